What follows belongs to an exercise in optimizing a design on an open flow for small area, a short achievable clock period and few clock cycles; a production flow would make more cautious choices. In this exercise RTL edits were held to simulation tests only and were not proved equivalent to the original. Runs are listed by start time; runs that overlapped did not see each other's results, and the first one shown may already differ from the original design. The series may have gaps, and a smaller design here may also do less where the tests do not look. Power figures rest on the tool's default switching activity, not on a simulated workload.

$ cat design/flow/config.mk
export PLATFORM = sky130hd
export DESIGN_NAME = CPU
export DESIGN_NICKNAME = CPU
export VERILOG_FILES = /design/flow/design.v
export SDC_FILE = /design/flow/constraint.sdc
export NUM_CORES = 4
export LEC_CHECK = 0
export CAP_MARGIN = 20
export CORE_MARGIN = 2
export CORE_UTILIZATION = 40
export SLEW_MARGIN = 20
$ cat design/flow/constraint.sdc
create_clock -name core_clock -period 21.0 [get_ports {clk}]
set_input_delay 4.2000 -clock core_clock [delete_from_list [all_inputs] [get_ports {clk}]]
set_output_delay 4.2000 -clock core_clock [all_outputs]
set_load 0.01 [all_outputs]
$ cat design/flow/design.v
`timescale 1ns / 1ps
module Mux21_5bit(out, in0, in1, sel);
input [4:0] in0, in1;
input sel;
output reg [4:0] out;
always @(in0 or in1 or sel) begin
	if (sel == 1'b0)
		out = in0;
	else
		out = in1;
end
endmodule
`timescale 1ns / 1ps
module Mux_3_1(out, in00, in01, in10, sel);
input [31:0] in00, in01, in10;
input [1:0] sel;
output reg [31:0] out;
always @(in00 or in01 or in10 or sel) begin
	if (sel == 2'b00)
		out = in00;
	else if (sel == 2'b01)
		out = in01;
	else
		out = in10;
end
endmodule
`timescale 1ns / 1ps
module multiplexer21(a,b,select,out);
input [31:0]a,b;
input  select;
output reg [31:0]out;
always@(*) begin
	if(select) out=a;
	else out =b;
end
endmodule
`timescale 1ns / 1ps
module add4(inp, out);
input [31:0]inp;
output reg [31:0] out;
always@(inp)
	out=inp+4;
endmodule
`timescale 1ns / 1ps
module sign_extend(out, in);
input [15:0] in;
output reg [31:0] out;
always @(in) begin
	out[31:0] = { {16{in[15]}}, in[15:0] };
end
endmodule
`timescale 1ns / 1ps
module shifter(sh_result, op, a, sh_amt);
input signed [31:0] a;
input [2:0] op;
input [4:0] sh_amt;
output reg signed [31:0] sh_result;
always @ (op or a or sh_amt) begin
	sh_result = a;
	if (op == 3'b011) begin
		sh_result = a << sh_amt;
	end else if (op == 3'b100) begin
		sh_result = a >> sh_amt;
	end else if (op == 3'b101) begin
		sh_result = a >>> sh_amt;
	end
end
endmodule
`timescale 1ns / 1ps
module One_Bit_ALU(result, c_out_add, c_out_comp, a, b, sh_result, c_in_add, c_in_comp, op);
input a;
input b;
input sh_result;
input c_in_add;
input c_in_comp;
input [2:0] op;
output reg result;
output reg c_out_add;
output reg c_out_comp;
always @ (a or b or sh_result or c_in_add or c_in_comp or op) begin
	c_out_add = a&b | (a^b) & c_in_add;
	c_out_comp = ~b & c_in_comp;
	if (op == 3'b000) begin
		result = a & b;
	end else if (op == 3'b001) begin
		result = a ^ b;
	end else if (op == 3'b010) begin
		result = a;
	end else if (op == 3'b011) begin
		result = sh_result;
	end else if (op == 3'b100) begin
		result = sh_result;
	end else if (op == 3'b101) begin
		result = sh_result;	
	end else if (op == 3'b110) begin
		result = a ^ b ^ c_in_add;
	end else begin
		result = ~b ^ c_in_comp;
	end
end
endmodule
`timescale 1ns / 1ps
module ALU(result, neg_out, zero_out, carry_out, a, b, sh_amt, op, shift_src, clk, rst);
input [31:0] a;
input [31:0] b;
input [4:0] sh_amt;
input [2:0] op;
input shift_src, clk, rst;
output [31:0] result;
output wire zero_out;
output wire neg_out;
output reg carry_out;
reg zero, neg;
wire carry;
wire [31:0] sh_result, c_add, c_comp;
wire [4:0] sh_in;
Mux21_5bit ShiftSrc(
	.in0(sh_amt),
	.in1(b[4:0]),
	.sel(shift_src),
	.out(sh_in)
);
shifter Shifter (
		.sh_result(sh_result), 
		.op(op), 
		.a(a), 
		.sh_amt(sh_in)
	);
One_Bit_ALU alu0 (result[0], c_add[0], c_comp[0], a[0], b[0], sh_result[0], 1'b0, 1'b1, op),
			alu1  (result[1], c_add[1], c_comp[1], a[1], b[1], sh_result[1], c_add[0], c_comp[0], op),
			alu2  (result[2], c_add[2], c_comp[2], a[2], b[2], sh_result[2], c_add[1], c_comp[1], op),
			alu3  (result[3], c_add[3], c_comp[3], a[3], b[3], sh_result[3], c_add[2], c_comp[2], op),
			alu4  (result[4], c_add[4], c_comp[4], a[4], b[4], sh_result[4], c_add[3], c_comp[3], op),
			alu5  (result[5], c_add[5], c_comp[5], a[5], b[5], sh_result[5], c_add[4], c_comp[4], op),
			alu6  (result[6], c_add[6], c_comp[6], a[6], b[6], sh_result[6], c_add[5], c_comp[5], op),
			alu7  (result[7], c_add[7], c_comp[7], a[7], b[7], sh_result[7], c_add[6], c_comp[6], op),
			alu8  (result[8], c_add[8], c_comp[8], a[8], b[8], sh_result[8], c_add[7], c_comp[7], op),
			alu9  (result[9], c_add[9], c_comp[9], a[9], b[9], sh_result[9], c_add[8], c_comp[8], op),
			alu10 (result[10], c_add[10], c_comp[10], a[10], b[10], sh_result[10], c_add[9], c_comp[9], op),
			alu11 (result[11], c_add[11], c_comp[11], a[11], b[11], sh_result[11], c_add[10], c_comp[10], op),
			alu12 (result[12], c_add[12], c_comp[12], a[12], b[12], sh_result[12], c_add[11], c_comp[11], op),
			alu13 (result[13], c_add[13], c_comp[13], a[13], b[13], sh_result[13], c_add[12], c_comp[12], op),
			alu14 (result[14], c_add[14], c_comp[14], a[14], b[14], sh_result[14], c_add[13], c_comp[13], op),
			alu15 (result[15], c_add[15], c_comp[15], a[15], b[15], sh_result[15], c_add[14], c_comp[14], op),
			alu16 (result[16], c_add[16], c_comp[16], a[16], b[16], sh_result[16], c_add[15], c_comp[15], op),
			alu17 (result[17], c_add[17], c_comp[17], a[17], b[17], sh_result[17], c_add[16], c_comp[16], op),
			alu18 (result[18], c_add[18], c_comp[18], a[18], b[18], sh_result[18], c_add[17], c_comp[17], op),
			alu19 (result[19], c_add[19], c_comp[19], a[19], b[19], sh_result[19], c_add[18], c_comp[18], op),
			alu20 (result[20], c_add[20], c_comp[20], a[20], b[20], sh_result[20], c_add[19], c_comp[19], op),
			alu21 (result[21], c_add[21], c_comp[21], a[21], b[21], sh_result[21], c_add[20], c_comp[20], op),
			alu22 (result[22], c_add[22], c_comp[22], a[22], b[22], sh_result[22], c_add[21], c_comp[21], op),
			alu23 (result[23], c_add[23], c_comp[23], a[23], b[23], sh_result[23], c_add[22], c_comp[22], op),
			alu24 (result[24], c_add[24], c_comp[24], a[24], b[24], sh_result[24], c_add[23], c_comp[23], op),
			alu25 (result[25], c_add[25], c_comp[25], a[25], b[25], sh_result[25], c_add[24], c_comp[24], op),
			alu26 (result[26], c_add[26], c_comp[26], a[26], b[26], sh_result[26], c_add[25], c_comp[25], op),
			alu27 (result[27], c_add[27], c_comp[27], a[27], b[27], sh_result[27], c_add[26], c_comp[26], op),
			alu28 (result[28], c_add[28], c_comp[28], a[28], b[28], sh_result[28], c_add[27], c_comp[27], op),
			alu29 (result[29], c_add[29], c_comp[29], a[29], b[29], sh_result[29], c_add[28], c_comp[28], op),
			alu30 (result[30], c_add[30], c_comp[30], a[30], b[30], sh_result[30], c_add[29], c_comp[29], op),
			alu31 (result[31], carry    , c_comp[31], a[31], b[31], sh_result[31], c_add[30], c_comp[30], op);
always @(a or result) begin
	if (result[31] == 1)
		neg = 1;
	else
		neg = 0;
	if (result == 0)
		zero = 1;
	else
		zero = 0;
end
assign zero_out = zero;
assign neg_out = neg;
always @(posedge clk) begin
	if (rst)
		carry_out <= 1'b0;
	else if (op == 3'b110)
		carry_out <= carry;
end
endmodule
`timescale 1ns / 1ps
module ALU_Control(op, shift_src, ALUOp, func_code);
input [2:0] ALUOp;
input [7:0] func_code;
output reg [2:0] op;
output reg shift_src;
always @ (ALUOp or func_code) begin
    op = 3'b010;
    shift_src = 1'b0;
	if (ALUOp == 3'b000) begin 
        if (func_code == 8'b00000001)
            op = 3'b110;
        else if (func_code == 8'b00000010)
            op = 3'b111;
        else if (func_code == 8'b00000100) begin
            op = 3'b011;
            shift_src = 1'b1;
        end
        else if (func_code == 8'b00001000) begin
            op = 3'b100;
            shift_src = 1'b1;
        end
        else if (func_code == 8'b00010000) begin
            op = 3'b101;
            shift_src = 1'b1;
        end
        else if (func_code == 8'b01000000)
            op = 3'b000;
        else if (func_code == 8'b10000000)
            op = 3'b001;
    end
    else if (ALUOp == 3'b001)
        op = 3'b010;
    else if (ALUOp == 3'b010) begin
        op = 3'b011;
        shift_src = 1'b0;
    end
    else if (ALUOp == 3'b011) begin
        op = 3'b100;
        shift_src = 1'b0;
    end
    else if (ALUOp == 3'b100) begin
        op = 3'b101;
        shift_src = 1'b0;
    end
    else if (ALUOp == 3'b101)
        op = 3'b110;
    else if (ALUOp == 3'b110)
        op = 3'b111;
end
endmodule
`timescale 1ns / 1ps
module control_unit(CondBr,
RegBr,
UncondBr,
MemRead,
MemWrite,
WriteReg,
ALUSrc,
WriteSrc,
RegDst,
UncondControl,
CondControl,
ALUOp,
opCode,
functCode
);
input [5:0] opCode;
input [7:0] functCode;
output reg CondBr, RegBr,UncondBr, MemRead, MemWrite, WriteReg, ALUSrc, RegDst;
output reg [1:0] WriteSrc, UncondControl, CondControl;
output reg [2:0] ALUOp;
always@(opCode or functCode) begin
	if(opCode==6'b000110 || opCode==6'b000111 || opCode==6'b001000)
	CondBr=1'b1;
	else CondBr=1'b0;
	if(opCode==6'b100101 || opCode==6'b100110 || opCode==6'b100111 || opCode==6'b101000)
	UncondBr=1'b1;
	else UncondBr=1'b0;
	if(opCode==6'b000000 && functCode==8'b00100000)
	RegBr=1'b1;
	else RegBr=1'b0;
	if(opCode==6'b100001)
	MemWrite=1'b1;
	else MemWrite=1'b0;
	if(opCode==6'b100000 || opCode==6'b100001)
	MemRead=1'b1;
	else MemRead=1'b0;
	if(opCode==6'b000000)
	begin 
		if(functCode==8'b00100000 || functCode==8'b00000000)
		WriteReg=1'b0;
		else WriteReg=1'b1;
	end
	else if(opCode==6'b100000)
	WriteReg=1'b1;
	else if(opCode==6'b000001)
	WriteReg=1'b1;
	else if(opCode==6'b000010)
	WriteReg=1'b1;
	else if(opCode==6'b000011)
	WriteReg=1'b1;
	else if(opCode==6'b100110)
	WriteReg=1'b1;
	else if(opCode==6'b000100)
	WriteReg=1'b1;
	else if(opCode==6'b000101)
	WriteReg=1'b1;
	else WriteReg=1'b0;
	if(opCode==6'b000000)
	ALUSrc=1'b1;
	else ALUSrc=1'b0;
	if(opCode==6'b100110)
	RegDst=1'b0;
	else RegDst=1'b1;
	if(opCode==6'b000000)
	begin
		WriteSrc=2'b10;
	end
	else if(opCode==6'b100110)
	WriteSrc=2'b00;
	else if(opCode==6'b100000)
	WriteSrc=2'b01;
	else WriteSrc=2'b10;
	if(opCode==6'b100101 || opCode==6'b100110)
	UncondControl=2'b01;
	else if(opCode==6'b100111)
	UncondControl=2'b11;
	else UncondControl=2'b10;
	if(opCode==6'b000110)
	CondControl=2'b10;
	else if(opCode==6'b000111)
	CondControl=2'b11;
	else CondControl=2'b01;
	if(opCode==6'b000000)
	ALUOp=3'b000;
	else if(opCode==6'b100000 || opCode==6'b100001)
	ALUOp=3'b101;
	else if(opCode==6'b000001)
	ALUOp=3'b101;
	else if(opCode==6'b000010)
	ALUOp=3'b110;
	else if(opCode==6'b000011)
	ALUOp=3'b010;
	else if(opCode==6'b000100)
	ALUOp=3'b011;
	else if(opCode==6'b000101)
	ALUOp=3'b100;
	else ALUOp=3'b001;
end
endmodule
`timescale 1ns / 1ps
module branch_mechanism( zero, carry, negative, immediate, pseudo_add, 
			register, pc, uncondBr, condBr, regBr, out, condControl, uncondControl);  
input zero, carry, negative, uncondBr, condBr, regBr;
input [31:0] immediate, register, pc;
input [25:0] pseudo_add;
input [1:0] uncondControl, condControl;
output [31:0] out;
wire [31:0] condOut, uncondOut;
wire condFinal, condPrefinal, uncondFinal, uncondPrefinal  ;
reg [31:0] condAdd, uncondAdd;
multiplexer21 condMux(.a(condAdd),.b(pc),.select(condFinal),.out(condOut));
multiplexer21 uncondMux(.a(uncondAdd),.b(condOut),.select(uncondFinal),.out(uncondOut));
multiplexer21 regMux(.a(register),.b(uncondOut),.select(regBr),.out(out));
always@(pc or immediate)								 
begin
	condAdd=immediate;
	condAdd=condAdd<<2;
	condAdd=pc+condAdd;
end
always@(pseudo_add or pc) begin							 
	uncondAdd=pseudo_add;
	uncondAdd=uncondAdd<<2;
	uncondAdd[31]=pc[31];	uncondAdd[30]=pc[30];		 
	uncondAdd[29]=pc[29];	uncondAdd[28]=pc[28];
end
and condAnd(condFinal, condPrefinal, condBr);
or condOr(condPrefinal, bltz, bnz, bz);
and bltzAnd(bltz, negative, !condControl[0], condControl[1]);
and bzAnd(bz, zero, condControl[0], condControl[1]);
and bnzAnd(bnz, !zero, condControl[0], !condControl[1]);
and uncondAnd(uncondFinal, uncondPrefinal, uncondBr);
or uncondOr(uncondPrefinal, bcy, bncy, blb);
and bncyAnd(bncy,!carry, !uncondControl[0], uncondControl[1]);
and bcyAnd(bcy, carry, uncondControl[0], uncondControl[1]);
and blbAnd(blb, uncondControl[0], !uncondControl[1]);
endmodule
`timescale 1ns / 1ps
module register_file(read_reg1, read_reg2, write_reg, write_data, read_data1, read_data2, write, clk, rst);
input [4:0] read_reg1, read_reg2, write_reg;
input [31:0] write_data;
input write, clk, rst;
output reg [31:0]read_data1, read_data2;
reg [31:0] registers[31:0];
always@(posedge clk) begin
if(rst) 
	begin
		registers[0]<=32'b0;
		registers[1]<=32'b0;
		registers[2]<=32'b0;
		registers[3]<=32'b0;
		registers[3]<=32'b0;
		registers[4]<=32'b0;
		registers[5]<=32'b0;
		registers[6]<=32'b0;
		registers[7]<=32'b0;
		registers[8]<=32'b0;
		registers[9]<=32'b0;
		registers[10]<=32'b0;
		registers[11]<=32'b0;
		registers[12]<=32'b0;
		registers[13]<=32'b0;
		registers[14]<=32'b0;
		registers[15]<=32'b0;
		registers[16]<=32'b0;
		registers[17]<=32'b0;
		registers[18]<=32'b0;
		registers[19]<=32'b0;
		registers[20]<=32'b0;
		registers[21]<=32'b0;
		registers[22]<=32'b0;
		registers[23]<=32'b0;
		registers[24]<=32'b0;
		registers[25]<=32'b0;
		registers[26]<=32'b0;
		registers[27]<=32'b0;
		registers[28]<=32'b0;
		registers[29]<=32'b0;
		registers[30]<=32'b0;
		registers[31]<=32'b0;
	end
	if(!rst && write)
	registers[write_reg]<=write_data;
end
always@(*)
begin
	read_data1=registers[read_reg1];
	read_data2=registers[read_reg2];
end
endmodule
`timescale 1ns / 1ps
module pc(inp, out, clk, rst);
input [31:0]inp;
input clk, rst;
output reg [31:0] out;
always@(posedge clk) begin
	if(rst) 
		out<=0;
	else
		out<=inp;
end
endmodule
`timescale 1ns / 1ps
module CPU(clk, rst, imem_addr, imem_rdata, dmem_addr, dmem_wdata, dmem_we, dmem_rdata);
input clk, rst;
output [31:0] imem_addr;
input [31:0] imem_rdata;
output [9:0] dmem_addr;
output [31:0] dmem_wdata;
output dmem_we;
input [31:0] dmem_rdata;
wire CondBr, RegBr, UncondBr,  ALUSrc, RegDst,ShiftSrc;
wire WriteReg, ALU_Neg, ALU_Zero, ALU_Carry, MemRead, MemWrite;
wire [1:0] WriteSrc, UncondControl, CondControl;
wire [2:0] ALUOp, ALU_C_Out;
wire [4:0] WriteReg_In;
wire [31:0] inst, ALU_In_A, ALU_In_B, ALU_Result, PC_In;
wire [31:0] SignExtend_Out, PC_Out, Add4_Out, WriteData_In, ReadData_1, ReadData_2, DataMemory_Out;
control_unit Control_Unit(CondBr,
                            RegBr,
                            UncondBr,
                            MemRead,
                            MemWrite,
                            WriteReg,
                            ALUSrc,
                            WriteSrc,
                            RegDst,
                            UncondControl,
                            CondControl,
                            ALUOp,
                            inst[31:26],
                            inst[15:8]);
ALU_Control ALUControl (
	.op(ALU_C_Out), 
	.ALUOp(ALUOp), 
	.func_code(inst[15:8]),
	.shift_src(ShiftSrc)
);
ALU AL_Unit (
	.result(ALU_Result), 
	.neg_out(ALU_Neg), 
	.zero_out(ALU_Zero), 
	.carry_out(ALU_Carry), 
	.a(ALU_In_A), 
	.b(ALU_In_B), 
	.sh_amt(inst[20:16]), 
	.op(ALU_C_Out),
	.shift_src(ShiftSrc),
	.clk(clk),
	.rst(rst)
);
multiplexer21 ALUSrcMux1 (
	.a(ReadData_1),
	.b(ReadData_2),
	.select(!MemRead),
	.out(ALU_In_A)
);
multiplexer21 ALUSrcMux2 (
	.a(ReadData_2),
	.b(SignExtend_Out),
	.select(ALUSrc),
	.out(ALU_In_B)
);
Mux21_5bit WriteRegMux (
	.in1(inst[25:21]),
	.in0(5'b11111),
	.sel(RegDst),
	.out(WriteReg_In)
);
Mux_3_1 WriteDataMux (
	.out(WriteData_In), 
	.in00(Add4_Out),
	.in01(DataMemory_Out),
	.in10(ALU_Result), 
	.sel(WriteSrc)
);
register_file RegisterFile (
	.read_reg1(inst[25:21]), 
	.read_reg2(inst[20:16]), 
	.write_reg(WriteReg_In), 
	.write_data(WriteData_In), 
	.read_data1(ReadData_1), 
	.read_data2(ReadData_2), 
	.write(WriteReg), 
	.clk(clk),
	.rst(rst)
);
sign_extend Sign_Extend (
	.out(SignExtend_Out), 
	.in(inst[15:0])
);
branch_mechanism Branch_Unit (
	.zero(ALU_Zero), 
	.carry(ALU_Carry), 
	.negative(ALU_Neg), 
	.immediate(SignExtend_Out), 
	.pseudo_add(inst[25:0]), 
	.register(ReadData_1), 
	.pc(Add4_Out),
	.uncondBr(UncondBr), 
	.condBr(CondBr), 
	.regBr(RegBr), 
	.out(PC_In), 
	.condControl(CondControl), 
	.uncondControl(UncondControl)		
);
pc PC (
	.inp(PC_In), 
	.out(PC_Out), 
	.clk(clk), 
	.rst(rst)
);
add4 Add4(.inp(PC_Out), .out(Add4_Out));
assign imem_addr = PC_Out;
assign inst = imem_rdata;
assign dmem_addr = ALU_Result[9:0];
assign dmem_wdata = ReadData_1;
assign dmem_we = MemWrite;
assign DataMemory_Out = dmem_rdata;
endmodule
$ cat design/flow/run.sh
#!/bin/bash
# synth_recipe.tcl (not shown) runs the flow's synth.tcl, then flattens the netlist and writes it again
# the make line also repeats each setting of config.mk as NAME=value (left out here)
make -C /OpenROAD-flow-scripts/flow DESIGN_CONFIG=/design/flow/config.mk WORK_HOME=/design/flow/orfs CLKGATE_MAP_FILE= SYNTH_SCRIPT=/design/flow/synth_recipe.tcl finish
==> impl_results.md, run 1 <==
* Status: finished clean
* Hold slack at 568 ps
* Avg Inst Size Synth at 10.7 um2
* Die X at 406 um
* Post-synth EDFFs at 1024
* Initial antenna violation count at 19
* Synth-to-Final Area Change at 14.9%
* DRC at 0
* Setup Crit Path Kind: input pin to register
* Hold/Removal Path Class: register to register
* Warnings, synthesis at 19
* Remaining antenna violation count at 0
* Starting Density at 0.403
* Vias per cell at 6.63
* Setup WS pre-CTS at -867 ps
* Crit path max-delay cell type: clkdlybuf4s50_1
* Proportion of power drawn by flip-flops and latches at 0.420
* Site row count at 147
* Ranking of synthesized cells by area: edfxtp_1 47%, mux2i_1 15%, nor2_1 7.2%
* Core Util, Final at 0.463
* Gate Count Post-Synth at 6048
* Post-synthesis sequential area ratio at 0.485
* Clk sink count at roughly 1100
* Clk root buf: clkbuf_16
* CTS tree: done
* Final hold vios at 0
* RSZ-0062 raised after global routing: no
* Max-slew headroom at 0.114
* Tcrit/Tclk final at 0.984
* Routed via count at about 56000
* Worst-path fanout max at 21
* Die height at roughly 400 um
* Clk latency of the worst-skew pair at roughly 810 ps
* Overall Global Routing Usage at 0.380
* Post-route setup slack at 333 ps
* Setup TNS at 0 ps
* Longest Clk Path Bufs at 3
* Layout cells sized above 1 at 0.144
* Cts bufs inserted at 114
* Area leader, netlist: edfxtp_1
* Clock-pin slew on the worst setup and hold paths at 60 ps
* Port bufs at 140
* Critical path required time at 21560 ps
* DRC marker count from the first detailed-route iteration at 7924
* Clock skew at 105 ps
* Pin count of the biggest net entering global routing at 94
* Final setup viols at 0
* Crit end category: register
* Vias in the first global route at 53375
* Sw frac at 0.328
* DP Wirelength at roughly 220000 um
* Switching power at roughly 1.9 mW
* Cell variety after synth at 96
* Top FF cell, synth: edfxtp_1
* Final Wtd Congestion at ~1.1
* Die ar. at between 150000 and 200000 um2
* FF+latch count, synth at 1057
* Placed Cells at 8227
* Routed WL per cell at 37.8 um
* Worst vdd rail ir drop at 74.4 uV
* Top cell type's share of synthesized area at 0.475
* Crit path DAT at 21230 ps
* Clock power share at 0.346
* Final wirelength at between 300000 and 400000 um
* Core area at 161000 um2
* Max Freq at 48.4 MHz
* FFs w/ async S/R, synth at 0
* Number of H-tree levels at 3
* First-pass GRT wire length at 436000 um
* Tmin final at 20670 ps
* Non-filler instance count after layout at 8449
* IO Pins at 141
* Worst path max stage delay at 500 ps
* Remaining Overflow, GRT at 0
* Drt pass-1 iters at 9
* PwrDens at around 78 nW/um2
* Setup crit start kind: input pin
* Final nets at 6377
* Worst-margin pin slew at roughly 1300 ps
* Max_cap viols at 0
* Synthesized cell area at 64700 um2
* P_int at 3.88 mW
* Comb pwr share at 0.233
* # hold bufs at CTS at 0
* Leak Pwr at 28.5 nW
* CP dominant cell by count: fa_1
* Slew Viols, Final at 0
## layout make-up
cell class              count  area [um2]
flip-flops and latches   1057       31400
inverters                  83         312
clock buffers             140        2970
multi-input cells        4344       31300
well taps                2160        2700
fillers                 14929       86200
clock inverters            73         691
repair buffers            587        4990
diodes                      5        12.5
## critical path: cells and delay by family
| family | cells | cell delay [ps] |
|---|---|---|
| buffers and inverters | 6 | 1230 |
| and+or+nand+nor | 6 | 870 |
| muxes | 2 | 420 |
| AOI/OAI and AO/OA | 8 | 1670 |
| adders and majority gates | 32 | 12770 |
## final timing paths
| path | start | cells after the start | to | slack, ps |
|---|---|---|---|---|
| worst max-delay path | imem_rdata[24] | 54 | PC.out[5]$_SDFF_PP0_ | 330 |
| worst min-delay path | AL_Unit.carry_out$_SDFFE_PP0P_ | 2 | AL_Unit.carry_out$_SDFFE_PP0P_ | 570 |
| worst max register to register | RegisterFile.registers[15][0]$_SDFFCE_PN0P_ | 53 | PC.out[5]$_SDFF_PP0_ | 3530 |
| worst min register to register | AL_Unit.carry_out$_SDFFE_PP0P_ | 2 | AL_Unit.carry_out$_SDFFE_PP0P_ | 570 |
## logic make-up (layout without fill, tap and decap cells)
group,after synthesis,after routing,synth area share
AO/OA/AOI/OAI,1086,1086,0.115
XOR/XNOR,60,60,0.00812
adder cells (fa/ha/maj),124,124,0.0277
buffers and inverters,647,883,0.0427
flip-flops,1057,1057,0.485
multiplexers,1078,1078,0.188
other,0,5,0
AND/OR/NAND/NOR,1996,1996,0.133
## metrics by stage
stage / cell area (um2) / power (mW)
CTS: 74200 / 5.72
detailed placement: 70600 / 3.75
floorplan: 64700 / 3.11
global route: 74400 / 5.89
global placement: 70500 / 3.75
finish: 74400 / 5.77
## registers in the layout (all words and copies together) (netlist names)
register and flops:
AL_Unit.carry_out 1, PC.out 32, RegisterFile.registers 1024
## repair_timing
item                                    CTS  global route
buffers inserted                          0             1
gates resized for setup                   1            14
pin swaps                                 0             3
endpoints found under the setup margin   30            62
gates cloned                              0             0
## layout by cell type (no fill, tap or decap), types with 33 or more instances in the layout
master           synthesis  routed
nor3_1                  72      68
nand3_1                223     223
clkdlybuf4s50_1          0     134
nor4_1                  55      43
nand2_2                  0      66
ha_1                    92      92
o22ai_1                206     203
dfxtp_1                 33      33
edfxtp_1              1024    1024
buf_4                   18     433
nand4_1                 42      42
nor2_1                1241    1232
a22oi_1                319     319
nand2_1                224     158
o21ai_0                107     103
inv_1                   83      82
o221ai_1                43      43
o211ai_1                35      35
mux2i_1                967     963
xnor2_1                 42      42
clkbuf_16                0     114
a21oi_1                134     118
mux4_2                 108     108
## Yosys cell counts, types with 24 or more instances
cell type,number
ha_1,92
o22ai_1,206
clkbuf_1,361
nor3_1,72
o21ai_0,107
nor2_1,1241
dfxtp_1,33
nand4_1,42
fa_1,32
buf_2,134
a22oi_1,319
edfxtp_1,1024
nor4_1,55
buf_1,38
nand3_1,223
mux4_2,108
a221oi_1,26
nand2_1,224
o21ai_1,24
a21oi_1,134
xnor2_1,42
inv_1,83
o221ai_1,43
a31oi_1,28
o211ai_1,35
mux2i_1,967
## routing by layer
layer  wire, um  GRT usage  vias up  part of all wire
met1     121000      0.493    28253              0.38
met2     138000      0.569     3849              0.43
met4      25200      0.254       20             0.079
met3      35100     0.0843      809              0.11
li1           -          -    23075                 -
met5        124          0        -           0.00039
## power by group through the flow
stage	registers (mW)	clock network [mW]	logic, mW
floorplan	2.45	0	0.660
global placement	2.46	0	1.29
detailed placement	2.47	0	1.29
CTS	2.42	2.01	1.29
global route	2.43	2.08	1.37
finish	2.42	2.00	1.35
Testbench counts, summed over its fixed seeds: cycles 40,198.
==> run 2: changes to the inputs <==
==> design/flow/design.v (replaced) <==
module register_file(clk, rst, ra1, ra2, rd1, rd2, we, wa, wd);
input clk, rst;
input [4:0] ra1, ra2, wa;
input we;
input [31:0] wd;
output [31:0] rd1, rd2;
wire [31:0] wdr = wd & {32{~rst}};
wire [1023:0] flat;
genvar g;
generate
for (g = 0; g < 32; g = g + 1) begin : R
	reg [31:0] q;
	wire en = rst | (we & (wa == g));
	always @(posedge clk)
		if (en) q <= wdr;
	assign flat[g*32 +: 32] = q;
end
endgenerate
wire [31:0] oh1 = 32'd1 << ra1;
wire [31:0] oh2 = 32'd1 << ra2;
reg [31:0] o1, o2;
integer i;
always @(*) begin
	o1 = 32'd0;
	o2 = 32'd0;
	for (i = 0; i < 32; i = i + 1) begin
		o1 = o1 | (flat[i*32 +: 32] & {32{oh1[i]}});
		o2 = o2 | (flat[i*32 +: 32] & {32{oh2[i]}});
	end
end
assign rd1 = o1;
assign rd2 = o2;
endmodule
module CPU(clk, rst, imem_addr, imem_rdata, dmem_addr, dmem_wdata, dmem_we, dmem_rdata);
input clk, rst;
output [31:0] imem_addr;
input [31:0] imem_rdata;
output [9:0] dmem_addr;
output [31:0] dmem_wdata;
output dmem_we;
input [31:0] dmem_rdata;
reg [29:0] pc;           
reg        xv;           
reg [31:0] ir;           
reg [29:0] xpc1;         
reg        carry;
reg        wwe;          
reg        wload;        
reg [4:0]  wdst;
reg [31:0] wres;
reg [9:0]  maddr;
reg [31:0] mwdata;
reg        mwe;
wire [5:0]  fop = imem_rdata[31:26];
wire        f_j = (fop == 6'h25) | (fop == 6'h26);
wire [29:0] pc1 = pc + 30'd1;
wire [29:0] f_jt = {pc1[29:26], imem_rdata[25:0]};
wire [5:0] op = ir[31:26];
wire [4:0] r1 = ir[25:21];
wire [4:0] r2 = ir[20:16];
wire [7:0] fn = ir[15:8];
wire [31:0] imm = {{16{ir[15]}}, ir[15:0]};
wire isR    = (op == 6'h00);
wire fADD   = isR & (fn == 8'h01);
wire fCOMP  = isR & (fn == 8'h02);
wire fSHLLV = isR & (fn == 8'h04);
wire fSHRLV = isR & (fn == 8'h08);
wire fSHRAV = isR & (fn == 8'h10);
wire fBR    = isR & (fn == 8'h20);
wire fAND   = isR & (fn == 8'h40);
wire fXOR   = isR & (fn == 8'h80);
wire oADDI  = (op == 6'h01);
wire oCOMPI = (op == 6'h02);
wire oSHLL  = (op == 6'h03);
wire oSHRL  = (op == 6'h04);
wire oSHRA  = (op == 6'h05);
wire oBLTZ  = (op == 6'h06);
wire oBZ    = (op == 6'h07);
wire oBNZ   = (op == 6'h08);
wire oLW    = (op == 6'h20);
wire oSW    = (op == 6'h21);
wire oBL    = (op == 6'h26);
wire oBCY   = (op == 6'h27);
wire oBCNY  = (op == 6'h28);
wire mem    = oLW | oSW;
wire comp   = fCOMP | oCOMPI;
wire addc   = fADD | oADDI | mem;                  
wire shl    = fSHLLV | oSHLL;
wire shr    = fSHRLV | oSHRL | fSHRAV | oSHRA;
wire sha    = fSHRAV | oSHRA;
wire shv    = fSHLLV | fSHRLV | fSHRAV;
wire use1   = fADD | shv | fAND | fXOR | fBR | oADDI | oSHLL | oSHRL | oSHRA |
              oBLTZ | oBZ | oBNZ | oSW;
wire use2   = fADD | fCOMP | shv | fAND | fXOR | mem;
wire wr     = fADD | fCOMP | shv | fAND | fXOR | oADDI | oCOMPI | oSHLL | oSHRL | oSHRA |
              oLW | oBL;
wire [31:0] rf1, rf2;
register_file RF(.clk(clk), .rst(rst), .ra1(r1), .ra2(r2), .rd1(rf1), .rd2(rf2),
                 .we(wwe), .wa(wdst), .wd(wload ? dmem_rdata : wres));
wire f1 = wwe & (wdst == r1);
wire f2 = wwe & (wdst == r2);
wire [31:0] A = f1 ? wres : rf1;
wire [31:0] B = f2 ? wres : rf2;
wire stall = xv & wload & ((f1 & use1) | (f2 & use2));
wire go = xv & ~stall;
wire [31:0] ax  = mem ? B : (comp ? 32'd0 : A);
wire [31:0] ay0 = isR ? B : imm;
wire [31:0] ay  = comp ? ~ay0 : ay0;
wire [32:0] sum = {1'b0, ax} + {1'b0, ay} + {32'd0, comp};
wire [4:0]  sa = shv ? B[4:0] : r2;
wire [31:0] arev;
genvar k;
generate for (k = 0; k < 32; k = k + 1) begin : REV
	assign arev[k] = A[31-k];
end endgenerate
wire [31:0] shin = shl ? arev : A;
wire [63:0] shx  = {{32{sha & A[31]}}, shin} >> sa;
wire [31:0] shr_o = shx[31:0];
wire [31:0] shrev;
generate for (k = 0; k < 32; k = k + 1) begin : REV2
	assign shrev[k] = shr_o[31-k];
end endgenerate
wire [31:0] res = (addc | comp) ? sum[31:0] :
                  shl ? shrev :
                  shr ? shr_o :
                  fAND ? (A & B) :
                  fXOR ? (A ^ B) :
                  {xpc1, 2'b00};                         
wire azero = (A == 32'd0);
wire take = go & (fBR | (oBLTZ & A[31]) | (oBZ & azero) | (oBNZ & ~azero) |
                  (oBCY & carry) | (oBCNY & ~carry));
wire [29:0] tgt = fBR ? A[31:2] :
                  (oBLTZ | oBZ | oBNZ) ? (xpc1 + imm[29:0]) :
                  {xpc1[29:26], ir[25:0]};
always @(posedge clk) begin
	if (rst) begin
		pc <= 30'd0;
		xv <= 1'b0;
		carry <= 1'b0;
		wwe <= 1'b0;
		mwe <= 1'b0;
	end else begin
		if (take) begin
			pc <= tgt;
			xv <= 1'b0;
		end else if (!stall) begin
			pc <= f_j ? f_jt : pc1;
			xv <= 1'b1;
		end
		if (go & addc)
			carry <= sum[32];
		wwe <= go & wr;
		mwe <= go & oSW;
	end
	if (!stall) begin
		ir <= imem_rdata;
		xpc1 <= pc1;
	end
	wload <= oLW;
	wdst <= oBL ? 5'd31 : r1;
	wres <= res;
	maddr <= sum[9:0];
	mwdata <= A;
end
assign imem_addr = {pc, 2'b00};
assign dmem_addr = maddr;
assign dmem_wdata = mwdata;
assign dmem_we = mwe;
endmodule
==> impl_results.md, run 2 <==
* Critical path required time at 21630 ps
* Initial antenna violation count at 37
* Die X at 398 um
* Avg Inst Size Synth at roughly 11 um2
* Ranking of synthesized cells by area: edfxtp_1 53%, and3_1 6.3%, a22oi_1 5.8%
* Max FFs per register at 1024
* Site row count at 144
* Clock-pin slew on the worst setup and hold paths at 60 ps
* Worst-path fanout max at 79
* Area leader, netlist: edfxtp_1
* CTS tree: done
* Commonest non-fill, non-tap cell in the layout: edfxtp_1
* Worst R2R End: carry$_SDFFE_PP0P_
* FFs w/ async S/R, synth at 0
* Die ar. at 158000 um2
* Multi-input gate area at 25900 um2
* Post-synth EDFFs at 1086
* Clk latency of the worst-skew pair at 830 ps
* Hold slack at 528 ps
* # Post-CTS Setup Buffers at 0
* PwrDens at 88.3 nW/um2
* Vias per cell at 7.60
* Longest Clk Path Bufs at 3
* Worst path max stage delay at 930 ps
* RSZ-0062 raised after global routing: no
* Cts bufs inserted at 136
* Post-CTS Resized at 0
* FF+latch area at 34900 um2
* FF+latch count, synth at 1200
* Remaining antenna violation count at 0
* Die height at 398 um
* Most common cell in the netlist: edfxtp_1
* Core area at 154000 um2
* Setup TNS at 0 ps
* Remaining Overflow, GRT at 0
* Hold endpoint: pc[25]$_SDFFE_PP0P_
* First-pass GRT wire length at 448000 um
* Cell variety after synth at 103
* Crit end category: register
* Setup WS pre-CTS at 13290 ps
* Fillcell total at 13958
* Status: finished clean
* Pin count of the biggest net entering global routing at 82
* Worst path bufs/invs at 4
* Max-slew headroom at 0.105
* DP Wirelength at 202000 um
* Worst Reg-to-Reg Cells at 23
* Clk root buf: clkbuf_16
* Setup Crit Path Kind: register to register
* Warnings, synthesis at 2
* HP Start: pc[25]$_SDFFE_PP0P_
* Final Wtd Congestion at 1.04
* Worst-margin pin slew at about 1300 ps
* Commonest cells in the netlist: 1086 x edfxtp_1, 629 x and3_1, 483 x a22oi_1
* Crit path max-delay cell type: nor2_4
* Flop2flop setup slack at 12740 ps
* Tcrit/Tclk final at 0.393
* Drt pass-1 iters at 13
* DRC marker count from the first detailed-route iteration at between 10000 and 15000
* Synthesized cell area at 62000 um2
* Leak Pwr at around 28 nW
* Setup crit start kind: register
* Final wirelength at 335000 um
* Routed via count at 58440
* Tmin final at 8260 ps
* CP cell instances: buf_4 > nor2_4 > buf_4 > buf_4 > and3_1 > a2111oi_0 > and4_1 > a31oi_2 > a22o_1 > ha_1 > a21oi_1 > inv_1 > a211oi_1 > o21bai_1 > o311ai_0 > a21oi_1 > nor4_1 > o31ai_1 > o21ai_0 > nand2b_1 > o311a_1 > o21bai_1 > a21oi_1
* Worst vdd rail ir drop at between 90 and 100 uV
* Layout cells sized above 1 at 0.118
* Hold/Removal Path Class: register to register
* Gate Count Post-Synth at 5429
* Vias in the first global route at 53501
* Starting Density at 0.403
* Routed WL per cell at approximately 44 um
* CP top delay family: compound AO/OA/AOI/OAI gates
* Final setup viols at 0
* Slew Viols, Final at 0
* Biggest register: RF.R.q
* IO Pins at 141
* Synth-to-Final Area Change at 14.9%
* Top cell type's share of synthesized area at 0.526
* Max Freq at 121 MHz
* Clock skew at 49.0 ps
* DRC at 0
* Crit path DAT at 8880 ps
* Clk sink count at 1200
* Final nets at 5675
* Final hold vios at 0
* Post-route setup slack at roughly 13000 ps
* Port bufs at around 140
* Max_cap viols at 0
* Post-synthesis sequential area ratio at 0.563
* # hold bufs at CTS at 0
* FF-to-FF Start: ir[24]$_DFFE_PN_
* WHS Path Cells at 2
* Overall Global Routing Usage at 0.409
* Number of H-tree levels at 4
* Top FF cell, synth: edfxtp_1
* Commonest cells after routing, fill and taps aside: 1086 x edfxtp_1, 628 x and3_1, 483 x a22oi_1
run 2: where the power goes:
group | switching [mW] | internal [mW]
registers | 0.146 | 2.80
logic | 0.680 | 0.266
clock network | 1.05 | 1.35
total | 1.88 | 4.41
run 2: layout make-up:
| cell class | instances | share of cell area |
|---|---|---|
| clock inverter | 83 | 0.0111 |
| multi-input combinational | 3750 | 0.364 |
| inverter | 37 | 0.00197 |
| antenna | 32 | 0.00112 |
| sequential | 1200 | 0.490 |
| tap | 2044 | 0.0359 |
| timing repair buffer | 389 | 0.0460 |
| clock buffer | 158 | 0.0505 |
run 2: logic make-up after synthesis:
kind of cell,after synthesis,synth area share
compound gates,1472,0.176
xor+xnor,123,0.0174
fa+ha+maj,95,0.0194
buf+inv,480,0.0327
flops,1200,0.563
mux,144,0.0240
other cells,1,0.0000605
simple gates,1914,0.168
run 2: worst max path at each step:
stage                                    endpoint  slack, ps  depth (start not counted)             start
after floorplan           RF.R[12].q[0]$_DFFE_PP_      14530                          4               rst
after global placement         carry$_SDFFE_PP0P_      13270                         23  ir[24]$_DFFE_PN_
after detailed placement       carry$_SDFFE_PP0P_      13290                         23  ir[24]$_DFFE_PN_
after CTS                      carry$_SDFFE_PP0P_      13260                         23  ir[24]$_DFFE_PN_
after global routing             wres[30]$_DFF_P_      12570                         23  ir[24]$_DFFE_PN_
final                          carry$_SDFFE_PP0P_      12740                         23  ir[24]$_DFFE_PN_
run 2: stage by stage:
step	instance area (um2)	cells	total power, mW	utilization
floorplan	62000	5430	3.34	-
detailed placement	66700	7419	3.86	0.433
CTS	71100	7660	6.21	0.462
finish	71200	7693	6.29	0.462
global route	71200	7663	6.38	0.462
global placement	66700	7418	3.86	0.433
run 2: routing by layer:
layer / track usage / routed length [um] / up-vias / part of all wire
met5: 0.00212 / 424 / - / 0.0013
met4: 0.308 / 33000 / 46 / 0.099
met1: 0.491 / 111000 / 27902 / 0.33
li1: - / - / 22009 / -
met2: 0.568 / 133000 / 6521 / 0.40
met3: 0.192 / 56700 / 1962 / 0.17
run 2: worst reg2reg max path, stage by stage (launching register included):
cell       delay (ps)
edfxtp_1          370
buf_4             290
nor2_4            940
buf_4             600
buf_4             850
and3_1            350
a2111oi_0          60
and4_1            250
a31oi_2           850
a22o_1            260
ha_1              310
a21oi_1           180
inv_1             100
a211oi_1          260
o21bai_1          140
o311ai_0          560
a21oi_1           230
nor4_1            430
o31ai_1           160
o21ai_0           230
nand2b_1          140
o311a_1           310
o21bai_1          130
a21oi_1            80
Testbench counts for the RTL of run 2, summed over its fixed seeds: cycles 44,815.
==> run 3: changes to the inputs <==
==> design/flow/design.v (replaced) <==
module register_file(clk, rst, oh1, oh2, rd1, rd2, rd31, we, wa, wd);
input clk, rst;
input [31:0] oh1, oh2;    
input [4:0] wa;
input we;
input [31:0] wd;
output [31:0] rd1, rd2;
output [31:0] rd31;       
wire [31:0] wdr = wd & {32{~rst}};
wire [1023:0] flat;
genvar g;
generate
for (g = 0; g < 32; g = g + 1) begin : R
	reg [31:0] q;
	wire en = rst | (we & (wa == g));
	always @(posedge clk)
		if (en) q <= wdr;
	assign flat[g*32 +: 32] = q;
end
endgenerate
reg [31:0] o1, o2;
integer i;
always @(*) begin
	o1 = 32'd0;
	o2 = 32'd0;
	for (i = 0; i < 32; i = i + 1) begin
		o1 = o1 | (flat[i*32 +: 32] & {32{oh1[i]}});
		o2 = o2 | (flat[i*32 +: 32] & {32{oh2[i]}});
	end
end
assign rd31 = flat[31*32 +: 32];
assign rd1 = o1;
assign rd2 = o2;
endmodule
module CPU(clk, rst, imem_addr, imem_rdata, dmem_addr, dmem_wdata, dmem_we, dmem_rdata);
input clk, rst;
output [31:0] imem_addr;
input [31:0] imem_rdata;
output [9:0] dmem_addr;
output [31:0] dmem_wdata;
output dmem_we;
input [31:0] dmem_rdata;
reg [29:0] pc;           
reg        rq;           
reg        carry;
reg        xv;           
reg [31:0] ir;           
reg [29:0] xpc1;         
reg [31:0] xoh1, xoh2;   
reg        x_wr, x_bl, x_ld, x_st, x_addc, x_use1, x_use2;
reg        x_ya, x_yb, x_nb, x_xi, x_xp, x_cin;
reg        r_sum, r_shl, r_shr, r_and, r_xor, r_a, r_pc;
reg        x_sha, x_shv, x_br, x_bltz, x_bz, x_bnz;
reg        wwe;          
reg        wload;        
reg [4:0]  wdst;
reg [31:0] wres;         
reg [9:0]  maddr;
reg        mwe;
wire [5:0] fop = imem_rdata[31:26];
wire [7:0] ffn = imem_rdata[15:8];
wire fR     = (fop == 6'h00);
wire dADD   = fR & (ffn == 8'h01);
wire dCOMP  = fR & (ffn == 8'h02);
wire dSHLLV = fR & (ffn == 8'h04);
wire dSHRLV = fR & (ffn == 8'h08);
wire dSHRAV = fR & (ffn == 8'h10);
wire dBR    = fR & (ffn == 8'h20);
wire dAND   = fR & (ffn == 8'h40);
wire dXOR   = fR & (ffn == 8'h80);
wire dADDI  = (fop == 6'h01);
wire dCOMPI = (fop == 6'h02);
wire dSHLL  = (fop == 6'h03);
wire dSHRL  = (fop == 6'h04);
wire dSHRA  = (fop == 6'h05);
wire dBLTZ  = (fop == 6'h06);
wire dBZ    = (fop == 6'h07);
wire dBNZ   = (fop == 6'h08);
wire dLW    = (fop == 6'h20);
wire dSW    = (fop == 6'h21);
wire dB     = (fop == 6'h25);
wire dBL    = (fop == 6'h26);
wire dBCY   = (fop == 6'h27);
wire dBCNY  = (fop == 6'h28);
wire dSHV   = dSHLLV | dSHRLV | dSHRAV;
wire dCBR   = dBLTZ | dBZ | dBNZ;
wire [29:0] pc1 = pc + 30'd1;
wire [29:0] f_jt = {pc1[29:26], imem_rdata[25:0]};
wire        c_now;       
wire        f_j = dB | dBL | (dBCY & c_now) | (dBCNY & ~c_now);
wire [31:0] rf31;
wire [29:0] f_rt = (wwe & (wdst == 5'd31)) ? wres[31:2] : rf31[31:2];
wire [4:0] r1 = ir[25:21];
wire [4:0] r2 = ir[20:16];
wire [31:0] imm = {{16{ir[15]}}, ir[15:0]};
wire [31:0] rf1, rf2;
register_file RF(.clk(clk), .rst(rq), .oh1(xoh1), .oh2(xoh2), .rd1(rf1), .rd2(rf2), .rd31(rf31),
                 .we(wwe), .wa(wdst), .wd(wload ? dmem_rdata : wres));
wire f1 = wwe & (wdst == r1);
wire f2 = wwe & (wdst == r2);
wire [31:0] A = f1 ? wres : rf1;
wire [31:0] B = f2 ? wres : rf2;
wire stall = xv & wload & ((f1 & x_use1) | (f2 & x_use2));
wire go = xv & ~stall;
wire [31:0] xk = x_xi ? imm : x_xp ? {xpc1, 2'b00} : 32'd0;
wire [31:0] ax = x_ya ? A : xk;
wire [31:0] yk = x_xp ? {imm[29:0], 2'b00} : (imm ^ {32{x_cin}});
wire [31:0] ay = x_yb ? (B ^ {32{x_nb}}) : yk;
wire [33:0] sumx = {1'b0, ax, 1'b1} + {1'b0, ay, x_cin};    
wire [32:0] sum = sumx[33:1];
wire [4:0]  sa = x_shv ? B[4:0] : r2;
wire [31:0] arev;
wire [31:0] shr_o;
wire [31:0] shrev;
genvar k;
generate for (k = 0; k < 32; k = k + 1) begin : REV
	assign arev[k] = A[31-k];
	assign shrev[k] = shr_o[31-k];
end endgenerate
wire [31:0] shin = r_shl ? arev : A;
wire        fill = x_sha & A[31];
wire [31:0] s1 = sa[0] ? {{1{fill}}, shin[31:1]} : shin;
wire [31:0] s2 = sa[1] ? {{2{fill}}, s1[31:2]} : s1;
wire [31:0] s3 = sa[2] ? {{4{fill}}, s2[31:4]} : s2;
wire [31:0] s4 = sa[3] ? {{8{fill}}, s3[31:8]} : s3;
assign      shr_o = sa[4] ? {{16{fill}}, s4[31:16]} : s4;
wire [31:0] res = ({32{r_sum}} & sum[31:0]) |
                  ({32{r_shl}} & shrev) |
                  ({32{r_shr}} & shr_o) |
                  ({32{r_and}} & (A & B)) |
                  ({32{r_xor}} & (A ^ B)) |
                  ({32{r_a}}   & A) |
                  ({32{r_pc}}  & {xpc1, 2'b00});
wire azero = (A == 32'd0);
wire take = go & ((x_br & (A[31:2] != pc)) | (x_bltz & A[31]) | (x_bz & azero) | (x_bnz & ~azero));
wire [29:0] tgt = x_br ? A[31:2] : sum[31:2];
assign c_now = (xv & x_addc) ? sum[32] : carry;
always @(posedge clk) begin
	rq <= rst;
	if (rst) begin
		pc <= 30'd0;
		xv <= 1'b0;
		carry <= 1'b0;
		wwe <= 1'b0;
		mwe <= 1'b0;
	end else begin
		if (take) begin
			pc <= tgt;
			xv <= 1'b0;
		end else if (!stall) begin
			pc <= f_j ? f_jt : dBR ? f_rt : pc1;
			xv <= 1'b1;
		end
		if (go & x_addc)
			carry <= sum[32];
		wwe <= go & x_wr;
		mwe <= go & x_st;
	end
	if (!stall) begin
		ir <= imem_rdata;
		xpc1 <= pc1;
		xoh1 <= 32'd1 << imem_rdata[25:21];
		xoh2 <= 32'd1 << imem_rdata[20:16];
		x_wr   <= dADD | dCOMP | dSHV | dAND | dXOR | dADDI | dCOMPI | dSHLL | dSHRL | dSHRA |
		          dLW | dBL;
		x_bl   <= dBL;
		x_ld   <= dLW;
		x_st   <= dSW;
		x_addc <= dADD | dADDI | dLW | dSW;
		x_use1 <= dADD | dSHV | dAND | dXOR | dBR | dADDI | dSHLL | dSHRL | dSHRA | dCBR | dSW;
		x_use2 <= dADD | dCOMP | dSHV | dAND | dXOR | dLW | dSW;
		x_ya   <= dADD | dADDI;
		x_yb   <= dADD | dCOMP | dLW | dSW;
		x_nb   <= dCOMP;
		x_xi   <= dLW | dSW;
		x_xp   <= dCBR;
		x_cin  <= dCOMP | dCOMPI;
		r_sum  <= dADD | dADDI | dLW | dCOMP | dCOMPI;
		r_shl  <= dSHLLV | dSHLL;
		r_shr  <= dSHRLV | dSHRAV | dSHRL | dSHRA;
		r_and  <= dAND;
		r_xor  <= dXOR;
		r_a    <= dSW;
		r_pc   <= dBL;
		x_sha  <= dSHRAV | dSHRA;
		x_shv  <= dSHV;
		x_br   <= dBR;
		x_bltz <= dBLTZ;
		x_bz   <= dBZ;
		x_bnz  <= dBNZ;
	end
	wload <= x_ld;
	wdst <= x_bl ? 5'd31 : r1;
	wres <= res;
	maddr <= sum[9:0];
end
assign imem_addr = {pc, 2'b00};
assign dmem_addr = maddr;
assign dmem_wdata = wres;
assign dmem_we = mwe;
endmodule
==> design/flow/flow/run.sh (new file) <==
#!/bin/bash
# The standard ORFS layout, with timing repair (floorplan, CTS and global
# route stages) aiming for a setup slack of SETUP_SLACK_MARGIN instead of 0.
# The SDC, synthesis and every other step are the standard flow's own (standard.sh).
set -euo pipefail
bash standard.sh SETUP_SLACK_MARGIN=15.5 SKIP_GATE_CLONING=1 finish > standard.log 2>&1
==> design/flow/standard.sh (new file) <==
#!/bin/bash
# synth_recipe.tcl (not shown) runs the flow's synth.tcl, then flattens the netlist and writes it again
# the make line also repeats each setting of config.mk as NAME=value (left out here)
make -C /OpenROAD-flow-scripts/flow DESIGN_CONFIG=/design/flow/config.mk WORK_HOME=/design/flow/orfs CLKGATE_MAP_FILE= SYNTH_SCRIPT=/design/flow/synth_recipe.tcl "${@:-finish}"
removed: design/flow/run.sh
==> impl_results.md, run 3 <==
* Status: finished clean
* Synth-to-Final Area Change at 20.3%
* Clock skew at 32.7 ps
* Simple-gate share of the synthesized area at 0.0875
* Vias per cell at 7.67
* DRC at 0
* Top FF cell, synth: edfxtp_1
* Final nets at between 5000 and 6000
* PwrDens at roughly 86 nW/um2
* Multi-input gate area at 22600 um2
* Die X at ~390 um
* Hold/Removal Path Class: register to register
* Vias in the first global route at 50753
* Tcrit/Tclk final at 0.268
* Leak Pwr at 25.6 nW
* DRC marker count from the first detailed-route iteration at 11491
* Synthesized cell area at 59600 um2
* Clk latency of the worst-skew pair at between 800 and 900 ps
* Max-slew headroom at 0.146
* FF-to-FF Start: xoh1[10]$_SDFFCE_PP0N_
* Setup Crit Path Kind: register to register
* CTS tree: done
* Flop2flop setup slack at 15380 ps
* Synth Area in Compound Gates at 0.194
* RSZ-0062 raised after global routing: yes
* First-pass GRT wire length at 434000 um
* Post-synth EDFFs at 1168
* Setup TNS at 0 ps
* FFs w/ async S/R, synth at 0
* Hold endpoint: wload$_DFF_P_
* Largest family of logic cells by synthesized area: compound AO/OA/AOI/OAI gates
* Gate Count Post-Synth at approximately 4700
* Met2 Use GR at 0.586
* Die ar. at 152000 um2
* Worst Reg-to-Reg Cells at 15
* Placed Cells at between 6000 and 7000
* Remaining antenna violation count at 0
* Site row count at 141
* Non-filler instance count after layout at ~7100
* Starting Density at 0.403
* # hold bufs at CTS at 0
* Biggest register: RF.R.q
* Worst R2R End: pc[24]$_SDFFE_PP0P_
* Setup crit start kind: register
* Met3 usage at 0.207
* Worst vdd rail ir drop at ~96 uV
* Crit end category: register
* Clk sink count at 1251
* Fillcell total at approximately 13000
* Top cell type's share of synthesized area at 0.588
* Core area at about 150000 um2
* HP Start: x_ld$_DFFE_PN_
* Cts bufs inserted at 134
* Pin count of the biggest net entering global routing at 61
* Final hold vios at 0
* Tmin final at approximately 5600 ps
* Xor and xnor area share after synthesis at 0.0205
* FF+latch count, synth at 1251
* Worst-path fanout max at 22
* Max_cap viols at 0
* Post-synthesis sequential area ratio at 0.616
* Avg Inst Size Synth at 12.6 um2
* Clock-pin slew on the worst setup and hold paths at ~70 ps
* Remaining Overflow, GRT at 0
* Number of H-tree levels at 4
* Adder-Cell Fraction of Synth Area at 0.0140
* Drt pass-1 iters at 8
* Max Freq at 178 MHz
* Grt met1 use at 0.481
* Area leader, netlist: edfxtp_1
* Cell variety after synth at 81
* Routed WL per cell at about 46 um
* Clk root buf: clkbuf_16
* Final instance area at ~72000 um2
* Final Wtd Congestion at slightly above 1
* Commonest cells in the netlist: 1168 x edfxtp_1, 930 x a22oi_1, 267 x nor2_1
* Worst-margin pin slew at 1280 ps
* Warnings, synthesis at 2
* Max FFs per register at between 1000 and 1500
* Port bufs at 138
* Placed instance area at ~64000 um2
* Routed via count at 54483
* Initial antenna violation count at 13
* Overall Global Routing Usage at 0.418
* Most common cell in the netlist: edfxtp_1
* Commonest non-fill, non-tap cell in the layout: edfxtp_1
* Slew Viols, Final at 0
* Layout cells sized above 1 at 0.194
* Multiplexer area fraction after synthesis at 0.0407
* Commonest cells after routing, fill and taps aside: 1168 x edfxtp_1, 923 x a22oi_1, 305 x buf_4
* Die height at between 300 and 400 um
* Final setup viols at 0
* Ranking of synthesized cells by area: edfxtp_1 59%, a22oi_1 12%, mux2i_1 3.1%
* Longest Clk Path Bufs at 3
* DP Wirelength at around 190000 um
* Global route hottest layer: met2
* WHS Path Cells at 0
* FF+latch area at ~37000 um2
* Critical path required time at 21660 ps
* Crit path DAT at 6280 ps
* Final wirelength at 328000 um
* IO Pins at 141
==> run 3: cell count changes in the layout (fill, tap and decap cells not counted), moves of 92 or more <==
cell       delta
a2111oi_0   -185
a22oi_1     +440
and3_1      -616
buf_6       +114
dfxtp_1      -98
nand3_1     -104
nand4_1      +92
o21ai_0      -98
==> run 3: repair_timing <==
action	in CTS	in global routing
gates cloned	0	0
endpoints found under the setup margin	266	141
pin swaps	21	46
buffers inserted	148	35
resized for setup	694	161
==> run 3: how the worst max path moves through the flow <==
stage	to	slack [ps]	cells past startpoint	startpoint
after floorplan	pc[28]$_SDFFE_PP0P_	15090	9	imem_rdata[31]
after global placement	pc[24]$_SDFFE_PP0P_	13680	20	wdst[0]$_SDFF_PP1_
after detailed placement	pc[22]$_SDFFE_PP0P_	13780	10	imem_rdata[14]
after CTS	imem_addr[22]	15400	2	pc[20]$_SDFFE_PP0P_
after global routing	pc[24]$_SDFFE_PP0P_	15390	11	imem_rdata[29]
final	pc[24]$_SDFFE_PP0P_	15380	15	xoh1[10]$_SDFFCE_PP0N_
==> run 3: report_power, final <==
part / internal (mW) / total [mW] / switching, mW / leakage (nW)
Combinational: 0.213 / 0.750 / 0.537 / 10.4
Sequential: 2.84 / 2.93 / 0.0906 / 13.0
Clock: 1.39 / 2.45 / 1.06 / 2.15
==> run 3: cells by family after synthesis <==
| logic type | after synthesis |
|---|---|
| AO/OA/AOI/OAI | 1576 |
| XOR/XNOR | 139 |
| adder cells (fa/ha/maj) | 66 |
| buffers and inverters | 416 |
| flip-flops | 1251 |
| multiplexers | 226 |
| other | 1 |
| AND/OR/NAND/NOR | 1060 |
==> run 3: critical path, stage by stage, from the launching register on <==
cell	delay, ps
edfxtp_1	390
buf_6	250
buf_6	270
a22oi_1	280
nand4_1	130
or4_1	700
mux2_2	470
nor4_1	490
nand4_1	690
o21a_1	390
a221o_1	300
o21a_1	180
buf_4	200
nor2_2	100
buf_4	380
a2111oi_1	150
==> run 3: cell type report <==
type                       instances  area share
antenna                           12    0.000419
clock buffer                     159      0.0499
clock inverter                    86      0.0119
inverter                          64     0.00347
multi-input combinational       3069       0.315
sequential                      1251       0.516
tap                             1930      0.0337
timing repair buffer             534      0.0701
==> run 3: routing by layer <==
layer,vias up,share of wire
met1,26128,0.31
met4,12,0.11
met2,6261,0.40
li1,20017,-
met5,-,0.00058
met3,2065,0.18
==> run 3: stage by stage <==
step	power [mW]	setup slack [ps]	utilization	hold WS (ps)
2_1_floorplan	3.25	15090	-	323
3_3_place_gp	3.62	13680	0.433	333
3_5_place_dp	3.62	13780	0.434	340
4_1_cts	6.04	15400	0.478	361
5_1_grt	6.21	15390	0.485	371
6_report	6.13	15380	0.485	361
Testbench counts for the RTL of run 3, summed over its fixed seeds: cycles 42,676.
==> run 4: changes to the inputs <==
--- a/design/flow/design.v
+++ b/design/flow/design.v
@@ -45,7 +45,6 @@
 reg        carry;
 reg        xv;           
 reg [31:0] ir;           
-reg [29:0] xpc1;         
 reg [31:0] xoh1, xoh2;   
 reg        x_wr, x_bl, x_ld, x_st, x_addc, x_use1, x_use2;
 reg        x_ya, x_yb, x_nb, x_xi, x_xp, x_cin;
@@ -102,7 +101,7 @@
 wire [31:0] B = f2 ? wres : rf2;
 wire stall = xv & wload & ((f1 & x_use1) | (f2 & x_use2));
 wire go = xv & ~stall;
-wire [31:0] xk = x_xi ? imm : x_xp ? {xpc1, 2'b00} : 32'd0;
+wire [31:0] xk = x_xi ? imm : x_xp ? {pc, 2'b00} : 32'd0;
 wire [31:0] ax = x_ya ? A : xk;
 wire [31:0] yk = x_xp ? {imm[29:0], 2'b00} : (imm ^ {32{x_cin}});
 wire [31:0] ay = x_yb ? (B ^ {32{x_nb}}) : yk;
@@ -130,7 +129,7 @@
                   ({32{r_and}} & (A & B)) |
                   ({32{r_xor}} & (A ^ B)) |
                   ({32{r_a}}   & A) |
-                  ({32{r_pc}}  & {xpc1, 2'b00});
+                  ({32{r_pc}}  & {ir[29:0], 2'b00});    
 wire azero = (A == 32'd0);
 wire take = go & ((x_br & (A[31:2] != pc)) | (x_bltz & A[31]) | (x_bz & azero) | (x_bnz & ~azero));
 wire [29:0] tgt = x_br ? A[31:2] : sum[31:2];
@@ -157,8 +156,7 @@
 		mwe <= go & x_st;
 	end
 	if (!stall) begin
-		ir <= imem_rdata;
-		xpc1 <= pc1;
+		ir <= dBL ? {2'b00, pc1} : imem_rdata;
 		xoh1 <= 32'd1 << imem_rdata[25:21];
 		xoh2 <= 32'd1 << imem_rdata[20:16];
 		x_wr   <= dADD | dCOMP | dSHV | dAND | dXOR | dADDI | dCOMPI | dSHLL | dSHRL | dSHRA |
--- a/design/flow/config.mk
+++ b/design/flow/config.mk
@@ -7,5 +7,7 @@
 export LEC_CHECK = 0
 export CAP_MARGIN = 20
 export CORE_MARGIN = 2
-export CORE_UTILIZATION = 40
+export CORE_UTILIZATION = 50
+export CTS_CLUSTER_DIAMETER = 100
+export CTS_CLUSTER_SIZE = 20
 export SLEW_MARGIN = 20
==> impl_results.md, run 4 <==
* Status: finished clean
* CP dominant cell by count: buf_12
* Synth-to-Final Area Change at 16.5%
* Final hold vios at 0
* Non-filler instance count after layout at 6552
* Routed WL per cell at 50.4 um
* Max Freq at between 150 and 200 MHz
* Avg Inst Size Synth at 12.7 um2
* Biggest register: RF.R.q
* Die ar. at 122000 um2
* Tcrit/Tclk final at 0.285
* Setup TNS at 0 ps
* Starting Density at 0.505
* Overall Global Routing Usage at 0.528
* Setup Crit Path Kind: register to register
* Final setup viols at 0
* Final nets at between 5000 and 6000
* Remaining Overflow, GRT at 0
* Vias in the first global route at between 50000 and 60000
* Hold endpoint: wload$_DFF_P_
* Area leader, netlist: edfxtp_1
* Setup crit start kind: register
* Drt pass-1 iters at 14
* Port bufs at 138
* Worst path max stage delay at 1010 ps
* Worst-path fanout max at 18
* Hold/Removal Path Class: register to register
* DRC marker count from the first detailed-route iteration at 13164
* Leak Pwr at 24.5 nW
* Final wirelength at 330000 um
* FF+latch count, synth at 1225
* FFs w/ async S/R, synth at 0
* Number of H-tree levels at 3
* Die X at 350 um
* Core Util, Final at 0.589
* FF-to-FF Start: xoh2[12]$_SDFFCE_PP0N_
* Max FFs per register at between 1000 and 1500
* Slew Viols, Final at 0
* Max-slew headroom at 0.120
* Vias per cell at 8.39
* Commonest non-fill, non-tap cell in the layout: edfxtp_1
* IO Pins at 141
* # hold bufs at CTS at 0
* Clock-pin slew on the worst setup and hold paths at 90 ps
* Worst Reg-to-Reg Cells at 25
* Worst vdd rail ir drop at 67.0 uV
* Max_cap viols at 0
* Cell variety after synth at 95
* Initial antenna violation count at 27
* Layout cells sized above 1 at 0.200
* Gate Count Post-Synth at 4711
* Die height at about 350 um
* Hold slack at 375 ps
* Remaining antenna violation count at 0
* CTS tree: done
* Ranking of synthesized cells by area: edfxtp_1 57%, a22oi_1 11%, mux2i_1 3.4%
* PwrDens at 74.3 nW/um2
* Crit path max-delay cell type: nor4_4
* Routed via count at 54981
* Core area at 118000 um2
* Clk latency of the worst-skew pair at 750 ps
* Cts bufs inserted at between 70 and 80
* WHS Path Cells at 0
* Longest Clk Path Bufs at 3
* HP Start: x_ld$_DFFE_PN_
* Placed Cells at 6233
* Commonest cells in the netlist: 1142 x edfxtp_1, 900 x a22oi_1, 258 x nor2_1
* Synthesized cell area at 59700 um2
* Crit path DAT at about 6600 ps
* Worst-margin pin slew at roughly 1300 ps
* Worst R2R End: pc[6]$_SDFFE_PP0P_
* Site row count at about 130
* First-pass GRT wire length at 434000 um
* Clk sink count at 1225
* Post-synth EDFFs at around 1100
* DP Wirelength at between 150000 and 200000 um
* Pwr Total at 5.17 mW
* Top FF cell, synth: edfxtp_1
* Critical path required time at around 22000 ps
* Commonest cells after routing, fill and taps aside: 1142 x edfxtp_1, 897 x a22oi_1, 271 x buf_4
* Most common cell in the netlist: edfxtp_1
* RSZ-0062 raised after global routing: yes
* Tmin final at 5980 ps
* Warnings, synthesis at 2
* Crit end category: register
* Post-synthesis sequential area ratio at 0.602
* Top cell type's share of synthesized area at 0.574
* Pin count of the biggest net entering global routing at 85
* DRC at 0
* Final Wtd Congestion at roughly 1.1
* Clk root buf: clkbuf_16
* Flop2flop setup slack at 15020 ps
* Clock skew at 64.0 ps
[run 4: worst max-delay path by stage]
stage | to | startpoint | slack, ps | cells past startpoint
after detailed placement | pc[5]$_SDFFE_PP0P_ | imem_rdata[26] | 13750 | 11
after global placement | pc[9]$_SDFFE_PP0P_ | imem_rdata[26] | 13720 | 11
after floorplan | pc[1]$_SDFFE_PP0P_ | imem_rdata[28] | 15020 | 12
after CTS | wres[29]$_DFF_P_ | xoh2[14]$_SDFFCE_PP0N_ | 15450 | 22
after global routing | pc[6]$_SDFFE_PP0P_ | xoh2[14]$_SDFFCE_PP0N_ | 15050 | 26
final | pc[6]$_SDFFE_PP0P_ | xoh2[12]$_SDFFCE_PP0N_ | 15020 | 25
[run 4: final cells by class]
type / count / area, um2
timing repair buffer: 541 / 5380
antenna: 28 / 70.1
tap: 1536 / 1920
fill: 9555 / 48600
sequential: 1225 / 36200
clock inverter: 9 / 80.1
inverter: 56 / 213
multi-input combinational: 3070 / 23800
clock buffer: 87 / 1920
[run 4: per-layer routing]
layer,share of wire,wire length [um],vias up,global-route usage
met4,0.095,31400,24,0.351
met2,0.37,122000,6702,0.676
met1,0.34,111000,26605,0.678
li1,-,-,19797,-
met5,0.00099,327,-,0.0145
met3,0.20,65000,1853,0.287
[run 4: logic make-up (layout without fill, tap and decap cells)]
logic type / count (synthesis) / in the layout / synth area share
AO/OA/AOI/OAI: 1569 / 1569 / 0.195
flip-flops: 1225 / 1225 / 0.602
AND/OR/NAND/NOR: 1011 / 1011 / 0.0881
buffers and inverters: 417 / 693 / 0.0284
multiplexers: 281 / 281 / 0.0518
XOR/XNOR: 141 / 141 / 0.0211
adder cells (fa/ha/maj): 66 / 66 / 0.0139
other: 1 / 30 / 0.0000628
[run 4: power by group]
| group | internal (mW) | switching (mW) |
|---|---|---|
| clock network | 0.651 | 0.840 |
| registers | 2.78 | 0.0936 |
| logic | 0.235 | 0.573 |
[run 4: critical path: cells and delay by family (launching register included)]
kind,cells,cell delay [ps]
xor gates and xnor gates,1,200
DFF,1,460
adders and majority gates,1,310
AOI/OAI and AO/OA,9,1600
and+or+nand+nor,7,1880
buffers and inverters,6,1010
muxes,1,340
[run 4: metrics by stage]
step	setup slack [ps]	cell area [um2]
finish	15020	69600
detailed placement	13750	63600
global route	15050	69500
floorplan	15020	59900
CTS	15450	68800
global placement	13720	63600
[run 4: timing repair]
item / 4_1_cts / 5_1_grt
pin swaps: 57 / 39
gates resized for setup: 822 / 101
setup endpoints to repair: 423 / 110
setup buffers: 163 / 29
Testbench counts for the RTL of run 4, summed over its fixed seeds: cycles 42,676.
==> run 5: changes to the inputs <==
--- a/design/flow/design.v
+++ b/design/flow/design.v
@@ -45,6 +45,7 @@
 reg        carry;
 reg        xv;           
 reg [31:0] ir;           
+reg [29:0] xpc1;         
 reg [31:0] xoh1, xoh2;   
 reg        x_wr, x_bl, x_ld, x_st, x_addc, x_use1, x_use2;
 reg        x_ya, x_yb, x_nb, x_xi, x_xp, x_cin;
@@ -83,6 +84,7 @@
 wire dBCNY  = (fop == 6'h28);
 wire dSHV   = dSHLLV | dSHRLV | dSHRAV;
 wire dCBR   = dBLTZ | dBZ | dBNZ;
+wire f_off  = (imem_rdata[15:0] != 16'd0);
 wire [29:0] pc1 = pc + 30'd1;
 wire [29:0] f_jt = {pc1[29:26], imem_rdata[25:0]};
 wire        c_now;       
@@ -101,7 +103,7 @@
 wire [31:0] B = f2 ? wres : rf2;
 wire stall = xv & wload & ((f1 & x_use1) | (f2 & x_use2));
 wire go = xv & ~stall;
-wire [31:0] xk = x_xi ? imm : x_xp ? {pc, 2'b00} : 32'd0;
+wire [31:0] xk = x_xi ? imm : x_xp ? {xpc1, 2'b00} : 32'd0;
 wire [31:0] ax = x_ya ? A : xk;
 wire [31:0] yk = x_xp ? {imm[29:0], 2'b00} : (imm ^ {32{x_cin}});
 wire [31:0] ay = x_yb ? (B ^ {32{x_nb}}) : yk;
@@ -129,7 +131,7 @@
                   ({32{r_and}} & (A & B)) |
                   ({32{r_xor}} & (A ^ B)) |
                   ({32{r_a}}   & A) |
-                  ({32{r_pc}}  & {ir[29:0], 2'b00});    
+                  ({32{r_pc}}  & {xpc1, 2'b00});
 wire azero = (A == 32'd0);
 wire take = go & ((x_br & (A[31:2] != pc)) | (x_bltz & A[31]) | (x_bz & azero) | (x_bnz & ~azero));
 wire [29:0] tgt = x_br ? A[31:2] : sum[31:2];
@@ -156,7 +158,8 @@
 		mwe <= go & x_st;
 	end
 	if (!stall) begin
-		ir <= dBL ? {2'b00, pc1} : imem_rdata;
+		ir <= imem_rdata;
+		xpc1 <= pc1;
 		xoh1 <= 32'd1 << imem_rdata[25:21];
 		xoh2 <= 32'd1 << imem_rdata[20:16];
 		x_wr   <= dADD | dCOMP | dSHV | dAND | dXOR | dADDI | dCOMPI | dSHLL | dSHRL | dSHRA |
@@ -183,9 +186,9 @@
 		x_sha  <= dSHRAV | dSHRA;
 		x_shv  <= dSHV;
 		x_br   <= dBR;
-		x_bltz <= dBLTZ;
-		x_bz   <= dBZ;
-		x_bnz  <= dBNZ;
+		x_bltz <= dBLTZ & f_off;
+		x_bz   <= dBZ & f_off;
+		x_bnz  <= dBNZ & f_off;
 	end
 	wload <= x_ld;
 	wdst <= x_bl ? 5'd31 : r1;
--- a/design/flow/config.mk
+++ b/design/flow/config.mk
@@ -7,7 +7,8 @@
 export LEC_CHECK = 0
 export CAP_MARGIN = 20
 export CORE_MARGIN = 2
-export CORE_UTILIZATION = 50
+export CORE_UTILIZATION = 40
 export CTS_CLUSTER_DIAMETER = 100
 export CTS_CLUSTER_SIZE = 20
+export PLACE_DENSITY = 0.7
 export SLEW_MARGIN = 20
==> impl_results.md, run 5 <==
* Status: finished clean
* FF+latch count, synth at around 1300
* Longest Clk Path Bufs at 3
* Drt pass-1 iters at 29
* Setup WS pre-CTS at around 14000 ps
* Cts bufs inserted at 75
* Worst vdd rail ir drop at 68.1 uV
* Number of H-tree levels at 3
* Cell variety after synth at 87
* Hold slack at 357 ps
* Worst path max stage delay at between 700 and 800 ps
* Clock power share at 0.299
* Die height at 392 um
* Placed Cells at 6756
* Slew Viols, Final at 0
* Sw frac at 0.290
* Vias per cell at 7.88
* IO Pins at 141
* Clock-pin slew on the worst setup and hold paths at 90 ps
* Die ar. at 153000 um2
* Synthesized cell area at 60100 um2
* Remaining antenna violation count at 0
* Port bufs at 138
* Non-filler instance count after layout at 7057
* Clk root buf: clkbuf_16
* Routed via count at 55617
* Max_cap viols at 0
* Die X at 392 um
* PwrDens at ~75 nW/um2
* Area leader, netlist: edfxtp_1
* Tcrit/Tclk final at 0.271
* CP dominant cell by count: a21oi_1
* Top cell type's share of synthesized area at 0.583
* Vias in the first global route at 50616
* Synth-to-Final Area Change at 16.9%
* Routed WL per cell at approximately 46 um
* Setup TNS at 0 ps
* Commonest cells in the netlist: 1168 x edfxtp_1, 865 x a22oi_1, 249 x nor2_1
* DRC marker count from the first detailed-route iteration at roughly 14000
* Crit end category: register
* Clk latency of the worst-skew pair at 750 ps
* Post-synth EDFFs at about 1200
* Hold/Removal Path Class: register to register
* Remaining Overflow, GRT at 0
* Setup crit start kind: register
* Ranking of synthesized cells by area: edfxtp_1 58%, a22oi_1 11%, dfxtp_1 2.8%
* Initial antenna violation count at 17
* Final hold vios at 0
* FFs w/ async S/R, synth at 0
* DRC at 0
* Most common cell in the netlist: edfxtp_1
* Post-synthesis sequential area ratio at 0.611
* Setup Crit Path Kind: register to register
* P_int at 3.75 mW
* DP Wirelength at 189000 um
* Worst-path fanout max at 17
* Critical path required time at approximately 22000 ps
* Switching power at 1.53 mW
* Crit path DAT at 6220 ps
* Max Freq at 176 MHz
* Clk sink count at around 1300
* Leak Pwr at approximately 25 nW
* Crit path max-delay cell type: a21oi_1
* Final wirelength at 322000 um
* Post-route setup slack at 15310 ps
* First-pass GRT wire length at 423000 um
* CP top delay family: compound AO/OA/AOI/OAI gates
* Commonest cells after routing, fill and taps aside: 1168 x edfxtp_1, 856 x a22oi_1, 292 x buf_4
* Top FF cell, synth: edfxtp_1
* Comb pwr share at 0.146
* Max FFs per register at 1024
* Tmin final at between 5000 and 6000 ps
* Biggest register: RF.R.q
* Final Wtd Congestion at between 1 and 1.5
* Core area at ~150000 um2
* Overall Global Routing Usage at 0.403
* Starting Density at 0.402
* Final setup viols at 0
* Gate Count Post-Synth at 4738
* Core Util, Final at 0.470
* Clock skew at 39.0 ps
* CTS tree: done
* Worst path bufs/invs at 4
* Warnings, synthesis at 2
* Avg Inst Size Synth at 12.7 um2
* Layout cells sized above 1 at 0.189
* Site row count at 142
* RSZ-0062 raised after global routing: yes
* Pin count of the biggest net entering global routing at 66
* Proportion of power drawn by flip-flops and latches at 0.555
* Final nets at 5126
* Worst-margin pin slew at 1170 ps
* Commonest non-fill, non-tap cell in the layout: edfxtp_1
* Max-slew headroom at 0.219
* CP cell instances: buf_4 > buf_6 > a221oi_2 > nand3_1 > nor4_4 > a21oi_4 > xnor2_1 > a21oi_1 > ha_1 > and4_1 > a21oi_1 > o21ai_0 > a21oi_2 > buf_4 > buf_4 > o21bai_1 > a21oi_1 > xnor2_1 > a21oi_1 > o221ai_1
[run 5: changes by cell type after synthesis, moves of 13 or more]
cell	change
a22oi_1	-35
a31oi_1	+26
buf_2	+31
clkbuf_1	-36
edfxtp_1	+26
mux2_4	-13
mux2i_1	-59
nand2_1	+40
nand3b_1	-16
o21ai_0	+26
[run 5: power by group through the flow]
stage               clock (mW)  sequential, mW  combinational (mW)
finish                    1.58            2.93               0.773
global route              1.64            2.93               0.756
CTS                       1.56            2.92               0.677
detailed placement           0            2.99               0.634
global placement             0            2.99               0.633
floorplan                    0            2.94               0.303
[run 5: logic make-up (layout without fill, tap and decap cells)]
kind of cell,after synthesis,count (layout),share of synthesized area
buffers and inverters,418,702,0.0285
and+or+nand+nor,1029,1029,0.0873
AOI/OAI and AO/OA,1628,1628,0.201
DFF,1251,1251,0.611
muxes,199,199,0.0369
adders and majority gates,66,66,0.0139
xor gates and xnor gates,146,146,0.0214
other,1,20,0.0000624
[run 5: repair_timing]
| item | in CTS | in global routing |
|---|---|---|
| resized for setup | 662 | 251 |
| endpoints found under the setup margin | 353 | 159 |
| setup buffers | 105 | 71 |
| pin swaps | 34 | 70 |
| hold buffers | 0 | 0 |
[run 5: per-stage QoR]
stage          cell area [um2]  power (mW)
6_report                 70300        5.28
5_1_grt                  70200        5.33
4_1_cts                  68600        5.15
3_5_place_dp             64600        3.63
3_3_place_gp             64600        3.63
2_1_floorplan            60300        3.25
[run 5: layout make-up]
| cell class | count | area [um2] |
|---|---|---|
| clock inverters | 14 | 229 |
| well taps | 2016 | 2520 |
| flip-flops and latches | 1251 | 37000 |
| fillers | 13171 | 79300 |
| inverters | 62 | 241 |
| clock buffers | 92 | 1980 |
| repair buffers | 534 | 5000 |
| diodes | 18 | 45.0 |
| multi-input cells | 3070 | 23300 |
[run 5: per-layer routing]
layer | up-vias | track usage | share of wire
met5 | - | 0.0338 | 0.0031
met4 | 44 | 0.326 | 0.12
met3 | 2496 | 0.242 | 0.19
met2 | 6852 | 0.539 | 0.38
met1 | 26303 | 0.453 | 0.31
li1 | 19922 | - | -
[run 5: final timing paths]
| check | cells past startpoint | end | start | slack [ps] |
|---|---|---|---|---|
| hold / removal | 0 | wload$_DFF_P_ | x_ld$_DFFE_PN_ | 360 |
| setup reg to reg | 20 | wres[10]$_DFF_P_ | xoh2[24]$_SDFFCE_PN0N_ | 15310 |
| setup / recovery | 20 | wres[10]$_DFF_P_ | xoh2[24]$_SDFFCE_PN0N_ | 15310 |
| hold reg to reg | 0 | wload$_DFF_P_ | x_ld$_DFFE_PN_ | 360 |
Testbench counts for the RTL of run 5, summed over its fixed seeds: cycles 42,429.
==> run 6: changes to the inputs <==
--- a/design/flow/design.v
+++ b/design/flow/design.v
@@ -6,7 +6,7 @@
 input [31:0] wd;
 output [31:0] rd1, rd2;
 output [31:0] rd31;       
-wire [31:0] wdr = wd & {32{~rst}};
+wire [31:0] wdr = wd;      
 wire [1023:0] flat;
 genvar g;
 generate
@@ -50,7 +50,7 @@
 reg        x_wr, x_bl, x_ld, x_st, x_addc, x_use1, x_use2;
 reg        x_ya, x_yb, x_nb, x_xi, x_xp, x_cin;
 reg        r_sum, r_shl, r_shr, r_and, r_xor, r_a, r_pc;
-reg        x_sha, x_shv, x_br, x_bltz, x_bz, x_bnz;
+reg        x_sha, x_shv, x_br, x_bltz, x_bz, x_bnz, x_r31;
 reg        wwe;          
 reg        wload;        
 reg [4:0]  wdst;
@@ -95,8 +95,10 @@
 wire [4:0] r2 = ir[20:16];
 wire [31:0] imm = {{16{ir[15]}}, ir[15:0]};
 wire [31:0] rf1, rf2;
+wire        wl = wload & ~rq;
+wire [31:0] wd = wl ? dmem_rdata : (wres & {32{~rq}});
 register_file RF(.clk(clk), .rst(rq), .oh1(xoh1), .oh2(xoh2), .rd1(rf1), .rd2(rf2), .rd31(rf31),
-                 .we(wwe), .wa(wdst), .wd(wload ? dmem_rdata : wres));
+                 .we(wwe), .wa(wdst), .wd(wd));
 wire f1 = wwe & (wdst == r1);
 wire f2 = wwe & (wdst == r2);
 wire [31:0] A = f1 ? wres : rf1;
@@ -133,7 +135,8 @@
                   ({32{r_a}}   & A) |
                   ({32{r_pc}}  & {xpc1, 2'b00});
 wire azero = (A == 32'd0);
-wire take = go & ((x_br & (A[31:2] != pc)) | (x_bltz & A[31]) | (x_bz & azero) | (x_bnz & ~azero));
+wire br_miss = ~x_r31 | (wwe & (wdst == 5'd31));
+wire take = go & ((x_br & br_miss) | (x_bltz & A[31]) | (x_bz & azero) | (x_bnz & ~azero));
 wire [29:0] tgt = x_br ? A[31:2] : sum[31:2];
 assign c_now = (xv & x_addc) ? sum[32] : carry;
 always @(posedge clk) begin
@@ -190,6 +193,10 @@
 		x_bz   <= dBZ & f_off;
 		x_bnz  <= dBNZ & f_off;
 	end
+	if (!stall)
+		x_r31 <= (imem_rdata[25:21] == 5'd31) & ~rq & ~(wwe & wload & (wdst == 5'd31));
+	else
+		x_r31 <= x_r31 & ~(wwe & (wdst == 5'd31));
 	wload <= x_ld;
 	wdst <= x_bl ? 5'd31 : r1;
 	wres <= res;
--- a/design/flow/config.mk
+++ b/design/flow/config.mk
@@ -10,5 +10,4 @@
 export CORE_UTILIZATION = 40
 export CTS_CLUSTER_DIAMETER = 100
 export CTS_CLUSTER_SIZE = 20
-export PLACE_DENSITY = 0.7
 export SLEW_MARGIN = 20
==> impl_results.md, run 6 <==
* Comb pwr share at 0.138
* Core Util, Final at 0.468
* Starting Density at 0.402
* Pin count of the biggest net entering global routing at 79
* Met3 usage at 0.185
* FF+latch count, synth at ~1300
* Setup Crit Path Kind: register to register
* Worst path bufs/invs at 5
* Avg Inst Size Synth at 12.7 um2
* Ranking of synthesized cells by area: edfxtp_1 58%, a22oi_1 12%, dfxtp_1 2.8%
* Remaining antenna violation count at 0
* Clock power share at 0.299
* Commonest non-fill, non-tap cell in the layout: edfxtp_1
* Max_cap viols at 0
* Synthesized cell area at 60000 um2
* DRC marker count from the first detailed-route iteration at 12153
* Commonest cells after routing, fill and taps aside: 1168 x edfxtp_1, 918 x a22oi_1, 285 x buf_4
* CP dominant cell by count: buf_12
* Multi-input gate area at 22700 um2
* Tcrit/Tclk final at 0.279
* Post-synth EDFFs at 1168
* Die height at 391 um
* Switching power at 1.47 mW
* Final nets at 5095
* Routed WL per cell at 45.9 um
* Final instance area at 69900 um2
* Worst vdd rail ir drop at 53.4 uV
* PwrDens at roughly 74 nW/um2
* Post-synthesis sequential area ratio at 0.612
* Die ar. at 153000 um2
* Core area at 149000 um2
* Cell variety after synth at 98
* Most common cell in the netlist: edfxtp_1
* FF+latch area at 37000 um2
* Warnings, synthesis at 2
* Gate Count Post-Synth at 4707
* Worst path max stage delay at 730 ps
* Pwr Total at around 5.2 mW
* DP Wirelength at 188000 um
* Top cell type's share of synthesized area at 0.584
* Final setup viols at 0
* Max Freq at ~170 MHz
* RSZ-0062 raised after global routing: yes
* # hold bufs at CTS at 0
* Crit path max-delay cell type: nor4_4
* Cts bufs inserted at 75
* Clk latency of the worst-skew pair at 740 ps
* Synth-to-Final Area Change at 16.4%
* Setup TNS at 0 ps
* Longest Clk Path Bufs at 3
* Overall Global Routing Usage at 0.410
* Placed instance area at 64600 um2
* Flop2flop setup slack at roughly 15000 ps
* Final hold vios at 0
* Critical path required time at 21570 ps
* Setup crit start kind: register
* Clock-pin slew on the worst setup and hold paths at around 90 ps
* Top FF cell, synth: edfxtp_1
* Number of H-tree levels at 3
* Clk root buf: clkbuf_16
* Tmin final at 5860 ps
* Max FFs per register at 1024
* CP cell instances: buf_4 > a221oi_1 > nand3_1 > nor4_4 > a21oi_2 > xnor2_1 > a21oi_1 > ha_1 > nand4_1 > nor2_2 > or4b_4 > a21oi_4 > o2111ai_2 > buf_6 > a311o_1 > and4b_1 > a211oi_4 > buf_12 > buf_16 > buf_12 > mux2i_2 > o221ai_1
* Site row count at ~140
* Grt met1 use at 0.492
* DRC at 0
* Vias in the first global route at 50165
* Hold/Removal Path Class: register to register
* Crit end category: register
* Area leader, netlist: edfxtp_1
* Routed via count at 54295
* Status: finished clean
* Vias per cell at 7.74
* Slew Viols, Final at 0
* Met2 Use GR at 0.571
* P_int at 3.73 mW
* CTS tree: done
* Initial antenna violation count at 17
* Die X at between 300 and 400 um
* Clk sink count at roughly 1300
* Remaining Overflow, GRT at 0
* First-pass GRT wire length at 428000 um
* Fillcell total at 13324
* Port bufs at 138
* Worst-margin pin slew at 1270 ps
* Hold slack at 340 ps
* Layout cells sized above 1 at 0.186
* Crit path DAT at 6430 ps
* CP top delay family: simple AND/OR/NAND/NOR gates
* Leak Pwr at 24.4 nW
* Final wirelength at 322000 um
* FFs w/ async S/R, synth at 0
* Final Wtd Congestion at 1.04
* Sw frac at 0.283
* Drt pass-1 iters at 14
* Global route hottest layer: met2
* Max-slew headroom at 0.153
* Commonest cells in the netlist: 1168 x edfxtp_1, 924 x a22oi_1, 253 x nor2_1
* Clock skew at about 37 ps
* Biggest register: RF.R.q
* IO Pins at 141
* Worst-path fanout max at 23
* Proportion of power drawn by flip-flops and latches at 0.563
run 6: cell count changes after synthesis, sizes merged, moves of 23 or more:
cell | before | now
nand2 | 208 | 248
mux2i | 144 | 121
a22oi | 865 | 924
xnor2 | 115 | 92
o21ai | 86 | 63
run 6: worst paths after layout:
check	startpoint	end	cells past startpoint
worst max register to register	xoh2[13]$_SDFFCE_PP0N_	pc[4]$_SDFFE_PP0P_	22
worst max-delay path	xoh2[13]$_SDFFCE_PP0N_	pc[4]$_SDFFE_PP0P_	22
worst min-delay path	x_ld$_DFFE_PN_	wload$_DFF_P_	0
worst min register to register	x_ld$_DFFE_PN_	wload$_DFF_P_	0
run 6: power by group through the flow:
stage                     clock [mW]  combinational, mW  sequential, mW
after CTS                       1.54              0.663            2.92
after global placement             0              0.609            2.99
final                           1.55              0.719            2.93
after detailed placement           0              0.612            2.99
after global routing            1.62              0.713            2.93
after floorplan                    0              0.298            2.95
run 6: cells by family after synthesis:
logic type	after synthesis	share of synthesized area
AOI/OAI and AO/OA	1659	0.207
DFF	1252	0.612
buffers and inverters	412	0.0288
xor gates and xnor gates	117	0.0175
muxes	170	0.0345
adders and majority gates	66	0.0139
and+or+nand+nor	1030	0.0863
other	1	0.0000625
run 6: area by class of cell:
type,count,share of cell area
antenna,18,0.000645
clock buffer,87,0.0284
clock inverter,12,0.00215
inverter,57,0.00313
multi-input combinational,3044,0.325
sequential,1252,0.529
tap,2016,0.0361
timing repair buffer,533,0.0750
run 6: through the flow:
| stage | std cells | worst slack, ps |
|---|---|---|
| 2_1_floorplan | 4708 | 14840 |
| 3_3_place_gp | 6734 | 13530 |
| 3_5_place_dp | 6736 | 13520 |
| 4_1_cts | 6989 | 15410 |
| 5_1_grt | 7003 | 15130 |
| 6_report | 7019 | 15140 |
run 6: timing repair:
| item | 4_1_cts | 5_1_grt |
|---|---|---|
| gates cloned | 0 | 0 |
| pin swaps | 52 | 12 |
| resized for setup | 749 | 49 |
| endpoints found under the setup margin | 355 | 46 |
| buffers inserted | 154 | 11 |
run 6: layer usage:
layer,vias up,routed length (um)
li1,19826,-
met4,21,33700
met2,6184,128000
met1,26303,105000
met5,-,307
met3,1961,56400
Testbench counts for the RTL of run 6, summed over its fixed seeds: cycles 42,429.
==> run 7: changes to the inputs <==
--- a/design/flow/design.v
+++ b/design/flow/design.v
@@ -105,9 +105,9 @@
 wire [31:0] B = f2 ? wres : rf2;
 wire stall = xv & wload & ((f1 & x_use1) | (f2 & x_use2));
 wire go = xv & ~stall;
-wire [31:0] xk = x_xi ? imm : x_xp ? {xpc1, 2'b00} : 32'd0;
+wire [31:0] xk = x_xi ? imm : 32'd0;
 wire [31:0] ax = x_ya ? A : xk;
-wire [31:0] yk = x_xp ? {imm[29:0], 2'b00} : (imm ^ {32{x_cin}});
+wire [31:0] yk = imm ^ {32{x_cin}};
 wire [31:0] ay = x_yb ? (B ^ {32{x_nb}}) : yk;
 wire [33:0] sumx = {1'b0, ax, 1'b1} + {1'b0, ay, x_cin};    
 wire [32:0] sum = sumx[33:1];
@@ -137,7 +137,8 @@
 wire azero = (A == 32'd0);
 wire br_miss = ~x_r31 | (wwe & (wdst == 5'd31));
 wire take = go & ((x_br & br_miss) | (x_bltz & A[31]) | (x_bz & azero) | (x_bnz & ~azero));
-wire [29:0] tgt = x_br ? A[31:2] : sum[31:2];
+wire [29:0] cbt = xpc1 + imm[29:0];           
+wire [29:0] tgt = x_br ? A[31:2] : cbt;
 assign c_now = (xv & x_addc) ? sum[32] : carry;
 always @(posedge clk) begin
 	rq <= rst;
==> impl_results.md, run 7 <==
* Post-synth EDFFs at 1167
* Tmin final at between 5000 and 6000 ps
* Core Util, Final at 0.463
* Synth-to-Final Area Change at 15.1%
* Setup TNS at 0 ps
* Most common cell in the netlist: edfxtp_1
* Routed WL per cell at 46.3 um
* FF-to-FF Start: xoh1[27]$_SDFFCE_PN0N_
* Site row count at 143
* Drt pass-1 iters at 13
* Final setup viols at 0
* Ranking of synthesized cells by area: edfxtp_1 57%, a22oi_1 12%, dfxtp_1 2.8%
* Status: finished clean
* Setup Crit Path Kind: register to output pin
* Vias in the first global route at 51294
* Synthesized cell area at ~61000 um2
* WHS Path Cells at 0
* Max_cap viols at 0
* Remaining antenna violation count at 0
* FFs w/ async S/R, synth at 0
* Crit end category: output pin
* Biggest register: RF.R.q
* Starting Density at 0.402
* Final nets at 5338
* IO Pins at approximately 140
* Pin count of the biggest net entering global routing at 76
* Setup WS pre-CTS at ~14000 ps
* DRC marker count from the first detailed-route iteration at 12011
* Commonest cells in the netlist: 1167 x edfxtp_1, 936 x a22oi_1, 279 x nand2_1
* Clock-pin slew on the worst setup and hold paths at 90 ps
* Tcrit/Tclk final at 0.265
* Final instance area at 70200 um2
* Leak Pwr at 24.4 nW
* Crit path DAT at 1360 ps
* Commonest non-fill, non-tap cell in the layout: edfxtp_1
* Max FFs per register at between 1000 and 1500
* Remaining Overflow, GRT at 0
* Simple-gate share of the synthesized area at 0.0958
* Initial antenna violation count at 22
* Avg Inst Size Synth at 12.3 um2
* Critical path required time at about 17000 ps
* Worst R2R End: pc[8]$_SDFFE_PP0P_
* Clk sink count at 1251
* Flop2flop setup slack at about 15000 ps
* Core area at 152000 um2
* Post-synthesis sequential area ratio at 0.602
* Slew Viols, Final at 0
* Layout cells sized above 1 at 0.172
* DRC at 0
* FF+latch count, synth at 1251
* Non-filler instance count after layout at 7238
* Xor and xnor area share after synthesis at 0.0202
* PwrDens at 75.1 nW/um2
* Largest family of logic cells by synthesized area: compound AO/OA/AOI/OAI gates
* Critical path depth at 2
* Synth Area in Compound Gates at 0.214
* CTS tree: done
* Clk latency of the worst-skew pair at 790 ps
* Final hold vios at 0
* Area leader, netlist: edfxtp_1
* # hold bufs at CTS at 0
* Routed via count at about 56000
* Number of H-tree levels at 3
* Adder-Cell Fraction of Synth Area at 0.0199
* Placed Cells at 6999
* Hold/Removal Path Class: register to register
* Gate Count Post-Synth at between 4000 and 5000
* Crit path max-delay cell type: dfxtp_2
* Worst vdd rail ir drop at 71.9 uV
* Top FF cell, synth: edfxtp_1
* Vias per cell at 7.71
* Post-route setup slack at 15440 ps
* RSZ-0062 raised after global routing: yes
* HP Start: x_ld$_DFFE_PN_
* Final wirelength at 335000 um
* Max-slew headroom at 0.167
* Worst path max stage delay at between 300 and 400 ps
* Worst path bufs/invs at 2
* Die ar. at between 150000 and 200000 um2
* Worst Reg-to-Reg Cells at 21
* Die X at 395 um
* Port bufs at 138
* Overall Global Routing Usage at 0.416
* Cell variety after synth at 90
* Placed instance area at 65800 um2
* Hold endpoint: wload$_DFF_P_
* Cts bufs inserted at 76
* Worst-margin pin slew at 1210 ps
* Clk root buf: clkbuf_16
* Longest Clk Path Bufs at 3
* Top cell type's share of synthesized area at 0.574
* CP cell instances: buf_8 > buf_6
* Multiplexer area fraction after synthesis at 0.0196
* Max Freq at between 150 and 200 MHz
* Worst-path fanout max at 2
* Clock skew at approximately 70 ps
* CP top delay family: flip-flops
* Hold slack at 353 ps
* Setup crit start kind: register
* Warnings, synthesis at 2
* Pwr Total at 5.27 mW
* Die height at 395 um
* First-pass GRT wire length at 444000 um
* DP Wirelength at 200000 um
* Final Wtd Congestion at ~1
* Commonest cells after routing, fill and taps aside: 1167 x edfxtp_1, 932 x a22oi_1, 307 x buf_4
-- run 7: how the worst max path moves through the flow --
| stage | startpoint | endpoint | slack, ps |
|---|---|---|---|
| floorplan | imem_rdata[29] | pc[28]$_SDFFE_PP0P_ | 14990 |
| global placement | imem_rdata[10] | pc[23]$_SDFFE_PP0P_ | 13910 |
| detailed placement | xoh2[6]$_SDFFCE_PP0N_ | pc[8]$_SDFFE_PP0P_ | 13820 |
| CTS | wres[0]$_DFF_P_ | dmem_wdata[0] | 15450 |
| global route | xoh2[25]$_SDFFCE_PN0N_ | pc[7]$_SDFFE_PP0P_ | 15420 |
| finish | wres[16]$_DFF_P_ | dmem_wdata[16] | 15440 |
-- run 7: timing repair --
item                                    in CTS  in global routing
endpoints found under the setup margin     394                 70
buffers inserted                            96                 30
pin swaps                                   15                 41
gates resized for setup                    549                165
endpoints found under the hold margin        0                  0
-- run 7: logic make-up (layout without fill, tap and decap cells) --
family / count (synthesis) / after routing
xor gates and xnor gates: 137 / 137
muxes: 106 / 106
buffers and inverters: 421 / 672
DFF: 1251 / 1251
adders and majority gates: 96 / 96
and+or+nand+nor: 1154 / 1154
other: 1 / 11
AOI/OAI and AO/OA: 1781 / 1781
-- run 7: cell type report --
type | instances | area (um2)
Inverter | 61 | 229
Timing Repair Buffer | 510 | 4350
Tap cell | 2030 | 2540
Clock buffer | 84 | 1940
Clock inverter | 17 | 254
Fill cell | 13684 | 81500
Antenna cell | 9 | 22.5
Multi-Input combinational cell | 3276 | 23900
Sequential cell | 1251 | 36900
-- run 7: where the power goes --
group          leakage [nW]  internal [mW]  switching (mW)
Sequential             13.0           2.84          0.0958
Clock                  1.06          0.679           0.901
Combinational          10.3          0.208           0.552
-- run 7: worst register-to-register path, delay by kind of cell, from the launching register on --
family                   cells  cell delay (ps)
AO/OA/AOI/OAI               12             2610
adder cells (fa/ha/maj)      1              390
flip-flops                   1              580
AND/OR/NAND/NOR              4              850
buffers and inverters        4             1000
-- run 7: layer usage --
| layer | GRT usage | wire [um] | share of wire | vias to the layer above |
|---|---|---|---|---|
| met1 | 0.487 | 107000 | 0.32 | 26994 |
| met2 | 0.580 | 132000 | 0.40 | 6110 |
| li1 | - | - | - | 20700 |
| met5 | 0 | 197 | 0.00059 | - |
| met4 | 0.339 | 38000 | 0.11 | 24 |
| met3 | 0.195 | 57900 | 0.17 | 1957 |
Testbench counts for the RTL of run 7, summed over its fixed seeds: cycles 42,429.
==> run 8: changes to the inputs <==
==> design/flow/flow/run.sh (replaced) <==
#!/bin/bash
# The standard ORFS layout, with timing repair (floorplan, CTS and global
# route stages) aiming for a setup slack of SETUP_SLACK_MARGIN instead of 0.
# The SDC, synthesis and every other step are the standard flow's own (standard.sh).
set -euo pipefail
bash standard.sh SETUP_SLACK_MARGIN=15.6 SKIP_GATE_CLONING=1 finish > standard.log 2>&1
==> impl_results.md, run 8 <==
* Clock-pin slew on the worst setup and hold paths at ~80 ps
* FFs w/ async S/R, synth at 0
* Gate Count Post-Synth at 4947
* Xor and xnor area share after synthesis at 0.0202
* Die ar. at 156000 um2
* Worst setup endpoint: dmem_wdata[14]
* WHS Path Cells at 0
* Synthesized cell area at 61000 um2
* Cts bufs inserted at 75
* Max_cap viols at 0
* Leak Pwr at 24.5 nW
* Die X at 395 um
* DRC at 0
* Hold/Removal Path Class: register to register
* Commonest non-fill, non-tap cell in the layout: edfxtp_1
* Synth Area in Compound Gates at 0.214
* Comb pwr share at 0.147
* Post-synthesis sequential area ratio at 0.602
* Multiplexer area fraction after synthesis at 0.0196
* Worst-margin pin slew at 1190 ps
* Max-slew headroom at 0.186
* Multi-input gate area at 24200 um2
* Final Wtd Congestion at 1.03
* Critical Path Source: wres[14]$_DFF_P_
* Critical path required time at 16800 ps
* First-pass GRT wire length at between 400000 and 500000 um
* Placed Cells at 6987
* Most common cell in the netlist: edfxtp_1
* Core area at 152000 um2
* DP Wirelength at 204000 um
* Final nets at 5336
* Layout cells sized above 1 at 0.179
* Area leader, netlist: edfxtp_1
* Final instance area at 71000 um2
* Post-route setup slack at between 15000 and 20000 ps
* Commonest cells in the netlist: 1167 x edfxtp_1, 936 x a22oi_1, 279 x nand2_1
* Fillcell total at 13706
* Top cell type's share of synthesized area at 0.574
* Adder-Cell Fraction of Synth Area at 0.0199
* Final wirelength at 339000 um
* FF+latch area at 37000 um2
* FF+latch count, synth at roughly 1300
* Synth-to-Final Area Change at 16.3%
* Site row count at roughly 140
* Largest family of logic cells by synthesized area: compound AO/OA/AOI/OAI gates
* Routed WL per cell at 46.8 um
* Crit path max-delay cell type: dfxtp_4
* Simple-gate share of the synthesized area at 0.0958
* Starting Density at 0.402
* Remaining antenna violation count at 0
* Worst Reg-to-Reg Cells at 21
* Crit path DAT at 1360 ps
* Setup Crit Path Kind: register to output pin
* CP top delay family: flip-flops
* Core Util, Final at 0.468
* Warnings, synthesis at 2
* Clk latency of the worst-skew pair at approximately 750 ps
* HP Start: x_ld$_DFFE_PN_
* P_int at 3.73 mW
* DRC marker count from the first detailed-route iteration at between 10000 and 15000
* Clk sink count at 1251
* Avg Inst Size Synth at 12.3 um2
* Worst path bufs/invs at 1
* Max Freq at 180 MHz
* Sw frac at 0.294
* Setup TNS at 0 ps
* Max FFs per register at around 1000
* FF-to-FF Start: xoh2[16]$_SDFFCE_PN0N_
* Setup WS pre-CTS at 13560 ps
* Clk root buf: clkbuf_16
* CP cell instances: buf_6
* Placed instance area at 65700 um2
* Crit end category: output pin
* CTS tree: done
* Worst vdd rail ir drop at 65.1 uV
* Non-filler instance count after layout at between 7000 and 8000
* Vias in the first global route at between 50000 and 60000
* Flop2flop setup slack at 15480 ps
* Post-synth EDFFs at 1167
* Initial antenna violation count at 32
* Slew Viols, Final at 0
* Cell variety after synth at 90
* Final hold vios at 0
* Commonest cells after routing, fill and taps aside: 1167 x edfxtp_1, 935 x a22oi_1, 288 x buf_4
* Clock skew at 44.4 ps
* Tmin final at 5560 ps
* Critical path depth at 1
* IO Pins at 141
* Number of H-tree levels at 3
* Final setup viols at 0
* Pwr Total at approximately 5.3 mW
* Proportion of power drawn by flip-flops and latches at 0.557
* Top FF cell, synth: edfxtp_1
* Remaining Overflow, GRT at 0
* Worst R2R End: pc[25]$_SDFFE_PP0P_
* Die height at 395 um
* Port bufs at 138
* Tcrit/Tclk final at 0.265
* Switching power at 1.55 mW
* Hold slack at 355 ps
* Drt pass-1 iters at 11
* Status: finished clean
* PwrDens at 74.3 nW/um2
* Worst path max stage delay at 490 ps
* Longest Clk Path Bufs at 3
* Pin count of the biggest net entering global routing at 83
* Routed via count at 56234
* Ranking of synthesized cells by area: edfxtp_1 57%, a22oi_1 12%, dfxtp_1 2.8%
* Vias per cell at 7.76
* Biggest register: RF.R.q
* Setup crit start kind: register
* Clock power share at 0.296
* Overall Global Routing Usage at 0.418
* RSZ-0062 raised after global routing: yes
* Worst-path fanout max at 4
-- run 8: kinds of logic (layout without fill, tap and decap cells) --
family / after synthesis / in the layout
fa+ha+maj: 96 / 96
mux: 106 / 106
compound gates: 1781 / 1781
xor+xnor: 137 / 137
buf+inv: 421 / 669
simple gates: 1154 / 1154
other cells: 1 / 22
flops: 1251 / 1251
-- run 8: power groups by stage --
stage	clock (mW)	sequential, mW	combinational [mW]
6_report	1.56	2.94	0.776
5_1_grt	1.63	2.94	0.767
4_1_cts	1.55	2.93	0.688
3_5_place_dp	0	3.00	0.651
3_3_place_gp	0	3.00	0.652
2_1_floorplan	0	2.95	0.308
-- run 8: per-layer routing --
layer  vias to the layer above  GRT usage  share of wire
met5                         -     0.0216         0.0019
met3                      2193      0.202           0.17
met4                        34      0.319           0.11
li1                      20724          -              -
met2                      6366      0.589           0.40
met1                     26917      0.486           0.32
-- run 8: final cells by class --
class | count | area share
inverter | 61 | 0.00323
tap | 2030 | 0.0358
clock inverter | 16 | 0.00287
clock buffer | 83 | 0.0275
antenna | 20 | 0.000705
multi-input combinational | 3276 | 0.341
timing repair buffer | 509 | 0.0682
sequential | 1251 | 0.521
-- run 8: how the worst min path moves through the flow --
stage	endpoint	slack [ps]
floorplan	wload$_DFF_P_	320
global placement	wload$_DFF_P_	330
detailed placement	wload$_DFF_P_	340
CTS	wload$_DFF_P_	360
global route	wload$_DFF_P_	370
finish	wload$_DFF_P_	360
-- run 8: worst reg2reg max path: stages (launching register included) --
cell and delay [ps]:
edfxtp_1 520, buf_12 220, buf_16 180, a22o_1 260, a221oi_2 220, nand3_2 140
nor4_4 610, a21oi_4 210, xnor2_2 190, a21oi_1 90, ha_1 380, a2111oi_2 310
o21ai_1 160, a22oi_2 250, o211ai_1 260, a31oi_4 350, a21oi_4 100, a21o_4 210
buf_12 150, a211o_1 230, a22o_1 210, a211oi_2 200
-- run 8: what timing repair did --
action,in CTS,in global routing
endpoints found under the setup margin,719,250
setup buffers,93,44
resized for setup,654,237
endpoints found under the hold margin,0,0
pin swaps,24,76
hold buffers,0,0

-- afterwards: timing with drivers on the ports --
No port has a modelled driver above. Below, the same layouts with a new extraction and two added sets of constraints.
Step 1 (the two cells are an assumption about what drives the block):
set clk [get_ports {clk}]
set_driving_cell -lib_cell sky130_fd_sc_hd__clkbuf_16 $clk
set_driving_cell -lib_cell sky130_fd_sc_hd__buf_2 [delete_from_list [all_inputs] $clk]
Step 2 also shifts input and output timing later by t, the mid clock arrival at the registers, as if the neighbouring blocks saw the same clock.
a / b / c = no drivers / after step 1 / after step 2; a / b = the first two.
run	t, ns	setup slack, ns	worst hold slack (ns)	latest minus earliest clock arrival (ns)	cell pins on the clock port's net
run 1	0.848	0.333 / 0.385 / -0.462	0.568 / 0.568 / 0.568	0.105 / 0.105	1
run 2	0.887	12.743 / 12.743 / 12.743	0.528 / 0.528 / 0.528	0.049 / 0.049	1
run 3	0.888	15.377 / 15.331 / 14.576	0.361 / 0.361 / 0.361	0.032 / 0.032	1
run 4	0.802	15.016 / 15.016 / 14.618	0.375 / 0.375 / 0.375	0.064 / 0.064	1
run 5	0.811	15.305 / 15.305 / 14.609	0.357 / 0.357 / 0.357	0.040 / 0.040	1
run 6	0.814	15.142 / 15.142 / 14.565	0.340 / 0.340 / 0.340	0.038 / 0.037	1
run 7	0.836	15.443 / 15.361 / 14.758	0.353 / 0.353 / 0.353	0.070 / 0.069	1
run 8	0.812	15.441 / 15.360 / 14.731	0.355 / 0.355 / 0.355	0.044 / 0.044	1
With both steps, setup timing fails in run 1, where it was met with ideal ports. The setup slack of run 3, which loses most, moves by -0.046 ns with the drivers and by -0.801 ns with both steps.
